Source: an optimization exercise on an open RTL-to-GDS flow (aim: small area, a short achievable clock period and few clock cycles). Production flows keep margins and buffers that such runs may drop. Only simulation tests tie the RTL to the original design; equivalence was not proved. Order is by start time. A run may have started before the one above it ended, and the first run may already hold edits. The series may have gaps, and a smaller design here may also do less where the tests do not look. Power and IR drop assume default switching activity.

<file path="design/flow/run.sh">
#!/bin/bash
# synth_recipe.tcl (not shown) runs the flow's synth.tcl, then flattens the netlist and writes it again
# the make line also repeats each setting of config.mk as NAME=value (left out here)
make -C /OpenROAD-flow-scripts/flow DESIGN_CONFIG=/design/flow/config.mk WORK_HOME=/design/flow/orfs CLKGATE_MAP_FILE= SYNTH_SCRIPT=/design/flow/synth_recipe.tcl finish
</file>
<file path="design/flow/config.mk">
export PLATFORM = sky130hd
export DESIGN_NAME = pipelined
export DESIGN_NICKNAME = pipelined
export VERILOG_FILES = /design/flow/design.v
export SDC_FILE = /design/flow/constraint.sdc
export NUM_CORES = 4
export LEC_CHECK = 0
export CAP_MARGIN = 20
export CORE_MARGIN = 2
export CORE_UTILIZATION = 40
export SLEW_MARGIN = 20
</file>
<file path="design/flow/constraint.sdc">
create_clock -name core_clock -period 15.0 [get_ports {i_clk}]
set_input_delay 3.0000 -clock core_clock [delete_from_list [all_inputs] [get_ports {i_clk}]]
set_output_delay 3.0000 -clock core_clock [all_outputs]
set_load 0.01 [all_outputs]
</file>
<file path="design/flow/design.v">
module full_adder (
	input logic a,
	input logic b,
	input logic cin,
	output logic sum,
	output logic cout
	);
	assign sum = a^b^cin;
	assign cout = (a&b) | cin&(a^b); 
endmodule
module fulladder_32(
	input logic [31:0] a,
	input logic [31:0] b,
	output logic [31:0] sum
	);
	logic [32:0] carry; 
	assign carry[0]=0;
    genvar i;
    generate
        for (i = 0; i < 32; i = i + 1) begin: adder_loop
            full_adder fa (
                .a(a[i]),
                .b(b[i]),
                .cin(carry[i]),
                .sum(sum[i]),
                .cout(carry[i+1])
            );
        end
    endgenerate
endmodule
module sub_32 (
	input logic [31:0] a,
	input logic [31:0] b,
	output logic [31:0] s,
	output logic cout
	);
	logic [31:0] b_inv;
	logic [32:0] carry;
    assign b_inv = ~b;   
    assign carry[0] = 1;  
	genvar i;
    generate
        for (i = 0; i < 32; i = i + 1) begin: adder_loop
            full_adder fa (
                .a(a[i]),
                .b(b_inv[i]),
                .cin(carry[i]),
                .sum(s[i]),
                .cout(carry[i+1])
            );
        end
    endgenerate
    assign cout = carry[32];
endmodule
module and_32 (
	input logic [31:0] a,
	input logic [31:0] b,
	output logic [31:0] c
	);
	assign c = a&b;
endmodule
module or_32 (
	input logic [31:0] a,
	input logic [31:0] b,
	output logic [31:0] c
	);
assign c = a|b;
endmodule
module xor_32 (
	input logic [31:0] a,
	input logic [31:0] b,
	output logic [31:0] c
	);
	assign c = a^b;
endmodule
module sll_32 (
    input  logic [31:0] a,     
    input  logic [31:0] b,     
    output logic [31:0] c      
);
    logic [31:0] stage1, stage2, stage3, stage4, stage5;
    logic [4:0] shift;
    assign shift = b[4:0];
    assign stage1 = shift[4] ? {a[15:0], 16'b0} : a;
    assign stage2 = shift[3] ? {stage1[23:0], 8'b0} : stage1;
    assign stage3 = shift[2] ? {stage2[27:0], 4'b0} : stage2;
    assign stage4 = shift[1] ? {stage3[29:0], 2'b0} : stage3;
    assign stage5 = shift[0] ? {stage4[30:0], 1'b0} : stage4;
    assign c = stage5;
endmodule
module srl_32 (
    input  logic [31:0] a,     
    input  logic [31:0] b,     
    output logic [31:0] c      
);
    logic [31:0] stage1, stage2, stage3, stage4, stage5;
    logic [4:0] shift;
    assign shift = b[4:0];
    assign stage1 = shift[4] ? {16'b0, a[31:16]} : a;
    assign stage2 = shift[3] ? {8'b0, stage1[31:8]} : stage1;
    assign stage3 = shift[2] ? {4'b0, stage2[31:4]} : stage2;
    assign stage4 = shift[1] ? {2'b0, stage3[31:2]} : stage3;
    assign stage5 = shift[0] ? {1'b0, stage4[31:1]} : stage4;
    assign c = stage5;
endmodule
module sra_32 (
    input  logic [31:0] a,     
    input  logic [31:0] b,     
    output logic [31:0] c      
);
    logic [31:0] stage1, stage2, stage3, stage4, stage5;
    logic [4:0] shift;
    logic sign_extend;  
    assign shift = b[4:0];
    assign sign_extend = a[31];  
    assign stage1 = shift[4] ? {{16{sign_extend}}, a[31:16]} : a;
    assign stage2 = shift[3] ? {{8{sign_extend}}, stage1[31:8]} : stage1;
    assign stage3 = shift[2] ? {{4{sign_extend}}, stage2[31:4]} : stage2;
    assign stage4 = shift[1] ? {{2{sign_extend}}, stage3[31:2]} : stage3;
    assign stage5 = shift[0] ? {{1{sign_extend}}, stage4[31:1]} : stage4;
    assign c = stage5;
endmodule
module comparator_32bit (
    input logic [31:0] a,
    input logic [31:0] b,
    output logic A_lt_B   
);
    logic [31:0] sub_result;
    logic cout;
    logic a_sign, b_sign;
    assign a_sign = a[31];
    assign b_sign = b[31];
    sub_32 sub (
        .a(a),
        .b(b),
        .s(sub_result),
        .cout(cout)
    );
    assign A_lt_B = (a_sign & ~b_sign) |   
                    (~(a_sign ^ b_sign) & ~cout);   
endmodule
module comparator_32bit_unsigned(
    input logic [31:0] a, b,   
    output logic a_lt_b       
);
    logic [31:0] sub_result;
    logic borrow;
    sub_32 subtractor (
        .a(a),
        .b(b),
        .s(sub_result),
        .cout(borrow) 
    );
    assign a_lt_b = ~borrow; 
endmodule
module mux2_1 (
	input logic a,
	input logic b,
	input logic s,
	output logic y
	);
	assign y = s ? b : a;
endmodule
module mux2_1_32bit (
	input  logic [31:0] a,
	input  logic [31:0] b,
	input  logic        s,
	output logic [31:0] y 
);
	assign y = s ? b : a;
endmodule
module mux4_1_32bit (
	input logic [31:0] a,
	input logic [31:0] b,
	input logic [31:0] c,
	input logic [31:0] d,
	input logic [1:0] s,
	output logic [31:0] y
);
	assign y = (s == 2'b00) ? a :
              (s == 2'b01) ? b :
              (s == 2'b10) ? c :
			d;
endmodule
module mux16_1 (
    input  logic [15:0][31:0] in,  
    input  logic [3:0] sel,         
    output logic [31:0] out         
);
    assign out = (in[0]  & {32{~sel[3] & ~sel[2] & ~sel[1] & ~sel[0]}}) |
                 (in[1]  & {32{~sel[3] & ~sel[2] & ~sel[1] &  sel[0]}}) |
                 (in[2]  & {32{~sel[3] & ~sel[2] &  sel[1] & ~sel[0]}}) |
                 (in[3]  & {32{~sel[3] & ~sel[2] &  sel[1] &  sel[0]}}) |
                 (in[4]  & {32{~sel[3] &  sel[2] & ~sel[1] & ~sel[0]}}) |
                 (in[5]  & {32{~sel[3] &  sel[2] & ~sel[1] &  sel[0]}}) |
                 (in[6]  & {32{~sel[3] &  sel[2] &  sel[1] & ~sel[0]}}) |
                 (in[7]  & {32{~sel[3] &  sel[2] &  sel[1] &  sel[0]}}) |
                 (in[8]  & {32{ sel[3] & ~sel[2] & ~sel[1] & ~sel[0]}}) |
                 (in[9]  & {32{ sel[3] & ~sel[2] & ~sel[1] &  sel[0]}}) |
                 (in[10] & {32{ sel[3] & ~sel[2] &  sel[1] & ~sel[0]}}) |
                 (in[11] & {32{ sel[3] & ~sel[2] &  sel[1] &  sel[0]}}) |
                 (in[12] & {32{ sel[3] &  sel[2] & ~sel[1] & ~sel[0]}}) |
                 (in[13] & {32{ sel[3] &  sel[2] & ~sel[1] &  sel[0]}}) |
                 (in[14] & {32{ sel[3] &  sel[2] &  sel[1] & ~sel[0]}}) |
                 (in[15] & {32{ sel[3] &  sel[2] &  sel[1] &  sel[0]}});
endmodule
module alu (
	input logic [31:0] i_op_a,
	input logic [31:0] i_op_b,
	input logic [3:0] i_alu_op,
	output logic [31:0] o_alu_data
	);
	logic cout;
	logic [31:0] o_add;
	logic [31:0] o_sub;
	logic [31:0] o_slt;
	logic [31:0] o_sltu;
	logic [31:0] o_xor;
	logic [31:0] o_or;
	logic [31:0] o_and;
	logic [31:0] o_sll;
	logic [31:0] o_srl;
	logic [31:0] o_sra;
	logic [15:0][31:0] mux_inputs;
	assign mux_inputs[0]  = o_add;
	assign mux_inputs[1]  = o_sub;
	assign mux_inputs[2]  = o_slt;
	assign mux_inputs[3]  = o_sltu;
	assign mux_inputs[4]  = o_xor;
	assign mux_inputs[5]  = o_or;
	assign mux_inputs[6]  = o_and;
	assign mux_inputs[7]  = o_sll;
	assign mux_inputs[8]  = o_srl;
	assign mux_inputs[9]  = o_sra;
	assign mux_inputs[10] = 32'b0;   
	assign mux_inputs[11] = 32'b0;
	assign mux_inputs[12] = 32'b0;
	assign mux_inputs[13] = 32'b0;
	assign mux_inputs[14] = 32'b0;
	assign mux_inputs[15] = 32'b0;
	assign o_slt[31:1] = 31'b0;
	assign o_sltu[31:1] = 31'b0;
	fulladder_32 ADD (.a (i_op_a),
							.b (i_op_b),
							.sum (o_add));
	sub_32 SUB (.a (i_op_a),
					.b (i_op_b),
					.s (o_sub),
					.cout (cout));  
	comparator_32bit SLT (.a (i_op_a),
								 .b (i_op_b),
								 .A_lt_B (o_slt[0]));
	comparator_32bit_unsigned SLTU (.a (i_op_a),
											  .b (i_op_b),
											  .a_lt_b (o_sltu[0]));
	xor_32 XOR (.a (i_op_a),
					.b (i_op_b),
					.c (o_xor));
	or_32 OR (.a (i_op_a),
				 .b (i_op_b),
				 .c (o_or));
	and_32 AND (.a (i_op_a),
					.b (i_op_b),
					.c (o_and));
	sll_32 SLL (.a (i_op_a),
					.b (i_op_b),
					.c (o_sll));
	srl_32 SRL (.a (i_op_a),
					.b (i_op_b),
					.c (o_srl));
	sra_32 SRA (.a (i_op_a),
					.b (i_op_b),
					.c (o_sra));
	mux16_1 MUX (.in(mux_inputs),
						.sel(i_alu_op),
						.out(o_alu_data));
endmodule
module brc_comparator_signed(
	input logic [31:0] a,
	input logic [31:0] b,
	output logic A_eq_B,
	output logic A_lt_B 
);
	logic [31:0] sub_result;
	logic cout;
	logic a_sign, b_sign;
	assign a_sign = a[31];
	assign b_sign = b[31];
	sub_32 sub (
		.a(a),
		.b(b),
		.s(sub_result),
		.cout(cout)
	);
	assign A_eq_B = (sub_result == 0);
	assign A_lt_B = (a_sign & ~b_sign) |   
                    (~(a_sign ^ b_sign) & ~cout);   
endmodule
module brc_comparator_unsigned(
    input logic [31:0] a, b,     
    output logic A_eq_B,         
    output logic A_lt_B        
);
    logic [31:0] sub_result;
    logic borrow;
    sub_32 subtractor (
        .a(a),
        .b(b),
        .s(sub_result),
        .cout(borrow)  
    );
    assign A_eq_B = (sub_result == 32'b0);  
    assign A_lt_B = ~borrow;                
endmodule
module brc (
	input logic [31:0] i_rs1_data,  
	input logic [31:0] i_rs2_data,  
	input logic i_br_un,           
	output logic o_br_less,        
	output logic o_br_equal        
);
	logic signed_eq, signed_lt;
	logic unsigned_eq, unsigned_lt;
	brc_comparator_signed comp_signed (
		.a(i_rs1_data),
		.b(i_rs2_data),
		.A_eq_B(signed_eq),
		.A_lt_B(signed_lt)
	);
	brc_comparator_unsigned comp_unsigned (
		.a(i_rs1_data),
		.b(i_rs2_data),
		.A_eq_B(unsigned_eq),
		.A_lt_B(unsigned_lt)
	);
	mux2_1 mux_eq (
		.a(unsigned_eq),
		.b(signed_eq),
		.s(i_br_un),
		.y(o_br_equal)
	);
	mux2_1 mux_lt (
		.a(unsigned_lt),
		.b(signed_lt),
		.s(i_br_un),
		.y(o_br_less)
	);
endmodule
module branch_decision (
    input logic [2:0] fun3,            
    input logic branch,                
    input logic br_equal, br_less,     
    output logic branch_taken                 
);
    always_comb begin
		 if (branch) begin
        case (fun3)
				  3'b000: branch_taken = br_equal;         
				  3'b001: branch_taken = !br_equal;        
				  3'b100: branch_taken = br_less;          
				  3'b101: branch_taken = !br_less;         
				  3'b110: branch_taken = br_less;          
				  3'b111: branch_taken = !br_less;         
            default: branch_taken = 1'b0;
        endcase
		end
		else branch_taken = 1'b0;
	end
endmodule
module immgenn (
    input  logic [31:0] i_inst,   
    output logic [31:0] o_imm     
);
    logic [4:0] opcode;           
    assign opcode = i_inst[6:2];
    always_comb begin
        case (opcode)
            5'b00100: begin
                o_imm = {{21{i_inst[31]}}, i_inst[30:20]};  
            end
            5'b00000: begin
                o_imm = {{21{i_inst[31]}}, i_inst[30:20]};
            end
            5'b01000: begin
                o_imm = {{21{i_inst[31]}}, i_inst[30:25], i_inst[11:7]};
            end
            5'b11000: begin
                o_imm = {{20{i_inst[31]}} , i_inst[7], i_inst[30:25], i_inst[11:8], 1'b0};  
            end
            5'b11011: begin
                o_imm = {{12{i_inst[31]}}, i_inst[19:12], i_inst[20], i_inst[30:21], 1'b0};  
            end
            5'b01101: begin
                o_imm = {i_inst[31:12], 12'b0};  
            end
            5'b00101: begin
                o_imm = {i_inst[31:12], 12'b0};  
            end
            5'b11001: begin
                o_imm = {{21{i_inst[31]}}, i_inst[30:20]};
            end
            default: begin
                o_imm = 32'b0;
            end
        endcase
    end
endmodule
module controlunit (
    input logic [31:0] i_instr,
    output logic pc_sel, rd_wren, br_un, opa_sel, opb_sel, mem_wren, inst_vld,
    output logic [3:0] alu_op,
    output logic [1:0] wb_sel,
    output logic [3:0] lsu_op,
    output logic branch,   
    output logic [2:0] fun3   
);
    logic [4:0] opcode;
    logic fun7;
    logic br_unte;
    always_comb begin 
        opcode = i_instr[6:2];
        fun3   = i_instr[14:12];  
        fun7   = i_instr[30];
        br_unte = i_instr[13];
    end
    always_comb begin
        pc_sel    = 1'b0;     
        br_un     = 1'b0;     
        rd_wren   = 1'b0;     
        opa_sel   = 1'b0;     
        opb_sel   = 1'b1;     
        mem_wren  = 1'b0;     
        alu_op    = 4'b0000;  
        wb_sel    = 2'b00;    
        lsu_op    = 4'b0100;  
        inst_vld  = 1'b1;
        branch    = 1'b0;     
	inst_vld = (i_instr == 32'h00000013) ? 1'b0 : 1'b1;
        case (opcode)
				5'b01100: begin
					pc_sel  = 1'b0;
					rd_wren = 1'b1;
					opa_sel = 1'b0;
					opb_sel = 1'b0;  
					wb_sel  = 2'b00;  
					inst_vld = 1'b0;
								case  (fun3)
										3'b000: begin
															case  (fun7)
																1'b0: alu_op = 4'b0000;  
																1'b1: alu_op = 4'b0001;  
															endcase
													end
										3'b001: alu_op = 4'b0111;  
										3'b010: alu_op = 4'b0010;  
										3'b011: alu_op = 4'b0011;  
										3'b100: alu_op = 4'b0100;  
										3'b101: begin
															case (fun7)
																1'b0: alu_op = 4'b1000;  
																1'b1: alu_op = 4'b1001;  
															endcase
													end
										3'b110: alu_op = 4'b0101;  
										3'b111: alu_op = 4'b0110;  
								endcase													
						end
				5'b00100: begin
					pc_sel  = 1'b0;
					rd_wren = 1'b1;
					opa_sel = 1'b0;
					opb_sel = 1'b1;  
					wb_sel  = 2'b00;  
					inst_vld = 1'b0;
									case (fun3)
											3'b000: alu_op = 4'b0000;  
											3'b001: alu_op = 4'b0111;  
											3'b010: alu_op = 4'b0010;  
											3'b011: alu_op = 4'b0011;  
											3'b100: alu_op = 4'b0100;  
											3'b101: begin
															case (fun7)
																1'b0: alu_op = 4'b1000;  
																1'b1: alu_op = 4'b1001;  
															endcase
														end
											3'b110: alu_op = 4'b0101;  
											3'b111: alu_op = 4'b0110;  
									endcase
							end
            5'b11000: begin
                opa_sel   = 1'b1;
                opb_sel   = 1'b1;  
                rd_wren   = 1'b0;
                mem_wren  = 1'b0;
                inst_vld  = 1'b0;
                branch    = 1'b1;   
                case (br_unte)
                    1'b0: br_un = 1'b1;  
                    1'b1: br_un = 1'b0;  
                endcase
            end
				5'b01000: begin
					pc_sel   = 1'b0;
					rd_wren  = 1'b0;
					opa_sel  = 1'b0;
					opb_sel  = 1'b1;  
					mem_wren = 1'b1;
					wb_sel   = 2'b01;  
					inst_vld = 1'b0;
					case (fun3)
							3'b000: lsu_op = 4'b1000;  
							3'b001: lsu_op = 4'b1001;  
							3'b010: lsu_op = 4'b1010;  
							default: begin
										end
					endcase
							 end
				5'b00000: begin
					pc_sel   = 1'b0;
					rd_wren  = 1'b1;
					opa_sel  = 1'b0;
					opb_sel  = 1'b1;  
					mem_wren = 1'b0;
					wb_sel   = 2'b01;  
					inst_vld = 1'b0;
					case (fun3)
							3'b000: lsu_op = 4'b0000;  
							3'b001: lsu_op = 4'b0010;  
							3'b010: lsu_op = 4'b0100;  
							3'b100: lsu_op = 4'b0001;  
							3'b101: lsu_op = 4'b0011;  
							default: begin
										end
					endcase
							 end			
				5'b11011: begin    
					pc_sel   = 1'b1;
					rd_wren  = 1'b1;
					opa_sel  = 1'b1;
					opb_sel  = 1'b1;  
					mem_wren = 1'b0;
					wb_sel   = 2'b10;  
					inst_vld = 1'b0;
							 end
				5'b11001: begin 	 
					pc_sel   = 1'b1;
					rd_wren  = 1'b1;
					opa_sel  = 1'b0;
					opb_sel  = 1'b1;  
					mem_wren = 1'b0;
					wb_sel   = 2'b10;  
					inst_vld = 1'b0;
							end
				5'b01101: begin 
					pc_sel   = 1'b0;
					rd_wren  = 1'b1;
					mem_wren = 1'b0;
					opb_sel  = 1'b1;
					wb_sel   = 2'b11;   
					inst_vld = 1'b0;
						end
				5'b00101: begin
					pc_sel   = 1'b0;
					rd_wren  = 1'b1;
					opa_sel  = 1'b1;
					opb_sel  = 1'b1;  
					mem_wren = 1'b0;
					wb_sel   = 2'b00;  
					inst_vld = 1'b0;
						end
				default: begin
				end
			endcase
			if (i_instr == 32'h00000013) inst_vld = 1'b1;
		end
endmodule
module regfile (
    input  logic        i_clk,
    input  logic        i_reset,
    input  logic [4:0]  i_rs1_addr,   
    input  logic [4:0]  i_rs2_addr,   
    input  logic [4:0]  i_rd_addr,    
    input  logic [31:0] i_rd_data,    
    input  logic        i_rd_wren,    
	 output logic [31:0] o_rs1_data,   
    output logic [31:0] o_rs2_data   
);
    logic [31:0] registers [31:0];
    assign o_rs1_data = (i_rs1_addr == 5'd0) ? 32'd0 : registers[i_rs1_addr];
    assign o_rs2_data = (i_rs2_addr == 5'd0) ? 32'd0 : registers[i_rs2_addr];
    always_ff @(posedge i_clk) begin
        if (!i_reset) begin
            for (int i = 0; i < 32; i = i + 1) begin
                registers[i] <= 32'd0;
            end
        end else if (i_rd_wren && i_rd_addr != 5'd0) begin
            registers[i_rd_addr] <= i_rd_data;  
        end
    end
endmodule
module stageif (
	input logic i_clk, i_reset, 
	input logic pc_sel_ex,
	input logic i_reset_pc, i_enable_pc,
	input logic [31:0] alu_data,
	input logic [31:0] i_imem_rdata,
	output logic [8:0] o_imem_addr,
	output logic [31:0] instr,
	output logic [31:0] pc,
	output logic [31:0] pc_four
);
	logic [31:0] pc_next ;
	   assign pc_four = pc + 32'd4;
    always_comb begin
        if (pc_sel_ex) begin  
            pc_next = alu_data;
        end
        else begin
            pc_next = pc_four;
        end
    end
    always_ff @(posedge i_clk) begin
        if (!i_reset) begin 
		  pc <= 32'h0;
		  end
        else if (i_enable_pc) begin
		  pc <= pc_next;
		  end
		  else begin
		  pc <= pc;
		  end
    end
	assign o_imem_addr = pc[10:2];
	assign instr = i_imem_rdata;
endmodule
module if_ff (
		input logic i_clk, i_enable_if, i_reset_if,
		input logic [31:0] instr,
		input logic [31:0] pc,
		input logic [31:0] pc_four,
		output logic [31:0] instr_id,
		output logic [31:0] pc_id,
		output logic [31:0] pc_four_id
);
	always_ff @(posedge i_clk) begin
		if (!i_reset_if) begin
			instr_id 	<= 32'h0000_0013;
			pc_id 		<= 32'h0;
			pc_four_id	<= 32'h0;
			end
		else if (i_enable_if) begin
			instr_id 	<= instr;
			pc_id 		<= pc;
			pc_four_id	<= pc_four;
			end
		end
endmodule
module stageid(
	input logic i_clk, i_reset,
	input logic rd_wren_wb,
	input logic [31:0] instr_id, pc_id, pc_four_id, instr_wb, wb_data,
	output logic pc_sel, rd_wren, inst_vld, opa_sel, opb_sel, mem_wren,
	output logic [3:0] alu_op, lsu_op,
	output logic [1:0] wb_sel,
	output logic [31:0] rs1_data, rs2_data, immgen,
	output logic branch,
	output logic [2:0] fun3,
	output logic br_un,
			input logic [31:0] alu_data_mem, alu_data,
		input logic [1:0] forward_a, forward_b
);
	logic [31:0] rs1_data_src, rs2_data_src;
    regfile regfile (
        .i_clk          (i_clk),
        .i_reset        (i_reset),
        .i_rs1_addr     (instr_id [19:15]),
        .i_rs2_addr     (instr_id [24:20]),
        .i_rd_addr      (instr_wb [11:7]),
        .i_rd_data      (wb_data),
        .i_rd_wren      (rd_wren_wb),
        .o_rs1_data     (rs1_data_src),
        .o_rs2_data     (rs2_data_src)
);
	    immgenn immgenn (
        .i_inst (instr_id),
        .o_imm (immgen)
);
    controlunit controlunit (
        .i_instr    (instr_id),
        .pc_sel     (pc_sel),
        .rd_wren    (rd_wren),
		  .inst_vld		(inst_vld),
        .br_un      (br_un),
        .opa_sel    (opa_sel),
        .opb_sel    (opb_sel),
        .mem_wren   (mem_wren),
        .alu_op     (alu_op),
        .wb_sel     (wb_sel),
		  .lsu_op      (lsu_op),
		  .branch		(branch),  
		  .fun3			(fun3)	  
    );
	 	mux4_1_32bit rs1_sel (
		.a (rs1_data_src),
		.b (wb_data),
		.c	(alu_data_mem),
		.d	(alu_data),
		.s	(forward_a),
		.y	(rs1_data)
	);
	mux4_1_32bit rs2_sel (
		.a (rs2_data_src),
		.b (wb_data),
		.c	(alu_data_mem),
		.d	(alu_data),
		.s	(forward_b),
		.y	(rs2_data)
	);
endmodule
module id_ff (
		input logic i_clk, i_reset_id, i_enable_id,
		input logic pc_sel, rd_wren, inst_vld, opa_sel, opb_sel, mem_wren,
		input logic [3:0] alu_op,
		input logic [1:0] wb_sel,
		input logic [31:0] rs1_data,
		input logic [31:0] rs2_data,
		input logic [31:0] immgen,
		input logic [31:0] instr_id,
		input logic [31:0] pc_id,
		input logic [31:0] pc_four_id,
		input logic [3:0] lsu_op,
		input logic branch,		 
		input logic [2:0] fun3,  
		input logic	br_un,
		output logic pc_sel_ex_temp, rd_wren_ex, inst_vld_ex, opa_sel_ex, opb_sel_ex, mem_wren_ex,  
		output logic [3:0] alu_op_ex,
		output logic [1:0] wb_sel_ex,
		output logic [31:0] rs1_data_ex,
		output logic [31:0] rs2_data_ex,
		output logic [31:0] immgen_ex,
		output logic [31:0] instr_ex,
		output logic [31:0] pc_ex,
		output logic [31:0] pc_four_ex,
		output logic [3:0] lsu_op_ex,
		output logic branch_ex,
		output logic [2:0] fun3_ex,
		output logic br_un_ex
);
		always_ff @(posedge i_clk) begin
			if (!i_reset_id) begin
				pc_sel_ex_temp	<= 1'b0;
				rd_wren_ex 		<= 1'b0;
				inst_vld_ex 	<= 1'b1;
				br_un_ex			<= 1'b0;
				opa_sel_ex 		<= 1'b0;
				opb_sel_ex 		<= 1'b0;
				mem_wren_ex		<= 1'b0;
				alu_op_ex		<= 4'b0000;
				wb_sel_ex		<= 2'b00;
				rs1_data_ex		<= 32'h0;
				rs2_data_ex		<= 32'h0;
				immgen_ex		<= 32'h0;
				instr_ex			<= 32'h0000_0013;
				pc_ex				<= 32'h0;
				pc_four_ex		<= 32'h0;
				lsu_op_ex		<= 4'b0000;
				branch_ex		<= 1'b0;
				fun3_ex			<= 3'b000;
			end
		else if (i_enable_id) begin
				pc_sel_ex_temp	<= pc_sel;
				rd_wren_ex 		<= rd_wren;
				inst_vld_ex 	<= inst_vld;
				br_un_ex			<= br_un;
				opa_sel_ex 		<= opa_sel;
				opb_sel_ex 		<= opb_sel;
				mem_wren_ex		<= mem_wren;
				alu_op_ex		<= alu_op;
				wb_sel_ex		<= wb_sel;
				rs1_data_ex		<= rs1_data;
				rs2_data_ex		<= rs2_data;
				immgen_ex		<= immgen;
				instr_ex			<= instr_id;
				pc_ex				<= pc_id;
				pc_four_ex		<= pc_four_id;
				lsu_op_ex		<= lsu_op;
				branch_ex		<= branch;
				fun3_ex			<= fun3;
			end
		end
endmodule
module stageex (
		input logic br_un_ex, opa_sel_ex, opb_sel_ex,
		input logic [31:0] pc_ex, rs1_data_ex, rs2_data_ex, immgen_ex,
		input logic [3:0] alu_op_ex,
		output logic br_less, br_equal,
		output logic [31:0] alu_data,
		input logic branch_ex,		
		input logic [2:0] fun3_ex, 
		input logic pc_sel_ex_temp, 
		input logic control_hazard,
		output logic branch_taken,
		output logic pc_sel_ex
);
		logic [31:0] operand_a, operand_b;
    brc brc (
        .i_rs1_data      (rs1_data_ex),
        .i_rs2_data      (rs2_data_ex),
        .i_br_un         (br_un_ex),
        .o_br_less       (br_less),
        .o_br_equal      (br_equal)
    );
    alu alu (
        .i_op_a      (operand_a),
        .i_op_b      (operand_b),
        .i_alu_op    (alu_op_ex),
        .o_alu_data  (alu_data)
    );
    mux2_1_32bit opa (
        .a (rs1_data_ex),
        .b (pc_ex),
        .s (opa_sel_ex),
        .y (operand_a)
    );
    mux2_1_32bit opb (
        .a (rs2_data_ex),
        .b (immgen_ex),
        .s (opb_sel_ex),
        .y (operand_b)
    );
	 branch_decision branch_decision (
		.fun3 			(fun3_ex),            
		.branch			(branch_ex),                
		.br_equal		(br_equal), 
		.br_less			(br_less),     
		.branch_taken  (branch_taken)
	);
	mux2_1 pc_sel_mux (
		.a (pc_sel_ex_temp),
		.b (1'b1),
		.s (control_hazard),
		.y (pc_sel_ex)
	);
endmodule
module ex_ff (
		input logic i_clk, i_reset_ex, i_enable_ex,
		input logic pc_sel_ex, rd_wren_ex, inst_vld_ex, mem_wren_ex,
		input logic [1:0] wb_sel_ex,
		input logic [31:0] alu_data,
		input logic [31:0] rs2_data_ex,
		input logic [31:0] immgen_ex,
		input logic [31:0] instr_ex,
		input logic [31:0] pc_ex,
		input logic [31:0] pc_four_ex,
		input logic [3:0] lsu_op_ex,
		output logic pc_sel_mem, rd_wren_mem, inst_vld_mem, mem_wren_mem,
		output logic [1:0] wb_sel_mem,
		output logic [31:0] alu_data_mem,
		output logic [31:0] rs2_data_mem,
		output logic [31:0] immgen_mem,
		output logic [31:0] instr_mem,
		output logic [31:0] pc_mem,
		output logic [31:0] pc_four_mem,
		output logic [3:0] lsu_op_mem
);
		always_ff @(posedge i_clk) begin
			if (!i_reset_ex) begin
				pc_sel_mem		<= 1'b0;
				rd_wren_mem 	<= 1'b0;
				inst_vld_mem 	<= 1'b1;
				mem_wren_mem	<= 1'b0;
				wb_sel_mem		<= 2'b00;
				alu_data_mem	<= 32'h0;
				rs2_data_mem	<= 32'h0;
				immgen_mem		<= 32'h0;
				instr_mem		<= 32'h0000_0013;
				pc_mem			<= 32'h0;
				pc_four_mem		<= 32'h0;
				lsu_op_mem 		<= 4'b0000;
				end
			else if (i_enable_ex) begin
				pc_sel_mem		<= pc_sel_ex;
				rd_wren_mem 	<= rd_wren_ex;
				inst_vld_mem 	<= inst_vld_ex;
				mem_wren_mem	<= mem_wren_ex;
				wb_sel_mem		<= wb_sel_ex;
				alu_data_mem	<=	alu_data;
				rs2_data_mem	<= rs2_data_ex;
				immgen_mem		<=	immgen_ex;
				instr_mem		<=	instr_ex;
				pc_mem			<= pc_ex;
				pc_four_mem		<= pc_four_ex;
				lsu_op_mem		<= lsu_op_ex;
				end
			end
endmodule
module lsu (
    input  logic        i_clk,
    input  logic        i_reset,
    input  logic [31:0] i_addr,
    input  logic [31:0] i_wdata,
    input  logic [3:0]  i_bmask,
    input  logic        i_wren,
    output logic [31:0] o_rdata,
    input  logic [31:0] i_dmem_rdata,
    output logic [8:0]  o_dmem_addr,
    output logic [31:0] o_dmem_wdata,
    output logic [3:0]  o_dmem_wmask,
    output logic        o_dmem_we,
    output logic [31:0] o_io_ledr,     
    output logic [31:0] o_io_ledg,     
    output logic [6:0]  o_io_hex0,     
    output logic [6:0]  o_io_hex1,     
    output logic [6:0]  o_io_hex2,     
    output logic [6:0]  o_io_hex3,     
    output logic [6:0]  o_io_hex4,     
    output logic [6:0]  o_io_hex5,     
    output logic [6:0]  o_io_hex6,     
    output logic [6:0]  o_io_hex7,     
    output logic [31:0] o_io_lcd,      
    input  logic [31:0] i_io_sw        
);
    logic [31:0] lcd_reg;               
    logic [31:0] ledr_reg;              
    logic [31:0] ledg_reg;              
    logic [6:0]  hex_reg [0:7];         
    logic is_ram_access;     
    logic is_ledr_access;    
    logic is_ledg_access;    
    logic is_hex0_3_access;  
    logic is_hex4_7_access;  
    logic is_lcd_access;     
    logic is_sw_access;      
    logic [3:0]  byte_en;    
    logic [31:0] st_data;    
    logic [31:0] rd_word;    
    always_comb begin
        is_ram_access    = (i_addr[31:11] == 21'b0);           
        is_ledr_access   = (i_addr[31:12] == 20'h10000);      
        is_ledg_access   = (i_addr[31:12] == 20'h10001);      
        is_hex0_3_access = (i_addr[31:12] == 20'h10002);      
        is_hex4_7_access = (i_addr[31:12] == 20'h10003);      
        is_lcd_access    = (i_addr[31:12] == 20'h10004);      
        is_sw_access     = (i_addr[31:12] == 20'h10010);      
    end
    always_comb begin
        case (i_bmask)
            4'b1000: begin
                byte_en = 4'b0001 << i_addr[1:0];
                st_data = {4{i_wdata[7:0]}};
            end
            4'b1001: begin
                byte_en = i_addr[1] ? 4'b1100 : 4'b0011;
                st_data = {2{i_wdata[15:0]}};
            end
            4'b1010: begin
                byte_en = 4'b1111;
                st_data = i_wdata;
            end
            default: begin
                byte_en = 4'b0000;
                st_data = i_wdata;
            end
        endcase
    end
    assign o_dmem_addr  = i_addr[10:2];
    assign o_dmem_wdata = st_data;
    assign o_dmem_wmask = byte_en;
    assign o_dmem_we    = i_wren && is_ram_access && (byte_en != 4'b0000);
    always_comb begin
        case (1'b1)
            is_ram_access:    rd_word = i_dmem_rdata;
            is_ledr_access:   rd_word = ledr_reg;
            is_ledg_access:   rd_word = ledg_reg;
            is_hex0_3_access: rd_word = {1'b0, hex_reg[3], 1'b0, hex_reg[2], 1'b0, hex_reg[1], 1'b0, hex_reg[0]};
            is_hex4_7_access: rd_word = {1'b0, hex_reg[7], 1'b0, hex_reg[6], 1'b0, hex_reg[5], 1'b0, hex_reg[4]};
            is_lcd_access:    rd_word = lcd_reg;
            is_sw_access:     rd_word = i_io_sw;
            default:          rd_word = 32'h0;
        endcase
    end
    always_comb begin
        case (i_bmask)
            4'b0000: case (i_addr[1:0])
                2'b00: o_rdata = {{24{rd_word[7]}},  rd_word[7:0]};
                2'b01: o_rdata = {{24{rd_word[15]}}, rd_word[15:8]};
                2'b10: o_rdata = {{24{rd_word[23]}}, rd_word[23:16]};
                2'b11: o_rdata = {{24{rd_word[31]}}, rd_word[31:24]};
            endcase
            4'b0001: case (i_addr[1:0])
                2'b00: o_rdata = {24'h0, rd_word[7:0]};
                2'b01: o_rdata = {24'h0, rd_word[15:8]};
                2'b10: o_rdata = {24'h0, rd_word[23:16]};
                2'b11: o_rdata = {24'h0, rd_word[31:24]};
            endcase
            4'b0010: o_rdata = i_addr[1] ? {{16{rd_word[31]}}, rd_word[31:16]}
                                         : {{16{rd_word[15]}}, rd_word[15:0]};
            4'b0011: o_rdata = i_addr[1] ? {16'h0, rd_word[31:16]} : {16'h0, rd_word[15:0]};
            default: o_rdata = rd_word;
        endcase
    end
    always_ff @(posedge i_clk) begin
        if (!i_reset) begin
            lcd_reg <= 0;
            ledr_reg <= 0;
            ledg_reg <= 0;
            for (int i = 0; i < 8; i++) begin
                hex_reg[i] <= 0;
            end
        end
        else if (i_wren) begin
            for (int b = 0; b < 4; b++) begin
                if (byte_en[b]) begin
                    if (is_ledr_access) ledr_reg[8*b +: 8] <= st_data[8*b +: 8];
                    if (is_ledg_access) ledg_reg[8*b +: 8] <= st_data[8*b +: 8];
                    if (is_lcd_access)  lcd_reg[8*b +: 8]  <= st_data[8*b +: 8];
                    if (is_hex0_3_access) hex_reg[b]   <= st_data[8*b +: 7];
                    if (is_hex4_7_access) hex_reg[b+4] <= st_data[8*b +: 7];
                end
            end
        end
    end
    assign o_io_ledr = ledr_reg;
    assign o_io_ledg = ledg_reg;
    assign o_io_lcd  = lcd_reg;
    assign o_io_hex0 = hex_reg[0];
    assign o_io_hex1 = hex_reg[1];
    assign o_io_hex2 = hex_reg[2];
    assign o_io_hex3 = hex_reg[3];
    assign o_io_hex4 = hex_reg[4];
    assign o_io_hex5 = hex_reg[5];
    assign o_io_hex6 = hex_reg[6];
    assign o_io_hex7 = hex_reg[7];
endmodule
module stagemem (
		input logic i_clk, i_reset,
		input logic mem_wren_mem,
		input logic [3:0] lsu_op_mem,
		input logic [31:0] alu_data_mem, rs2_data_mem,
		input logic [31:0] i_io_sw_wb,
		input logic [31:0] i_dmem_rdata,
		output logic [8:0] o_dmem_addr,
		output logic [31:0] o_dmem_wdata,
		output logic [3:0] o_dmem_wmask,
		output logic o_dmem_we,
		output logic [31:0] ld_data, o_io_lcd_mem, o_io_ledg_mem, o_io_ledr_mem,
		output logic [6:0] o_io_hex0_mem, o_io_hex1_mem, o_io_hex2_mem, o_io_hex3_mem, o_io_hex4_mem, o_io_hex5_mem, o_io_hex6_mem, o_io_hex7_mem
);     
    lsu lsu (
		.i_clk 	(i_clk),
		.i_reset (i_reset),
		.i_addr 	(alu_data_mem),
		.i_wdata (rs2_data_mem),
		.i_bmask (lsu_op_mem),
		.i_wren	(mem_wren_mem),
		.o_rdata (ld_data),
		.i_dmem_rdata (i_dmem_rdata),
		.o_dmem_addr  (o_dmem_addr),
		.o_dmem_wdata (o_dmem_wdata),
		.o_dmem_wmask (o_dmem_wmask),
		.o_dmem_we    (o_dmem_we),
       .o_io_ledr     (o_io_ledr_mem),
        .o_io_ledg     (o_io_ledg_mem),
        .o_io_hex0     (o_io_hex0_mem),
        .o_io_hex1     (o_io_hex1_mem),
        .o_io_hex2     (o_io_hex2_mem),
        .o_io_hex3     (o_io_hex3_mem),
        .o_io_hex4     (o_io_hex4_mem),
        .o_io_hex5     (o_io_hex5_mem),
        .o_io_hex6     (o_io_hex6_mem),
        .o_io_hex7     (o_io_hex7_mem),
        .o_io_lcd      (o_io_lcd_mem),
        .i_io_sw       (i_io_sw_wb)
    );
endmodule
module mem_ff (
		input logic i_clk, i_reset_mem, i_enable_mem,
		input logic pc_sel_mem, rd_wren_mem, inst_vld_mem,
		input logic [1:0] wb_sel_mem,
		input logic [31:0] ld_data,
		input logic [31:0] alu_data_mem,
		input logic [31:0] immgen_mem,
		input logic [31:0] instr_mem,
		input logic [31:0] pc_four_mem,
		input logic [31:0] pc_mem,
		input logic [31:0] i_io_sw,
		input logic [31:0] o_io_lcd_mem,
		input logic [31:0] o_io_ledg_mem,
		input logic [31:0] o_io_ledr_mem,
		input logic [6:0] o_io_hex0_mem,
		input logic [6:0] o_io_hex1_mem,
		input logic [6:0] o_io_hex2_mem,
		input logic [6:0] o_io_hex3_mem,
		input logic [6:0] o_io_hex4_mem,
		input logic [6:0] o_io_hex5_mem,
		input logic [6:0] o_io_hex6_mem,
		input logic [6:0] o_io_hex7_mem,
		output logic pc_sel_wb, rd_wren_wb, inst_vld_wb,
		output logic [1:0] wb_sel_wb,
		output logic [31:0] ld_data_wb,
		output logic [31:0] alu_data_wb,
		output logic [31:0] immgen_wb,
		output logic [31:0] instr_wb,
		output logic [31:0] pc_four_wb,
		output logic [31:0] pc_wb,
		output logic [31:0] o_io_lcd,
		output logic [31:0] o_io_ledg,
		output logic [31:0] o_io_ledr,
		output logic [6:0] o_io_hex0,
		output logic [6:0] o_io_hex1,
		output logic [6:0] o_io_hex2,
		output logic [6:0] o_io_hex3,
		output logic [6:0] o_io_hex4,
		output logic [6:0] o_io_hex5,
		output logic [6:0] o_io_hex6,
		output logic [6:0] o_io_hex7,
		output logic [31:0] i_io_sw_wb
);
		always_ff @(posedge i_clk) begin
			if (!i_reset_mem) begin
				pc_sel_wb 		<= 1'b0;
				rd_wren_wb 		<= 1'b0;
				inst_vld_wb		<= 1'b1;
				wb_sel_wb		<= 2'b00;
				ld_data_wb		<= 32'h0;
				alu_data_wb		<= 32'h0;
				immgen_wb		<= 32'h0;
				instr_wb			<= 32'h0000_0013;
				pc_four_wb		<= 32'h0;
				pc_wb				<= 32'h0;
				o_io_lcd		<= 32'h0;
				o_io_ledg	<= 32'h0;
				o_io_ledr	<= 32'h0;
				o_io_hex0	<= 7'b0000_000;
				o_io_hex1	<= 7'b0000_000;
				o_io_hex2	<= 7'b0000_000;
				o_io_hex3	<= 7'b0000_000;
				o_io_hex4	<= 7'b0000_000;
				o_io_hex5	<= 7'b0000_000;
				o_io_hex6	<= 7'b0000_000;
				o_io_hex7	<= 7'b0000_000;
				i_io_sw_wb		<= 32'h0;
				end
			else if (i_enable_mem) begin
				pc_sel_wb 		<= pc_sel_mem;
				rd_wren_wb 		<= rd_wren_mem;
				inst_vld_wb		<= inst_vld_mem;
				wb_sel_wb		<= wb_sel_mem;
				ld_data_wb		<= ld_data;
				alu_data_wb		<= alu_data_mem;
				immgen_wb		<= immgen_mem;
				instr_wb			<= instr_mem;
				pc_four_wb		<= pc_four_mem;
				pc_wb				<= pc_mem;
				o_io_lcd		<= o_io_lcd_mem;
				o_io_ledg	<= o_io_ledg_mem;
				o_io_ledr	<= o_io_ledr_mem;
				o_io_hex0	<= o_io_hex0_mem;
				o_io_hex1	<= o_io_hex1_mem;
				o_io_hex2	<= o_io_hex2_mem;
				o_io_hex3	<= o_io_hex3_mem;
				o_io_hex4	<= o_io_hex4_mem;
				o_io_hex5	<= o_io_hex5_mem;
				o_io_hex6	<= o_io_hex6_mem;
				o_io_hex7	<= o_io_hex7_mem;
				i_io_sw_wb		<= i_io_sw;
				end
			end
endmodule
module stagewb (
		input logic [31:0] pc_four_wb, alu_data_wb, ld_data_wb, immgen_wb,
		input logic [1:0] wb_sel_wb,
		output logic [31:0] wb_data
);
    mux4_1_32bit wb (
	    .a (alu_data_wb),
	    .b (ld_data_wb),
	    .c (pc_four_wb),
        .d (immgen_wb),
        .s (wb_sel_wb),
        .y (wb_data)
    );
endmodule
module hdu (
	input logic 		 i_clk,
	input logic 		 i_reset,
	input logic [31:0] instr_id,
	input logic [31:0] instr_ex,
	input logic [31:0] instr_mem,
	input logic [31:0] instr_wb,
	input logic rd_wren_ex, rd_wren_mem, rd_wren_wb,
	input logic pc_sel_ex_temp,
	input logic branch_taken,
	input logic [3:0] lsu_op_ex,
	input logic mem_wren_ex,
	input logic mem_wren_mem,
	output logic i_reset_pc, i_enable_pc,
	output logic i_reset_if, i_enable_if,	
	output logic i_reset_id, i_enable_id,
	output logic i_reset_ex, i_enable_ex,
	output logic i_reset_mem, i_enable_mem,
	output logic control_hazard,
	output logic [1:0] forward_a, forward_b
);
	logic [4:0] rs1_addr_id, rs2_addr_id, rd_addr_ex, rd_addr_mem, rd_addr_wb, rs1_addr_ex, rs2_addr_ex;
	logic is_rs2_addr_id;
	logic data_hazard_ex;
	logic [4:0] opcode_ex, opcode_mem;
	logic load_use_hazard;
	assign opcode_ex = instr_ex[6:2];
	assign opcode_mem = instr_mem[6:2];
	assign is_rs2_addr_id = ((instr_id[6:0] == 7'b0110011) ||    
							 (instr_id[6:0] == 7'b0100011) ||    
							 (instr_id[6:0] == 7'b1100011));     
	assign rs1_addr_id = instr_id[19:15];
	assign rs2_addr_id = instr_id[24:20];
	assign rs1_addr_ex = instr_ex[19:15];
	assign rs2_addr_ex = instr_ex[24:20];
	assign rd_addr_ex	 = instr_ex[11:7];
	assign rd_addr_mem = instr_mem[11:7];
	assign rd_addr_wb	 = instr_wb[11:7];
	assign data_hazard_ex = (rd_wren_ex && (rd_addr_ex != 5'd0) &&((rd_addr_ex == rs1_addr_id) || (rd_addr_ex == rs2_addr_id && is_rs2_addr_id)));
	assign control_hazard = branch_taken || pc_sel_ex_temp;
	assign load_use_hazard = (rd_wren_ex && (rd_addr_ex != 5'd0) && 
                             !mem_wren_ex && (opcode_ex ==5'b0000) && ((rd_addr_ex == rs1_addr_id) || (rd_addr_ex == rs2_addr_id && is_rs2_addr_id))) ||
									  (rd_wren_mem && (rd_addr_mem != 5'd0) && 
                             !mem_wren_mem && (opcode_mem ==5'b0000) && ((rd_addr_mem == rs1_addr_id) || (rd_addr_mem == rs2_addr_id && is_rs2_addr_id)))
									  || (opcode_ex == 5'b01101) || (opcode_mem == 5'b01101);
	always_comb begin
		 if ((rd_wren_ex) && (rd_addr_ex != 5'h0) && (rd_addr_ex == rs1_addr_id)) begin
			  forward_a = 2'b11;  
		 end else if ((rd_wren_mem) && (rd_addr_mem != 5'h0) && (rd_addr_mem == rs1_addr_id)) begin
			  forward_a = 2'b10;  
		 end else if ((rd_wren_wb) && (rd_addr_wb != 5'h0) && (rd_addr_wb == rs1_addr_id)) begin
        forward_a = 2'b01;  
		 end else begin
			  forward_a = 2'b00;  
		 end
		 if ((rd_wren_ex) && (rd_addr_ex != 5'h0) && (rd_addr_ex == rs2_addr_id) && is_rs2_addr_id) begin
			  forward_b = 2'b11;  
		 end else if ((rd_wren_mem) && (rd_addr_mem != 5'h0) && (rd_addr_mem == rs2_addr_id) && is_rs2_addr_id) begin
			  forward_b = 2'b10;  
		 end else if ((rd_wren_wb) && (rd_addr_wb != 5'h0) && (rd_addr_wb == rs2_addr_id) && is_rs2_addr_id) begin
			  forward_b = 2'b01;  
		 end else begin
			  forward_b = 2'b00;  
		 end
	end
	always_comb begin
		i_reset_pc   = i_reset;
		i_reset_if   = i_reset;
		i_reset_id   = i_reset;
		i_reset_ex   = i_reset;
		i_reset_mem  = i_reset;
		i_enable_pc  = 1'b1;
		i_enable_if  = 1'b1;
		i_enable_id  = 1'b1;
		i_enable_ex  = 1'b1;
		i_enable_mem = 1'b1;
		if (load_use_hazard) begin
            i_enable_pc = 1'b0;   
            i_enable_if = 1'b0;   
            i_enable_id = 1'b0;   
            i_reset_id  = 1'b0;   
		end
		if (control_hazard) begin
			i_reset_if  = 1'b0;
			i_reset_id  = 1'b0;
			i_enable_pc = 1'b1;
		end
	end
endmodule
module pipelined (
    input logic i_clk,
    input logic i_reset,
    input logic [31:0] i_io_sw,
    output logic [8:0]  o_imem_addr,
    input  logic [31:0] i_imem_rdata,
    output logic [8:0]  o_dmem_addr,
    output logic [31:0] o_dmem_wdata,
    output logic [3:0]  o_dmem_wmask,
    output logic        o_dmem_we,
    input  logic [31:0] i_dmem_rdata,
    output logic [31:0] o_io_lcd,
    output logic [31:0] o_io_ledg,
    output logic [31:0] o_io_ledr,
    output logic [6:0] o_io_hex0,
    output logic [6:0] o_io_hex1,
    output logic [6:0] o_io_hex2,
    output logic [6:0] o_io_hex3,
    output logic [6:0] o_io_hex4,
    output logic [6:0] o_io_hex5,
    output logic [6:0] o_io_hex6,
    output logic [6:0] o_io_hex7,
    output logic [31:0] o_pc_debug,
    output logic	o_insn_vld
);
	logic i_reset_pc,i_reset_if, i_reset_id, i_reset_ex, i_reset_mem;
	logic i_enable_pc, i_enable_if, i_enable_id, i_enable_ex, i_enable_mem;
   logic pc_sel_wb;
	logic [31:0] alu_data_mem, pc_four, pc, instr;
   logic pc_sel, rd_wren, inst_vld, br_un, opa_sel, opb_sel, mem_wren;
	logic [31:0] instr_id, pc_id, pc_four_id, rs1_data, rs2_data, immgen;
	logic [3:0] alu_op, lsu_op; 
	logic [1:0] wb_sel;
	logic branch;
	logic [2:0] fun3;
	logic pc_sel_ex, rd_wren_ex, inst_vld_ex, mem_wren_ex, br_un_ex,br_equal, br_less, opa_sel_ex, opb_sel_ex;
	logic [31:0] alu_data, rs1_data_ex, rs2_data_ex, immgen_ex, pc_ex, pc_four_ex, instr_ex;
	logic [3:0] alu_op_ex, lsu_op_ex;
	logic [1:0] wb_sel_ex;
	logic branch_ex;
	logic [2:0] fun3_ex;
	logic pc_sel_ex_temp;
	logic control_hazard;
	logic branch_taken;
	logic pc_sel_mem, rd_wren_mem, inst_vld_mem, mem_wren_mem;
	logic [31:0] rs2_data_mem, immgen_mem , pc_mem, pc_four_mem, instr_mem, ld_data;
	logic [3:0] lsu_op_mem;
	logic [1:0] wb_sel_mem;
	logic rd_wren_wb, inst_vld_wb;
	logic [31:0] pc_four_wb, alu_data_wb, ld_data_wb, immgen_wb, wb_data, pc_wb, instr_wb;
	logic [1:0] wb_sel_wb;
	logic [31:0] o_io_lcd_mem, o_io_ledg_mem, o_io_ledr_mem, i_io_sw_wb;
	logic [6:0] o_io_hex0_mem, o_io_hex1_mem, o_io_hex2_mem, o_io_hex3_mem, o_io_hex4_mem, o_io_hex5_mem, o_io_hex6_mem, o_io_hex7_mem; 
	logic [1:0] forward_a, forward_b;
		stageif stageif(
		.i_clk		(i_clk),
		.i_reset		(i_reset),
		.i_reset_pc	(i_reset_pc),
		.i_enable_pc (i_enable_pc),
		.pc_sel_ex	(pc_sel_ex),
		.alu_data	(alu_data),
		.i_imem_rdata	(i_imem_rdata),
		.o_imem_addr	(o_imem_addr),
		.instr 			(instr),
		.pc				(pc),
		.pc_four			(pc_four)
		);
	if_ff if_ff(
		.i_clk 				(i_clk),
		.i_reset_if 		(i_reset_if),
		.i_enable_if		(i_enable_if),
		.instr 				(instr),
		.pc					(pc),
		.pc_four				(pc_four),
		.instr_id 			(instr_id),
		.pc_id 				(pc_id),
		.pc_four_id 		(pc_four_id)
	);
		stageid stageid(
		.i_clk          (i_clk),
		.i_reset        (i_reset),
		.rd_wren_wb  	  (rd_wren_wb),
		.instr_id 			(instr_id),
		.pc_id 				(pc_id),
		.pc_four_id 		(pc_four_id),
		.instr_wb			(instr_wb),
		.wb_data				(wb_data),
		.alu_data_mem	(alu_data_mem),
		.alu_data		(alu_data),
		.forward_a		(forward_a),
		.forward_b		(forward_b),
        .pc_sel     (pc_sel),
        .rd_wren    (rd_wren),
		  .inst_vld		(inst_vld),
        .br_un      (br_un),
        .opa_sel    (opa_sel),
        .opb_sel    (opb_sel),
        .mem_wren   (mem_wren),
        .alu_op     (alu_op),
        .wb_sel     (wb_sel),
		  .lsu_op      (lsu_op),
        .rs1_data     (rs1_data),
        .rs2_data     (rs2_data),
		  .immgen		 (immgen),
		  .branch		(branch),
		  .fun3			(fun3)
		);
		id_ff id_ff(
		  .i_clk			(i_clk),
		  .i_reset_id 	(i_reset_id),
		  .i_enable_id	(i_enable_id),
        .pc_sel     (pc_sel),
        .rd_wren    (rd_wren),
		  .inst_vld		(inst_vld),
        .br_un      (br_un),
        .opa_sel    (opa_sel),
        .opb_sel    (opb_sel),
        .mem_wren   (mem_wren),
        .alu_op     (alu_op),
        .wb_sel     (wb_sel),
		  .lsu_op     (lsu_op),
		  .rs1_data	  (rs1_data),
		  .rs2_data		(rs2_data),
		  .immgen		(immgen),
		  .instr_id		(instr_id),
		  .pc_id			(pc_id),
		  .pc_four_id	(pc_four_id),
		  .branch		(branch),
		  .fun3			(fun3),
		  .pc_sel_ex_temp     (pc_sel_ex_temp),
        .rd_wren_ex    (rd_wren_ex),
		  .inst_vld_ex		(inst_vld_ex),
        .br_un_ex      (br_un_ex),
        .opa_sel_ex    (opa_sel_ex),
        .opb_sel_ex    (opb_sel_ex),
        .mem_wren_ex   (mem_wren_ex),
        .alu_op_ex     (alu_op_ex),
        .wb_sel_ex     (wb_sel_ex),
		  .lsu_op_ex     (lsu_op_ex),
		  .rs1_data_ex	  (rs1_data_ex),
		  .rs2_data_ex		(rs2_data_ex),
		  .immgen_ex		(immgen_ex),
		  .instr_ex		(instr_ex),
		  .pc_ex			(pc_ex),
		  .pc_four_ex	(pc_four_ex),
		  .branch_ex	(branch_ex),
		  .fun3_ex		(fun3_ex)
		);
		stageex stageex (
		.br_un_ex      (br_un_ex),
		.opa_sel_ex    (opa_sel_ex),
		.opb_sel_ex    (opb_sel_ex),
		.pc_ex			(pc_ex),
		.rs1_data_ex	(rs1_data_ex),
		.rs2_data_ex	(rs2_data_ex),
		.immgen_ex		(immgen_ex),
		.alu_op_ex     (alu_op_ex),
		.branch_ex		(branch_ex),		
		.fun3_ex			(fun3_ex), 
		.pc_sel_ex_temp (pc_sel_ex_temp), 
		.control_hazard (control_hazard),
		.br_less  	 	 (br_less),
		.br_equal   	(br_equal),
		.alu_data		(alu_data),
		.branch_taken	(branch_taken),
		.pc_sel_ex		(pc_sel_ex)
		);
	 ex_ff ex_ff (
				.i_clk 				(i_clk),
				.i_reset_ex			(i_reset_ex),
				.i_enable_ex		(i_enable_ex),
				.pc_sel_ex			(pc_sel_ex),
				.rd_wren_ex 		(rd_wren_ex),
				.inst_vld_ex		(inst_vld_ex),
				.mem_wren_ex		(mem_wren_ex),
				.wb_sel_ex			(wb_sel_ex),
				.alu_data			(alu_data),
				.rs2_data_ex		(rs2_data_ex),
				.immgen_ex			(immgen_ex),
				.instr_ex			(instr_ex),
				.pc_ex				(pc_ex),
				.pc_four_ex			(pc_four_ex),
				.lsu_op_ex 			(lsu_op_ex),
				.pc_sel_mem			(pc_sel_mem),
				.rd_wren_mem 		(rd_wren_mem),
				.inst_vld_mem		(inst_vld_mem),
				.mem_wren_mem		(mem_wren_mem),
				.wb_sel_mem			(wb_sel_mem),
				.alu_data_mem		(alu_data_mem),
				.rs2_data_mem		(rs2_data_mem),
				.immgen_mem			(immgen_mem),
				.instr_mem			(instr_mem),
				.pc_mem				(pc_mem),
				.pc_four_mem		(pc_four_mem),
				.lsu_op_mem 		(lsu_op_mem)
				);
		stagemem stagemem (
		.i_clk			(i_clk),
		.i_reset 		(i_reset),
		.mem_wren_mem	(mem_wren_mem),
		.lsu_op_mem		(lsu_op_mem),
		.alu_data_mem	(alu_data_mem),
		.rs2_data_mem	(rs2_data_mem),
		.i_io_sw_wb		(i_io_sw_wb),
		.i_dmem_rdata	(i_dmem_rdata),
		.o_dmem_addr	(o_dmem_addr),
		.o_dmem_wdata	(o_dmem_wdata),
		.o_dmem_wmask	(o_dmem_wmask),
		.o_dmem_we		(o_dmem_we),
		.ld_data 		(ld_data),
		.o_io_lcd_mem	(o_io_lcd_mem),
		.o_io_ledg_mem	(o_io_ledg_mem),
		.o_io_ledr_mem	(o_io_ledr_mem),
		.o_io_hex0_mem	(o_io_hex0_mem),
		.o_io_hex1_mem	(o_io_hex1_mem),
		.o_io_hex2_mem	(o_io_hex2_mem),
		.o_io_hex3_mem	(o_io_hex3_mem),
		.o_io_hex4_mem	(o_io_hex4_mem),
		.o_io_hex5_mem	(o_io_hex5_mem),
		.o_io_hex6_mem	(o_io_hex6_mem),
		.o_io_hex7_mem	(o_io_hex7_mem)
    );
			mem_ff mem_ff (
				.i_clk			(i_clk),
				.i_reset_mem	(i_reset_mem),
				.i_enable_mem	(i_enable_mem),
				.pc_sel_mem		(pc_sel_mem),
				.rd_wren_mem	(rd_wren_mem),
				.inst_vld_mem  (inst_vld_mem),
				.wb_sel_mem		(wb_sel_mem),		
				.ld_data			(ld_data),
				.alu_data_mem	(alu_data_mem),
				.immgen_mem		(immgen_mem),
				.instr_mem		(instr_mem),
				.pc_four_mem	(pc_four_mem),
				.pc_mem			(pc_mem),
        .o_io_ledr_mem     (o_io_ledr_mem),
        .o_io_ledg_mem     (o_io_ledg_mem),
        .o_io_hex0_mem     (o_io_hex0_mem),
        .o_io_hex1_mem     (o_io_hex1_mem),
        .o_io_hex2_mem     (o_io_hex2_mem),
        .o_io_hex3_mem     (o_io_hex3_mem),
        .o_io_hex4_mem     (o_io_hex4_mem),
        .o_io_hex5_mem     (o_io_hex5_mem),
        .o_io_hex6_mem     (o_io_hex6_mem),
        .o_io_hex7_mem     (o_io_hex7_mem),
        .o_io_lcd_mem      (o_io_lcd_mem),
        .i_io_sw       (i_io_sw),
				.pc_sel_wb		(pc_sel_wb),
				.rd_wren_wb		(rd_wren_wb),
				.inst_vld_wb  (inst_vld_wb),
				.wb_sel_wb		(wb_sel_wb),		
				.ld_data_wb		(ld_data_wb),
				.alu_data_wb	(alu_data_wb),
				.immgen_wb		(immgen_wb),
				.instr_wb		(instr_wb),
				.pc_four_wb		(pc_four_wb),
				.pc_wb			(pc_wb),
        .o_io_ledr     (o_io_ledr),
        .o_io_ledg    (o_io_ledg),
        .o_io_hex0     (o_io_hex0),
        .o_io_hex1    (o_io_hex1),
        .o_io_hex2     (o_io_hex2),
        .o_io_hex3    (o_io_hex3),
        .o_io_hex4     (o_io_hex4),
        .o_io_hex5     (o_io_hex5),
        .o_io_hex6     (o_io_hex6),
        .o_io_hex7    (o_io_hex7),
        .o_io_lcd     (o_io_lcd),
        .i_io_sw_wb       (i_io_sw_wb)
			);
		stagewb stagewb(
	    .alu_data_wb	 (alu_data_wb),
	    .ld_data_wb	 (ld_data_wb),
	    .pc_four_wb	 (pc_four_wb),
       .immgen_wb		 (immgen_wb),
       .wb_sel_wb		 (wb_sel_wb),
       .wb_data (wb_data)
		);
	assign o_pc_debug = pc_wb;
	assign o_insn_vld = !inst_vld_wb;
	hdu hdu (
		.i_clk			(i_clk),
		.i_reset			(i_reset),
		.instr_id 		(instr_id),
		.instr_ex 		(instr_ex),
		.instr_mem		(instr_mem),
		.instr_wb		(instr_wb),
		.rd_wren_ex		(rd_wren_ex),
		.rd_wren_mem	(rd_wren_mem),
		.rd_wren_wb		(rd_wren_wb),
		.i_reset_pc 	(i_reset_pc),
		.i_reset_if		(i_reset_if),
		.i_reset_id		(i_reset_id),
		.i_reset_ex		(i_reset_ex),
		.i_reset_mem	(i_reset_mem),
		.i_enable_pc	(i_enable_pc),
		.i_enable_if	(i_enable_if),
		.i_enable_id	(i_enable_id),		
		.i_enable_ex	(i_enable_ex),		
		.i_enable_mem	(i_enable_mem),
		.control_hazard (control_hazard),
		.branch_taken	(branch_taken),
		.pc_sel_ex_temp (pc_sel_ex_temp),
		.forward_a 		(forward_a),
		.forward_b		(forward_b),
		.lsu_op_ex		(lsu_op_ex),
		.mem_wren_ex	(mem_wren_ex),
		.mem_wren_mem	(mem_wren_mem)
	);
endmodule
</file>
==> results_dict.tcl, run 1 <==
set metrics [dict create \
    clk_pin_slew_worst_paths_ps 70 \
    slowest_stage "fa_1" \
    yosys_warnings 12 \
    period_minus_slack_ps 14690 \
    row_count 181 \
    ys_seq_area_share_pct 52.2 \
    rsz0062_at_grt "true" \
    slew_violations 0 \
    synthTopCellsByArea "edfxtp_1 (32%), dfxtp_1 (21%), mux4_2 (15%)" \
    ios 338 \
    ant_nets 0 \
    syn_area_sq_um 97500 \
    drt_iter0_drc 10700 \
    fin_cells 11800 \
    status "timing/DRC/antenna clean" \
    synth_area_per_cell_sq_um 11.7 \
    viasPerCell 6.17 \
    die_area_sq_um 248000 \
    first_pass_iters 9 \
    synth-compound-area-share_pct 7.32 \
    clock_latency_ps 900 \
    largest_reg_flops 1024 \
    final_util_pct 46.2 \
    fmaxAchievable_ghz 0.0681 \
    clockBufferDepth 3 \
    synth_cells 8305 \
    grt_pass1_vias 71400 \
    power.total_mw 13.8 \
    grt_pass1_wl_microns 560000 \
    numPortBuffers 337 \
    die_h_microns 498 \
    synth_top_family_by_area "multiplexers" \
    drv_cap 0 \
    required_ps 15790 \
    track_usage_pct 32.0 \
    cts.htree.levels 4 \
    synth_seq_cells 2029 \
    grt_max_degree 124 \
    relSlewSlack_pct 19.8 \
    max-vdd-ir-drop_mv 0.102 \
    cp_max_fo 6 \
    synth_top_area_share_pct 31.5 \
    synthFlopType "edfxtp_1" \
    synthMuxAreaShare_pct 19.1 \
    yosys.area_share.simple_pct 13.9 \
    worstPathArrival_ps 15480 \
    whs_path_depth 1 \
    route.vias.total 73100 \
    synth_edf_count 1024 \
    place.detailed.hpwl_microns 272000 \
    grt_antenna_before_repair 22 \
    reg2reg_depth 45 \
    grt_overflow 0 \
    cpMostUsedCell "fa_2" \
    start_util_pct 40.1 \
    power_density_nw_per_um2 123 \
    cp_slowest_stage_delay_ps 500 \
    async_flop_share_pct 0 \
    drc 0 \
    wl_microns 407000 \
    place.gp.congestion 1.01 \
    finalHoldWorstSlack_ps 404 \
    drive_above_1_share_pct 18.8 \
    core_sq_um 243000 \
    tightest_slew_ps 1190 \
    critical_path_class "flip-flop to flip-flop" \
    worstHoldPathType "flip-flop to flip-flop" \
    yosys.cell_types.count 104 \
    synthXorXnorAreaFrac_pct 0.791 \
    power_leakage_nw 38.6 \
    area_delta_synth_final_pct 15.1 \
    finalSetupViolCount 0 \
    synth_fa_ha_area_share_pct 2.80 \
    hold_violations 0 \
    fin_crit_sh_pct 97.9 \
    cts_tree "done" \
    yosys.area.top_type "edfxtp_1" \
    clock_skew_ps 52.8 \
    cts_sinks 2029 \
    cts-buffers-inserted 209 \
    nFillCells 22000 \
    cp-start-kind "flip-flop" \
    cts_root_buffer "clkbuf_16" \
    die_w_microns 498 \
    wl_per_cell_microns 34.4 \
    cp-end-kind "flip-flop" \
    dp_cells 11400 \
    layout.nets 8708 \
]
-- final timing paths --
| path | slack, ps | endpoint | start |
|---|---|---|---|
| min reg2reg | 400 | mem_ff.immgen_wb[1] | ex_ff.immgen_mem[1] |
| max | 310 | id_ff.rs2_data_ex[14] | id_ff.rs1_data_ex[0] |
| max reg2reg | 310 | id_ff.rs2_data_ex[14] | id_ff.rs1_data_ex[0] |
| min | 400 | mem_ff.immgen_wb[1] | ex_ff.immgen_mem[1] |
-- report_power, final --
part	total, mW	leakage, nW	internal, mW	switching, mW
sequential	6.21	18.7	6.00	0.215
combinational	2.27	16.6	0.786	1.49
clock	5.28	3.34	2.94	2.34
-- Yosys cell counts (94+ instances only) --
| library cell | number |
|---|---|
| inv_1 | 136 |
| clkbuf_1 | 527 |
| mux4_2 | 651 |
| mux2i_1 | 265 |
| edfxtp_1 | 1024 |
| nor2_1 | 1456 |
| nand2_1 | 672 |
| dfxtp_1 | 1005 |
| buf_2 | 108 |
| a21oi_1 | 382 |
| o21ai_0 | 124 |
| fa_1 | 94 |
| and2_1 | 472 |
-- kinds of logic after synthesis --
group	count (synthesis)
XOR/XNOR	88
multiplexers	1013
AND/OR/NAND/NOR	3016
flip-flops	2029
other	1
AO/OA/AOI/OAI	1087
buffers and inverters	909
adder cells (fa/ha/maj)	162
-- cell usage in the layout (no fill, tap or decap), types with 132 or more instances in the layout --
cell             synthesis  final
nor2_1                1456   1447
clkdlybuf4s50_1          0    336
inv_1                  136    132
a21oi_1                382    378
buf_4                   44    299
and2_1                 472    472
clkbuf_16                0    213
mux4_2                 651    651
nand2_1                672    638
mux2i_1                265    261
dfxtp_1               1005    988
edfxtp_1              1024   1024
-- final cells by class --
| cell class | instances | area (sq um) | area share [%] |
|---|---|---|---|
| sequential | 2029 | 50900 | 45.4 |
| clock inverter | 95 | 1010 | 0.905 |
| timing repair buffer | 660 | 6050 | 5.40 |
| inverter | 150 | 574 | 0.512 |
| antenna | 8 | 20.0 | 0.0179 |
| tap | 3202 | 4010 | 3.57 |
| multi-input combinational | 5398 | 43700 | 39.0 |
| clock buffer | 297 | 5870 | 5.23 |
-- metrics by stage --
step | worst slack (ps) | area (sq um) | TNS [ps]
global route | -133 | 112000 | -1400
floorplan | 42.4 | 97700 | 0
global placement | -504 | 105000 | -80010
finish | 311 | 112000 | 0
CTS | 0.233 | 112000 | 0
detailed placement | -529 | 105000 | -89230
-- critical path, delay by kind of cell (launching register included) --
family	cells	cell delay, ps
and+or+nand+nor	5	1300
AOI/OAI and AO/OA	3	380
adders and majority gates	32	12190
buffers and inverters	5	400
DFF	1	340
-- repair_timing --
action                     in CTS  in global routing
pin swaps                      18                 40
setup endpoints to repair     308                315
hold buffers                    0                  0
resized for setup               9                 51
setup buffers                   2                  7
cloned                          0                  2
-- metal layers --
layer	GRT usage (%)	vias up	share of wire (%)
met4	17.7	14	6.5
met3	8.59	1012	11
li1	-	30300	-
met1	41.2	37100	37
met2	49.1	4580	45
met5	0	-	0.023
Testbench counts, summed over its fixed seeds: cycles 102,311.
==> run 2: changes to the inputs <==
==> design/flow/design.v (replaced) <==
module pipelined (
    input  logic        i_clk,
    input  logic        i_reset,
    input  logic [31:0] i_io_sw,
    output logic [8:0]  o_imem_addr,
    input  logic [31:0] i_imem_rdata,
    output logic [8:0]  o_dmem_addr,
    output logic [31:0] o_dmem_wdata,
    output logic [3:0]  o_dmem_wmask,
    output logic        o_dmem_we,
    input  logic [31:0] i_dmem_rdata,
    output logic [31:0] o_io_lcd,
    output logic [31:0] o_io_ledg,
    output logic [31:0] o_io_ledr,
    output logic [6:0]  o_io_hex0,
    output logic [6:0]  o_io_hex1,
    output logic [6:0]  o_io_hex2,
    output logic [6:0]  o_io_hex3,
    output logic [6:0]  o_io_hex4,
    output logic [6:0]  o_io_hex5,
    output logic [6:0]  o_io_hex6,
    output logic [6:0]  o_io_hex7,
    output logic [31:0] o_pc_debug,
    output logic        o_insn_vld
);
  logic [31:0] pc_f;
  logic        v_e;
  logic [31:0] ir_e, pc_e;
  logic        v_m;        
  logic        wr_m;       
  logic        ld_m;       
  logic        st_m;       
  logic        we_m;       
  logic [4:0]  rd_m;
  logic [2:0]  f3_m;
  logic [31:0] pc_m, res_m, sd_m;
  logic [3:0]  mask_m;
  logic [31:0] rf [1:31];
  logic [31:0] rv;         
  logic [31:0] ledr_q, ledg_q, lcd_q;
  logic [6:0]  hex_q [0:7];
  wire [4:0] opc = ir_e[6:2];
  wire [4:0] rs1 = ir_e[19:15];
  wire [4:0] rs2 = ir_e[24:20];
  wire [4:0] rd  = ir_e[11:7];
  wire [2:0] f3  = ir_e[14:12];
  wire d_lui   = opc == 5'b01101;
  wire d_auipc = opc == 5'b00101;
  wire d_jal   = opc == 5'b11011;
  wire d_jalr  = opc == 5'b11001;
  wire d_br    = opc == 5'b11000;
  wire d_ld    = opc == 5'b00000;
  wire d_st    = opc == 5'b01000;
  wire d_opi   = opc == 5'b00100;
  wire d_op    = opc == 5'b01100;
  wire known   = d_lui | d_auipc | d_jal | d_jalr | d_br | d_ld | d_st | d_opi | d_op;
  wire d_wr    = d_lui | d_auipc | d_jal | d_jalr | d_ld | d_opi | d_op;
  wire use1    = d_jalr | d_br | d_ld | d_st | d_opi | d_op;
  wire use2    = d_br | d_st | d_op;
  wire [31:0] imm_i = {{20{ir_e[31]}}, ir_e[31:20]};
  wire [31:0] imm_s = {{20{ir_e[31]}}, ir_e[31:25], ir_e[11:7]};
  wire [31:0] imm_b = {{20{ir_e[31]}}, ir_e[7], ir_e[30:25], ir_e[11:8], 1'b0};
  wire [31:0] imm_u = {ir_e[31:12], 12'b0};
  wire [31:0] imm_j = {{12{ir_e[31]}}, ir_e[19:12], ir_e[20], ir_e[30:21], 1'b0};
  wire [31:0] r1 = rv[rs1] ? rf[rs1] : 32'd0;
  wire [31:0] r2 = rv[rs2] ? rf[rs2] : 32'd0;
  wire fw1 = wr_m & ~ld_m & (rd_m == rs1);
  wire fw2 = wr_m & ~ld_m & (rd_m == rs2);
  wire [31:0] a  = fw1 ? res_m : r1;
  wire [31:0] rb = fw2 ? res_m : r2;
  wire stall = v_e & ld_m & wr_m & (((rd_m == rs1) & use1) | ((rd_m == rs2) & use2));
  wire go    = v_e & ~stall;
  wire [31:0] b = (d_op | d_br) ? rb : (d_st ? imm_s : imm_i);
  wire [31:0] sum = a + b;
  wire [32:0] dif = {1'b0, a} - {1'b0, b};
  wire ltu = dif[32];
  wire lt  = (a[31] ^ b[31]) ? a[31] : ltu;
  wire eq  = a == b;
  wire [4:0]  sh  = b[4:0];
  wire [31:0] sll = a << sh;
  wire        fill = ir_e[30] & a[31];
  wire [31:0] sr1 = sh[4] ? {{16{fill}}, a[31:16]}  : a;
  wire [31:0] sr2 = sh[3] ? {{8{fill}},  sr1[31:8]} : sr1;
  wire [31:0] sr3 = sh[2] ? {{4{fill}},  sr2[31:4]} : sr2;
  wire [31:0] sr4 = sh[1] ? {{2{fill}},  sr3[31:2]} : sr3;
  wire [31:0] srx = sh[0] ? {fill,       sr4[31:1]} : sr4;
  logic [31:0] alu;
  always_comb begin
    case (f3)
      3'b000:  alu = (d_op & ir_e[30]) ? dif[31:0] : sum;
      3'b001:  alu = sll;
      3'b010:  alu = {31'd0, lt};
      3'b011:  alu = {31'd0, ltu};
      3'b100:  alu = a ^ b;
      3'b101:  alu = srx;
      3'b110:  alu = a | b;
      default: alu = a & b;
    endcase
  end
  wire [31:0] pc_imm = d_jal ? imm_j : (d_auipc ? imm_u : imm_b);
  wire [31:0] pc_tgt = pc_e + pc_imm;
  wire [31:0] pc_lnk = pc_e + 32'd4;
  logic [31:0] res_e;
  always_comb begin
    if (d_lui)                res_e = imm_u;
    else if (d_auipc)         res_e = pc_tgt;
    else if (d_jal | d_jalr)  res_e = pc_lnk;
    else if (d_op | d_opi)    res_e = alu;
    else                      res_e = sum;       
  end
  logic br_t;
  always_comb begin
    case (f3)
      3'b000:  br_t = eq;
      3'b001:  br_t = ~eq;
      3'b100:  br_t = lt;
      3'b101:  br_t = ~lt;
      3'b110:  br_t = ltu;
      3'b111:  br_t = ~ltu;
      default: br_t = 1'b0;
    endcase
  end
  wire redirect = go & (d_jal | d_jalr | (d_br & br_t));
  wire [31:0] target = d_jalr ? {sum[31:1], 1'b0} : pc_tgt;
  logic [3:0]  mask_e;
  logic [31:0] sd_e;
  always_comb begin
    case (f3)
      3'b000:  begin mask_e = 4'b0001 << sum[1:0];            sd_e = {4{rb[7:0]}};  end
      3'b001:  begin mask_e = sum[1] ? 4'b1100 : 4'b0011;     sd_e = {2{rb[15:0]}}; end
      3'b010:  begin mask_e = 4'b1111;                        sd_e = rb;            end
      default: begin mask_e = 4'b0000;                        sd_e = rb;            end
    endcase
  end
  wire ram_e = sum[31:11] == 21'd0;
  assign o_imem_addr = pc_f[10:2];
  always_ff @(posedge i_clk) begin
    if (!i_reset)      pc_f <= 32'd0;
    else if (redirect) pc_f <= target;
    else if (!stall)   pc_f <= pc_f + 32'd4;
  end
  always_ff @(posedge i_clk) begin
    if (!i_reset)      v_e <= 1'b0;
    else if (redirect) v_e <= 1'b0;
    else if (!stall)   v_e <= 1'b1;
  end
  always_ff @(posedge i_clk) begin
    if (!stall) begin
      ir_e <= i_imem_rdata;
      pc_e <= pc_f;
    end
  end
  always_ff @(posedge i_clk) begin
    if (!i_reset) begin
      v_m  <= 1'b0;
      wr_m <= 1'b0;
      ld_m <= 1'b0;
      st_m <= 1'b0;
      we_m <= 1'b0;
    end else begin
      v_m  <= go & known & (ir_e != 32'h00000013);
      wr_m <= go & d_wr & (rd != 5'd0);
      ld_m <= go & d_ld;
      st_m <= go & d_st;
      we_m <= go & d_st & ram_e & (mask_e != 4'b0000);
    end
  end
  always_ff @(posedge i_clk) begin
    rd_m   <= rd;
    f3_m   <= f3;
    pc_m   <= pc_e;
    res_m  <= res_e;
    sd_m   <= sd_e;
    mask_m <= mask_e;
  end
  assign o_dmem_addr  = res_m[10:2];
  assign o_dmem_wdata = sd_m;
  assign o_dmem_wmask = mask_m;
  assign o_dmem_we    = we_m;
  wire [19:0] pg = res_m[31:12];
  wire m_ram  = res_m[31:11] == 21'd0;
  wire m_ledr = pg == 20'h10000;
  wire m_ledg = pg == 20'h10001;
  wire m_hexl = pg == 20'h10002;
  wire m_hexh = pg == 20'h10003;
  wire m_lcd  = pg == 20'h10004;
  wire m_sw   = pg == 20'h10010;
  logic [31:0] io_word;
  always_comb begin
    io_word = 32'd0;
    if (m_ledr) io_word = ledr_q;
    if (m_ledg) io_word = ledg_q;
    if (m_hexl) io_word = {1'b0, hex_q[3], 1'b0, hex_q[2], 1'b0, hex_q[1], 1'b0, hex_q[0]};
    if (m_hexh) io_word = {1'b0, hex_q[7], 1'b0, hex_q[6], 1'b0, hex_q[5], 1'b0, hex_q[4]};
    if (m_lcd)  io_word = lcd_q;
    if (m_sw)   io_word = i_io_sw;
  end
  wire [31:0] word = m_ram ? i_dmem_rdata : io_word;
  logic [7:0]  ld_b;
  logic [15:0] ld_h;
  logic [31:0] ld_v;
  always_comb begin
    case (res_m[1:0])
      2'b00:   ld_b = word[7:0];
      2'b01:   ld_b = word[15:8];
      2'b10:   ld_b = word[23:16];
      default: ld_b = word[31:24];
    endcase
    ld_h = res_m[1] ? word[31:16] : word[15:0];
    case (f3_m)
      3'b000:  ld_v = {{24{ld_b[7]}}, ld_b};
      3'b100:  ld_v = {24'd0, ld_b};
      3'b001:  ld_v = {{16{ld_h[15]}}, ld_h};
      3'b101:  ld_v = {16'd0, ld_h};
      default: ld_v = word;
    endcase
  end
  wire [31:0] wb = ld_m ? ld_v : res_m;
  always_ff @(posedge i_clk) begin
    if (wr_m) rf[rd_m] <= wb;
  end
  always_ff @(posedge i_clk) begin
    if (!i_reset)  rv <= 32'd0;
    else if (wr_m) rv[rd_m] <= 1'b1;
  end
  always_ff @(posedge i_clk) begin
    if (!i_reset) begin
      ledr_q <= 32'd0;
      ledg_q <= 32'd0;
      lcd_q  <= 32'd0;
      for (int i = 0; i < 8; i++) hex_q[i] <= 7'd0;
    end else if (st_m) begin
      for (int k = 0; k < 4; k++) begin
        if (mask_m[k]) begin
          if (m_ledr) ledr_q[8*k +: 8] <= sd_m[8*k +: 8];
          if (m_ledg) ledg_q[8*k +: 8] <= sd_m[8*k +: 8];
          if (m_lcd)  lcd_q[8*k +: 8]  <= sd_m[8*k +: 8];
          if (m_hexl) hex_q[k]         <= sd_m[8*k +: 7];
          if (m_hexh) hex_q[k+4]       <= sd_m[8*k +: 7];
        end
      end
    end
  end
  assign o_io_ledr = ledr_q;
  assign o_io_ledg = ledg_q;
  assign o_io_lcd  = lcd_q;
  assign o_io_hex0 = hex_q[0];
  assign o_io_hex1 = hex_q[1];
  assign o_io_hex2 = hex_q[2];
  assign o_io_hex3 = hex_q[3];
  assign o_io_hex4 = hex_q[4];
  assign o_io_hex5 = hex_q[5];
  assign o_io_hex6 = hex_q[6];
  assign o_io_hex7 = hex_q[7];
  assign o_pc_debug = pc_m;
  assign o_insn_vld = v_m;
endmodule
==> results_dict.tcl, run 2 <==
set metrics [dict create \
    status "timing/DRC/antenna clean" \
    cts-buffers-inserted 154 \
    final_common_cell "edfxtp_1" \
    ys_seq_area_share_pct 50.8 \
    grt_antenna_before_repair 17 \
    syn_area_sq_um 75800 \
    switchingPower_mw 2.46 \
    largest_reg_flops 992 \
    clock_skew_ps 29.2 \
    period_minus_slack_ps 9210 \
    place.gp.congestion 1.06 \
    tns_ps 0 \
    synth_area_per_cell_sq_um 12.3 \
    multi_input_area_sq_um 35200 \
    grt_overflow 0 \
    cts_sinks 1396 \
    async_flop_share_pct 0 \
    synth_seq_cells 1396 \
    post-cts-setup-buffer-count 0 \
    core_sq_um 188000 \
    dp_cells 8740 \
    synth_top_area_share_pct 41.8 \
    cp-start-kind "flip-flop" \
    intPower_mw 6.85 \
    p_clk_share_pct 41.1 \
    required_ps 15730 \
    drt_iter0_drc 8606 \
    max-vdd-ir-drop_mv 0.135 \
    start_util_pct 40.3 \
    wl_per_cell_microns 34.2 \
    yosys.area.top_type "edfxtp_1" \
    drv_cap 0 \
    p_seq_share_pct 46.9 \
    reg2reg_depth 22 \
    power_frac_comb_pct 11.9 \
    viasPerCell 6.53 \
    fin_crit_sh_pct 61.4 \
    nFillCells 16800 \
    cts_resized 0 \
    finalHoldWorstSlack_ps 432 \
    layout.nets 6637 \
    yosys_warnings 2 \
    regMostFlops "rf" \
    ios 338 \
    place.detailed.hpwl_microns 210000 \
    synthTopCellsByArea "edfxtp_1 (42%), mux4_2 (16%), dfxtp_1 (9.0%)" \
    fin_cells 9034 \
    cp-end-kind "flip-flop" \
    cts_tree "done" \
    rsz0062_at_grt "false" \
    synthFlopType "edfxtp_1" \
    clock_latency_ps 840 \
    wl_microns 309000 \
    drc 0 \
    swShare_pct 26.4 \
    worstHoldPathType "flip-flop to flip-flop" \
    rrSetupSlack_ps 5790 \
    synthTopCellsByCount "edfxtp_1 (1056), nand2_1 (674), mux4_2 (537)" \
    reg2reg_to "pc_f[20]" \
    fmaxAchievable_ghz 0.109 \
    hold_path.startpoint "pc_f[0]" \
    grt_max_degree 117 \
    power_density_nw_per_um2 107 \
    synth_cells 6163 \
    die_h_microns 439 \
    row_count 159 \
    yosys.cell_types.count 96 \
    finalSetupViolCount 0 \
    route.vias.total 59000 \
    synth.most_common_cell "edfxtp_1" \
    slew_violations 0 \
    area_delta_synth_final_pct 15.3 \
    die_area_sq_um 193000 \
    regArea_sq_um 38600 \
    clk_pin_slew_worst_paths_ps 60 \
    relSlewSlack_pct 7.46 \
    drive_above_1_share_pct 18.2 \
    hold_violations 0 \
    final_util_pct 46.5 \
    dpl_cell_area_sq_um 82300 \
    postCtsHoldBufs 0 \
    cts.htree.levels 4 \
    crit_end "pc_f[20]" \
    numPortBuffers 337 \
    ant_nets 0 \
    layout_common_cells "edfxtp_1 (1056), nand2_1 (673), mux4_2 (537)" \
    worstPathArrival_ps 9940 \
    cts_root_buffer "clkbuf_16" \
    grt_pass1_wl_microns 431000 \
    grt_pass1_vias 56300 \
    synth_edf_count 1056 \
    track_usage_pct 31.3 \
    clockBufferDepth 3 \
    die_w_microns 439 \
    power_leakage_nw 29.7 \
    cp_max_fo 116 \
    final_area_sq_um 87500 \
    critical_path_class "flip-flop to flip-flop" \
    first_pass_iters 8 \
    tightest_slew_ps 1390 \
]
[run 2: cell count changes after synthesis, sizes merged, moves of 91 or more]
cell	before	now
nor2	1459	473
dfxtp	1005	340
and2	472	33
a21oi	383	516
mux4	651	543
clkbuf	527	271
fa	94	3
[run 2: cell type report]
class	instances	share of cell area, %
multi-input cells	4187	40.3
clock buffers	201	4.94
repair buffers	537	5.68
flip-flops and latches	1396	44.1
inverters	127	0.554
diodes	9	0.0258
clock inverters	82	0.883
well taps	2495	3.57
[run 2: layer usage]
metal	routed length (microns)	track usage (%)
met1	118000	41.1
met2	138000	47.8
met4	21200	18.6
met5	22	0
met3	31600	6.63
[run 2: worst min-delay path by stage]
stage                         end  cells past startpoint
after global placement    pc_e[0]                      0
after floorplan           f3_m[0]                      0
after CTS                 pc_e[0]                      0
after detailed placement  pc_e[0]                      0
final                     pc_e[0]                      0
after global routing      pc_e[1]                      0
[run 2: logic make-up after synthesis]
family | after synthesis | synth area share, %
AOI/OAI and AO/OA | 1453 | 12.3
xor gates and xnor gates | 122 | 1.41
adders and majority gates | 136 | 2.27
buffers and inverters | 580 | 3.42
DFF | 1396 | 50.8
muxes | 855 | 20.4
and+or+nand+nor | 1621 | 9.40
[run 2: worst max-delay path, cell delays in order (launching register included)]
cell and delay (ps):
dfxtp_4 840, buf_12 760, mux4_2 600, a2111oi_0 810, or4_1 390, o21ai_1 90
buf_4 220, nand2_1 80, buf_4 420, ha_1 290, inv_1 110, o21bai_1 250
a2111oi_0 150, o21bai_1 460, a221oi_1 200, a311oi_1 490, o21ai_0 220, a31oi_1 440
mux2i_2 480, and2_1 720, buf_4 410, mux2_2 370, o32ai_1 190
[run 2: power by group through the flow]
stage / clock network, mW / registers (mW) / logic [mW]
2_1_floorplan: 0 / 4.38 / 0.667
3_3_place_gp: 0 / 4.45 / 1.06
3_5_place_dp: 0 / 4.45 / 1.07
4_1_cts: 3.88 / 4.37 / 1.08
5_1_grt: 4.03 / 4.37 / 1.15
6_report: 3.83 / 4.37 / 1.11
[run 2: stage by stage]
step	setup slack [ps]	total power [mW]
final	5790	9.31
after global routing	5150	9.55
after floorplan	8440	5.05
after CTS	5550	9.32
after global placement	5600	5.52
after detailed placement	5640	5.52
Testbench counts for the RTL of run 2, summed over its fixed seeds: cycles 84,444.
==> run 3: changes to the inputs <==
--- a/design/flow/config.mk
+++ b/design/flow/config.mk
@@ -5,7 +5,9 @@
 export SDC_FILE = /design/flow/constraint.sdc
 export NUM_CORES = 4
 export LEC_CHECK = 0
+export ABC_CLOCK_PERIOD_IN_PS = 4000
 export CAP_MARGIN = 20
 export CORE_MARGIN = 2
-export CORE_UTILIZATION = 40
+export CORE_UTILIZATION = 55
+export SETUP_SLACK_MARGIN = 5
 export SLEW_MARGIN = 20
==> results_dict.tcl, run 3 <==
set metrics [dict create \
    status "timing/DRC/antenna clean" \
    swShare_pct 26.5 \
    ios 338 \
    synth.most_common_cell "edfxtp_1" \
    crit_family "compound AO/OA/AOI/OAI gates" \
    grt_pass1_vias 57300 \
    die_area_sq_um 141000 \
    yosys.cell_types.count 96 \
    intPower_mw 6.80 \
    grt_overflow 0 \
    final_area_sq_um 86300 \
    ant_nets 0 \
    post-cts-setup-buffer-count 0 \
    tightest_slew_ps 1300 \
    required_ps 15730 \
    cp-start-kind "flip-flop" \
    fmaxAchievable_ghz 0.107 \
    grt_antenna_before_repair 24 \
    numPortBuffers 337 \
    rsz0062_at_grt "false" \
    wl_microns 306000 \
    synth_seq_cells 1396 \
    synth_cells 6163 \
    finalSetupViolCount 0 \
    period_minus_slack_ps 9340 \
    row_count 136 \
    track_usage_pct 43.0 \
    first_pass_iters 6 \
    cp_max_fo 86 \
    area_delta_synth_final_pct 13.8 \
    regMostFlops "rf" \
    grt_pass1_wl_microns 430000 \
    syn_area_sq_um 75800 \
    die_h_microns 375 \
    synthTopCellsByCount "edfxtp_1 (1056), nand2_1 (674), mux4_2 (537)" \
    fin_crit_sh_pct 62.2 \
    cts-buffers-inserted 148 \
    relSlewSlack_pct 13.5 \
    yosys.area.top_type "edfxtp_1" \
    synthTopCellsByArea "edfxtp_1 (42%), mux4_2 (16%), dfxtp_1 (9.0%)" \
    drc 0 \
    tns_ps 0 \
    start_util_pct 55.3 \
    synth_area_per_cell_sq_um 12.3 \
    place.detailed.hpwl_microns 202000 \
    crit_path_cell_trace "buf_12 -> buf_6 -> mux4_2 -> mux4_2 -> mux2i_1 -> o21ai_0 -> nand2_1 -> o21ai_0 -> ha_1 -> a21oi_1 -> o21ai_0 -> a211oi_1 -> o21ai_0 -> a311oi_1 -> o21ai_0 -> a31oi_1 -> mux2i_2 -> nand2_1 -> mux2_2 -> a221oi_1" \
    yosys_warnings 2 \
    wl_per_cell_microns 36.8 \
    place.gp.congestion 1.06 \
    layout_common_cells "edfxtp_1 (1056), nand2_1 (674), mux4_2 (537)" \
    worstHoldPathType "flip-flop to flip-flop" \
    max-vdd-ir-drop_mv 0.161 \
    dpl_cell_area_sq_um 81200 \
    power_leakage_nw 29.5 \
    slew_violations 0 \
    critical_path_class "flip-flop to flip-flop" \
    largest_reg_flops 992 \
    final_common_cell "edfxtp_1" \
    viasPerCell 7.23 \
    cts_tree "done" \
    clock_skew_ps 60.8 \
    grt_max_degree 144 \
    cp_slowest_stage_delay_ps 700 \
    cts_sinks 1396 \
    p_seq_share_pct 47.3 \
    synthFlopType "edfxtp_1" \
    worst-path-buf-inv 2 \
    drv_cap 0 \
    cts.htree.levels 4 \
    core_sq_um 137000 \
    drive_above_1_share_pct 17.8 \
    ys_seq_area_share_pct 50.8 \
    power_frac_comb_pct 12.0 \
    layout.nets 6612 \
    drt_iter0_drc 9309 \
    switchingPower_mw 2.45 \
    cpMostUsedCell "o21ai_0" \
    power_density_nw_per_um2 107 \
    die_w_microns 375 \
    route.vias.total 60000 \
    slowest_stage "nand2_1" \
    cts_root_buffer "clkbuf_16" \
    worstPathArrival_ps 10060 \
    p_clk_share_pct 40.8 \
    synth_edf_count 1056 \
    hold_violations 0 \
    cp-end-kind "flip-flop" \
    synth_top_area_share_pct 41.8 \
    async_flop_share_pct 0 \
    power.total_mw 9.25 \
    clock_latency_ps 820 \
    clockBufferDepth 3 \
    clk_pin_slew_worst_paths_ps 70 \
]
==> run 3: power by group through the flow <==
stage	sequential (mW)	combinational, mW	clock, mW
2_1_floorplan	4.38	0.667	0
3_3_place_gp	4.45	1.05	0
3_5_place_dp	4.45	1.06	0
4_1_cts	4.37	1.07	3.79
5_1_grt	4.37	1.14	3.93
6_report	4.37	1.11	3.77
==> run 3: metrics by stage <==
step | util [%] | hold WS (ps) | worst slack, ps | cells
detailed placement | 59.2 | 424 | 5610 | 8020
CTS | 62.8 | 411 | 5470 | 8286
finish | 62.9 | 404 | 5660 | 8300
global placement | 59.2 | 413 | 5710 | 8020
global route | 62.9 | 417 | 5110 | 8290
floorplan | - | 346 | 8440 | 6163
==> run 3: worst paths after layout <==
check / startpoint / end / slack [ps] / cells past startpoint
hold reg to reg: pc_f[0] / pc_e[0] / 400 / 0
hold / removal: pc_f[0] / pc_e[0] / 400 / 0
setup reg to reg: flip-flop / pc_f[14] / 5660 / 20
setup / recovery: flip-flop / pc_f[14] / 5660 / 20
==> run 3: worst register-to-register path, stage by stage (launching register included) <==
cell	delay, ps
dfxtp_4	570
buf_12	490
buf_6	770
mux4_2	620
mux4_2	490
mux2i_1	630
o21ai_0	550
nand2_1	280
o21ai_0	150
ha_1	500
a21oi_1	220
o21ai_0	110
a211oi_1	440
o21ai_0	240
a311oi_1	550
o21ai_0	290
a31oi_1	350
mux2i_2	500
nand2_1	700
mux2_2	520
a221oi_1	270
==> run 3: timing repair <==
| item | in CTS | in global routing |
|---|---|---|
| gates resized for setup | 0 | 2 |
| setup endpoints to repair | 0 | 6 |
| hold buffers | 0 | 0 |
==> run 3: cell families after synthesis <==
group | after synthesis | synth area share [%]
and+or+nand+nor | 1621 | 9.40
muxes | 855 | 20.4
xor gates and xnor gates | 122 | 1.41
buffers and inverters | 580 | 3.42
adders and majority gates | 136 | 2.27
DFF | 1396 | 50.8
AOI/OAI and AO/OA | 1453 | 12.3
==> run 3: area by class of cell <==
class                           count  area [sq um]
Timing Repair Buffer              518          4820
Antenna cell                       12          30.0
Inverter                          127           483
Clock inverter                     81          1040
Fill cell                       10400         50900
Tap cell                         1794          2240
Sequential cell                  1396         38600
Clock buffer                      185          3910
Multi-Input combinational cell   4187         35200
==> run 3: metal layers <==
metal  vias up  global-route usage (%)  share of wire [%]
met4         6                    25.5                7.0
met3       965                    10.1                 12
li1      24400                       -                  -
met5         -                       0             0.0082
met2      4606                    64.6                 45
met1     30000                    57.2                 37
==> run 4: changes to the inputs <==
==> design/flow/flow/run.sh (new file) <==
#!/bin/bash
# The standard layout (standard.sh, standard synthesis unchanged), with the
# timing repair steps asked to leave extra setup slack so that they work the
# critical paths down further than the 15 ns clock alone requires.
set -euo pipefail
MARGIN=$(cat flow/margin.txt)
bash standard.sh synth > synth.log 2>&1
bash standard.sh SETUP_SLACK_MARGIN=$MARGIN finish > layout.log 2>&1
==> design/flow/flow/margin.txt (new file) <==
10
==> design/flow/standard.sh (new file) <==
#!/bin/bash
# synth_recipe.tcl (not shown) runs the flow's synth.tcl, then flattens the netlist and writes it again
# the make line also repeats each setting of config.mk as NAME=value (left out here)
make -C /OpenROAD-flow-scripts/flow DESIGN_CONFIG=/design/flow/config.mk WORK_HOME=/design/flow/orfs CLKGATE_MAP_FILE= SYNTH_SCRIPT=/design/flow/synth_recipe.tcl "${@:-finish}"
--- a/design/flow/config.mk
+++ b/design/flow/config.mk
@@ -9,5 +9,4 @@
 export CAP_MARGIN = 20
 export CORE_MARGIN = 2
 export CORE_UTILIZATION = 55
-export SETUP_SLACK_MARGIN = 5
 export SLEW_MARGIN = 20
removed: design/flow/run.sh
==> results_dict.tcl, run 4 <==
set metrics [dict create \
    synth.most_common_cell "edfxtp_1" \
    period_minus_slack_ps 6150 \
    die_area_sq_um 141000 \
    clock_skew_ps 39.5 \
    status "timing/DRC/antenna clean" \
    drv_cap 0 \
    drive_above_1_share_pct 28.5 \
    area_delta_synth_final_pct 25.3 \
    largest_reg_flops 992 \
    layout.nets 6998 \
    core_sq_um 137000 \
    synth_area_per_cell_sq_um 12.3 \
    required_ps 15680 \
    fin_crit_sh_pct 41.0 \
    worstPathArrival_ps 6830 \
    synthTopCellsByArea "edfxtp_1 (42%), mux4_2 (16%), dfxtp_1 (9.0%)" \
    place.gp.congestion 1.06 \
    track_usage_pct 47.3 \
    drt_iter0_drc 11200 \
    yosys.cell_types.count 96 \
    cp-end-kind "flip-flop" \
    synthTopCellsByCount "edfxtp_1 (1056), nand2_1 (674), mux4_2 (537)" \
    fmaxAchievable_ghz 0.162 \
    critical_path_class "flip-flop to flip-flop" \
    postCtsHoldBufs 0 \
    ant_nets 0 \
    yosys.area.top_type "edfxtp_1" \
    viasPerCell 7.43 \
    ys_seq_area_share_pct 50.8 \
    final_util_pct 69.3 \
    cts_sinks 1396 \
    die_h_microns 375 \
    grt_overflow 0 \
    hold_violations 0 \
    synthFlopType "edfxtp_1" \
    grt_pass1_wl_microns 468000 \
    setup_slack_ps 8850 \
    ios 338 \
    wl_per_cell_microns 39.0 \
    cp-start-kind "flip-flop" \
    cts_tree "done" \
    grt_pass1_vias 61000 \
    cts_root_buffer "clkbuf_16" \
    tns_ps 0 \
    rsz0062_at_grt "true" \
    synth_edf_count 1056 \
    grt_max_degree 83 \
    power_density_nw_per_um2 101 \
    final_common_cell "edfxtp_1" \
    relSlewSlack_pct 18.8 \
    clockBufferDepth 3 \
    synth_seq_cells 1396 \
    dp_slack_ps 5870 \
    row_count 136 \
    cts-buffers-inserted 149 \
    power.total_mw 9.56 \
    clock_latency_ps 830 \
    cts.htree.levels 4 \
    clk_pin_slew_worst_paths_ps 60 \
    wl_microns 339000 \
    first_pass_iters 13 \
    yosys_warnings 2 \
    layout_common_cells "edfxtp_1 (1056), nand2_1 (655), mux4_2 (538)" \
    finalSetupViolCount 0 \
    die_w_microns 375 \
    power_leakage_nw 33.0 \
    max-vdd-ir-drop_mv 0.121 \
    tightest_slew_ps 1210 \
    nFillCells 9549 \
    drc 0 \
    final_area_sq_um 95000 \
    async_flop_share_pct 0 \
    worstHoldPathType "flip-flop to flip-flop" \
    start_util_pct 55.3 \
    route.vias.total 64500 \
    cp_max_fo 4 \
    rrSetupSlack_ps 8850 \
    place.detailed.hpwl_microns 200000 \
    syn_area_sq_um 75800 \
    regMostFlops "rf" \
    slew_violations 0 \
    numPortBuffers 337 \
    synth_cells 6163 \
    synth_top_area_share_pct 41.8 \
    grt_antenna_before_repair 14 \
    dpl_cell_area_sq_um 81300 \
]
## run 4: per-layer routing
| layer | wire [microns] | GRT usage [%] | part of all wire, % | up-vias |
|---|---|---|---|---|
| li1 | - | - | - | 25300 |
| met4 | 28100 | 32.2 | 8.3 | 14 |
| met2 | 147000 | 69.0 | 43 | 5928 |
| met1 | 115000 | 60.0 | 34 | 31800 |
| met5 | 230 | 0.206 | 0.068 | - |
| met3 | 49000 | 15.8 | 14 | 1464 |
## run 4: report_power, final
| part | internal (mW) | total (mW) | switching [mW] |
|---|---|---|---|
| clock network | 2.11 | 3.75 | 1.63 |
| registers | 4.26 | 4.37 | 0.109 |
| logic | 0.570 | 1.44 | 0.870 |
| total | 6.95 | 9.56 | 2.61 |
## run 4: cells by family (layout without fill, tap and decap cells)
group	count (synthesis)	in the layout	share of synthesized area, %
fa+ha+maj	136	136	2.27
buf+inv	580	1270	3.42
other cells	0	13	0
flops	1396	1396	50.8
xor+xnor	122	122	1.41
mux	855	855	20.4
simple gates	1621	1641	9.40
compound gates	1453	1454	12.3
## run 4: cell type report
type / instances / area (sq um) / share of cell area (%)
antenna: 13 / 32.5 / 0.0342
clock buffer: 186 / 4050 / 4.26
clock inverter: 75 / 823 / 0.866
inverter: 127 / 529 / 0.557
multi-input combinational: 4208 / 38500 / 40.5
sequential: 1396 / 38600 / 40.6
tap: 1794 / 2240 / 2.36
timing repair buffer: 880 / 10300 / 10.8
timing repair inverter: 2 / 17.5 / 0.0184
## run 4: per-stage QoR
| step | hold WS [ps] | std cells |
|---|---|---|
| floorplan | 346 | 6163 |
| global placement | 425 | 8001 |
| detailed placement | 431 | 8004 |
| CTS | 443 | 8580 |
| global route | 454 | 8672 |
| finish | 446 | 8681 |
## run 4: path summary, 6_finish.rpt
check	startpoint	endpoint	cells after the start
worst max-delay path	flip-flop	res_m[31]	23
worst max register to register	flip-flop	res_m[31]	23
worst min-delay path	pc_f[1]	pc_e[1]	0
worst min register to register	pc_f[1]	pc_e[1]	0
## run 4: repair_timing
item / 4_1_cts / 5_1_grt
gates resized for setup: 634 / 153
gates cloned: 74 / 3
endpoints found under the setup margin: 1124 / 756
setup buffers: 241 / 85
pin swaps: 211 / 115
## run 4: critical path: stages (launching register included)
cell	delay [ps]
dfxtp_4	420
buf_12	140
buf_12	140
buf_16	130
mux4_2	520
mux4_2	480
nand2_2	90
o211ai_1	420
a22oi_2	480
inv_2	130
ha_4	210
a2111oi_4	310
nor2b_4	230
a221oi_4	90
buf_6	160
buf_6	110
a21o_4	250
a211o_4	360
a2111oi_4	490
o31ai_4	120
xnor2_2	200
a21oi_2	100
a211oi_2	330
a21oi_1	70
==> run 5: changes to the inputs <==
--- a/design/flow/design.v
+++ b/design/flow/design.v
@@ -35,8 +35,14 @@
   logic [2:0]  f3_m;
   logic [31:0] pc_m, res_m, sd_m;
   logic [3:0]  mask_m;
+  logic        wr_w;       
+  logic [4:0]  rd_w;
+  logic [31:0] wd_w;
   logic [31:0] rf [1:31];
   logic [31:0] rv;         
+  logic [31:1] oh1_e, oh2_e;   
+  logic        fm1_e, fm2_e;   
+  logic        fw1_e, fw2_e;   
   logic [31:0] ledr_q, ledg_q, lcd_q;
   logic [6:0]  hex_q [0:7];
   wire [4:0] opc = ir_e[6:2];
@@ -62,12 +68,15 @@
   wire [31:0] imm_b = {{20{ir_e[31]}}, ir_e[7], ir_e[30:25], ir_e[11:8], 1'b0};
   wire [31:0] imm_u = {ir_e[31:12], 12'b0};
   wire [31:0] imm_j = {{12{ir_e[31]}}, ir_e[19:12], ir_e[20], ir_e[30:21], 1'b0};
-  wire [31:0] r1 = rv[rs1] ? rf[rs1] : 32'd0;
-  wire [31:0] r2 = rv[rs2] ? rf[rs2] : 32'd0;
-  wire fw1 = wr_m & ~ld_m & (rd_m == rs1);
-  wire fw2 = wr_m & ~ld_m & (rd_m == rs2);
-  wire [31:0] a  = fw1 ? res_m : r1;
-  wire [31:0] rb = fw2 ? res_m : r2;
+  logic [31:0] a, rb;
+  always_comb begin
+    a  = ({32{fm1_e}} & res_m) | ({32{fw1_e}} & wd_w);
+    rb = ({32{fm2_e}} & res_m) | ({32{fw2_e}} & wd_w);
+    for (int i = 1; i < 32; i++) begin
+      a  = a  | ({32{oh1_e[i]}} & rf[i]);
+      rb = rb | ({32{oh2_e[i]}} & rf[i]);
+    end
+  end
   wire stall = v_e & ld_m & wr_m & (((rd_m == rs1) & use1) | ((rd_m == rs2) & use2));
   wire go    = v_e & ~stall;
   wire [31:0] b = (d_op | d_br) ? rb : (d_st ? imm_s : imm_i);
@@ -132,7 +141,11 @@
       default: begin mask_e = 4'b0000;                        sd_e = rb;            end
     endcase
   end
-  wire ram_e = sum[31:11] == 21'd0;
+  wire [11:0] lo11 = {1'b0, a[10:0]} + {1'b0, b[10:0]};
+  wire hi_zero = a[31:11] == 21'd0;
+  wire hi_one  = a[31:11] == 21'd1;
+  wire hi_ones = &a[31:11];
+  wire ram_e = b[11] ? (lo11[11] ? hi_zero : hi_one) : (lo11[11] ? hi_ones : hi_zero);
   assign o_imem_addr = pc_f[10:2];
   always_ff @(posedge i_clk) begin
     if (!i_reset)      pc_f <= 32'd0;
@@ -143,6 +156,29 @@
     if (!i_reset)      v_e <= 1'b0;
     else if (redirect) v_e <= 1'b0;
     else if (!stall)   v_e <= 1'b1;
+  end
+  wire [31:0] ir_n = stall ? ir_e : i_imem_rdata;
+  logic [31:0] rv_n;
+  always_comb begin
+    rv_n = rv;
+    if (wr_w) rv_n[rd_w] = 1'b1;
+  end
+  wire       wr_mn = go & d_wr & (rd != 5'd0);
+  wire [4:0] rs1_n = ir_n[19:15];
+  wire [4:0] rs2_n = ir_n[24:20];
+  wire fm1_n = wr_mn & (rd == rs1_n);
+  wire fm2_n = wr_mn & (rd == rs2_n);
+  wire fw1_n = wr_m & (rd_m == rs1_n) & ~fm1_n;
+  wire fw2_n = wr_m & (rd_m == rs2_n) & ~fm2_n;
+  always_ff @(posedge i_clk) begin
+    fm1_e <= fm1_n;
+    fm2_e <= fm2_n;
+    fw1_e <= fw1_n;
+    fw2_e <= fw2_n;
+    for (int i = 1; i < 32; i++) begin
+      oh1_e[i] <= (rs1_n == i[4:0]) & rv_n[i] & ~fm1_n & ~fw1_n;
+      oh2_e[i] <= (rs2_n == i[4:0]) & rv_n[i] & ~fm2_n & ~fw2_n;
+    end
   end
   always_ff @(posedge i_clk) begin
     if (!stall) begin
@@ -217,11 +253,18 @@
   end
   wire [31:0] wb = ld_m ? ld_v : res_m;
   always_ff @(posedge i_clk) begin
-    if (wr_m) rf[rd_m] <= wb;
+    if (!i_reset) wr_w <= 1'b0;
+    else          wr_w <= wr_m;
+    rd_w <= rd_m;
+    wd_w <= wb;
+  end
+  always_ff @(posedge i_clk) begin
+    for (int i = 1; i < 32; i++)
+      if (wr_w && rd_w == i[4:0]) rf[i] <= wd_w;
   end
   always_ff @(posedge i_clk) begin
     if (!i_reset)  rv <= 32'd0;
-    else if (wr_m) rv[rd_m] <= 1'b1;
+    else if (wr_w) rv[rd_w] <= 1'b1;
   end
   always_ff @(posedge i_clk) begin
     if (!i_reset) begin
==> design/flow/config.mk (replaced) <==
export PLATFORM = sky130hd
export DESIGN_NAME = pipelined
export DESIGN_NICKNAME = pipelined
export VERILOG_FILES = /design/flow/design.v
export SDC_FILE = /design/flow/constraint.sdc
export NUM_CORES = 4
export LEC_CHECK = 0
export CAP_MARGIN = 20
export CORE_MARGIN = 2
export CORE_UTILIZATION = 45
export SLEW_MARGIN = 20
==> results_dict.tcl, run 5 <==
set metrics [dict create \
    regMostFlops "rf" \
    synth_area_per_cell_sq_um 10.9 \
    ant_nets 0 \
    yosys.cell_types.count 94 \
    cpMostUsedCell "buf_4" \
    worstPathArrival_ps 6020 \
    grt_max_degree 93 \
    largest_reg_flops 992 \
    finalHoldWorstSlack_ps 447 \
    drv_cap 0 \
    period_minus_slack_ps 5340 \
    syn_area_sq_um 72200 \
    synthTopCellsByCount "edfxtp_1 (1046), a22oi_1 (627), nand2_1 (550)" \
    drt_iter0_drc 16900 \
    numPortBuffers 337 \
    cts_sinks 1489 \
    hold_violations 0 \
    power_leakage_nw 31.5 \
    wl_per_cell_microns 44.9 \
    synth_seq_cells 1489 \
    cts_tree "done" \
    relSlewSlack_pct 14.6 \
    yosys_warnings 3 \
    dp_cells 8814 \
    ios 338 \
    required_ps 15670 \
    nFillCells 13400 \
    synth_cells 6615 \
    final_common_cell "edfxtp_1" \
    postCtsHoldBufs 0 \
    slowest_stage "nor4_2" \
    yosys.area.top_type "edfxtp_1" \
    layout_common_cells "edfxtp_1 (1046), a22oi_1 (623), nand2_1 (511)" \
    layout.nets 7434 \
    place.detailed.hpwl_microns 256000 \
    clk_pin_slew_worst_paths_ps 60 \
    grt_pass1_wl_microns 559000 \
    rsz0062_at_grt "true" \
    fin_cells 9464 \
    crit_path_cell_trace "buf_4 -> a22oi_1 -> nand3_1 -> nor4_2 -> nand3_2 -> ha_4 -> buf_4 -> nor3_2 -> o31a_1 -> o2111ai_2 -> a311oi_2 -> o31ai_4 -> a31oi_4 -> mux2i_4 -> buf_6 -> buf_4 -> o21a_4 -> o21ai_0 -> a22oi_1 -> nor2_1" \
    ys_seq_area_share_pct 55.8 \
    critical_path_class "flip-flop to flip-flop" \
    drc 0 \
    fmaxAchievable_ghz 0.187 \
    cp_max_fo 32 \
    grt_antenna_before_repair 43 \
    grt_overflow 0 \
    cp-start-kind "flip-flop" \
    finalSetupViolCount 0 \
    async_flop_share_pct 0 \
    synthFlopType "edfxtp_1" \
    worstHoldPathType "flip-flop to flip-flop" \
    track_usage_pct 49.6 \
    tightest_slew_ps 1280 \
    setup_slack_ps 9660 \
    die_area_sq_um 164000 \
    drive_above_1_share_pct 18.9 \
    row_count 147 \
    dp_slack_ps 7720 \
    max-vdd-ir-drop_mv 0.131 \
    synthTopCellsByArea "edfxtp_1 (43%), dfxtp_1 (12%), a22oi_1 (6.5%)" \
    synth_edf_count 1046 \
    synth.most_common_cell "edfxtp_1" \
    tns_ps 0 \
    slew_violations 0 \
    power_density_nw_per_um2 106 \
    die_w_microns 405 \
    first_pass_iters 14 \
    route.vias.total 72900 \
    die_h_microns 405 \
    cts_root_buffer "clkbuf_16" \
    place.gp.congestion 1.02 \
    crit_family "compound AO/OA/AOI/OAI gates" \
    cp-end-kind "flip-flop" \
    fin_crit_sh_pct 35.6 \
    grt_pass1_vias 66100 \
    wl_microns 425000 \
    area_delta_synth_final_pct 26.5 \
    status "timing/DRC/antenna clean" \
    clock_skew_ps 58.2 \
    cts.htree.levels 4 \
    cts-buffers-inserted 159 \
    viasPerCell 7.70 \
    clock_latency_ps 870 \
    clockBufferDepth 3 \
    synth_top_area_share_pct 43.5 \
    core_sq_um 160000 \
    cp_slowest_stage_delay_ps 470 \
    worst-path-buf-inv 4 \
    start_util_pct 45.1 \
]
run 5: cell count changes after synthesis, moves of 56 or more:
cell,previous run,this run
nor3_1,79,180
nand3_1,127,183
nand4_1,18,163
a222oi_1,26,90
nand2_1,674,550
a221oi_1,30,216
a21oi_1,516,440
a22oi_1,90,627
clkbuf_1,271,343
mux2i_1,265,183
dfxtp_1,340,443
a22o_1,10,185
mux4_2,537,0
run 5: what timing repair did:
action | 4_1_cts | 5_1_grt
pin swaps | 118 | 153
cloned | 22 | 16
buffers inserted | 162 | 108
gates resized for setup | 570 | 276
setup endpoints to repair | 206 | 119
run 5: final timing paths:
check | from | end | slack [ps] | depth (start not counted)
setup reg to reg | oh1_e[16] | pc_f[11] | 9660 | 20
hold reg to reg | pc_f[1] | pc_e[1] | 450 | 0
setup / recovery | oh1_e[16] | pc_f[11] | 9660 | 20
hold / removal | pc_f[1] | pc_e[1] | 450 | 0
run 5: where the power goes:
group          internal, mW  total, mW  switching, mW
sequential             4.51       4.67          0.153
clock                  2.43       4.21           1.78
combinational         0.287      0.845          0.558
total                  7.23       9.72           2.49
run 5: cell type report:
| type | instances | area, sq um | area share (%) |
|---|---|---|---|
| timing repair buffer | 897 | 9670 | 10.6 |
| multi-input combinational | 4510 | 32400 | 35.5 |
| tap | 2086 | 2610 | 2.86 |
| clock buffer | 203 | 4340 | 4.75 |
| antenna | 49 | 123 | 0.134 |
| sequential | 1489 | 40500 | 44.3 |
| inverter | 141 | 568 | 0.622 |
| clock inverter | 89 | 1180 | 1.29 |
run 5: per-stage QoR:
step / power (mW) / instance area (sq um) / utilization [%]
2_1_floorplan: 5.06 / 72300 / -
3_5_place_dp: 5.42 / 78700 / 49.2
5_1_grt: 9.89 / 91300 / 57.1
4_1_cts: 9.60 / 88800 / 55.5
6_report: 9.72 / 91400 / 57.1
3_3_place_gp: 5.42 / 78600 / 49.1
run 5: kinds of logic after synthesis:
kind of cell | synth area share, %
AND/OR/NAND/NOR | 11.3
buffers and inverters | 3.46
adder cells (fa/ha/maj) | 2.42
XOR/XNOR | 1.69
multiplexers | 2.91
flip-flops | 55.8
AO/OA/AOI/OAI | 22.5
run 5: metal layers:
layer,up-vias,wire length [microns],track usage [%]
met5,-,704,2.94
met4,31,46300,38.3
met3,2645,68500,22.1
met2,7985,169000,69.5
met1,34900,141000,59.0
li1,27300,-,-
run 5: worst reg2reg max path, delay by kind of cell, from the launching register on:
family                     cells  cell delay (ps)
AOI/OAI and AO/OA              9             2140
and+or+nand+nor                5             1180
buffers and inverters          4              870
adders and majority gates      1              340
muxes                          1              320
DFF                            1              310
Testbench counts for the RTL of run 5, summed over its fixed seeds: cycles 84,444.
==> run 6: changes to the inputs <==
--- a/design/flow/design.v
+++ b/design/flow/design.v
@@ -108,7 +108,7 @@
   end
   wire [31:0] pc_imm = d_jal ? imm_j : (d_auipc ? imm_u : imm_b);
   wire [31:0] pc_tgt = pc_e + pc_imm;
-  wire [31:0] pc_lnk = pc_e + 32'd4;
+  wire [31:0] pc_lnk = pc_f;
   logic [31:0] res_e;
   always_comb begin
     if (d_lui)                res_e = imm_u;
--- a/design/flow/config.mk
+++ b/design/flow/config.mk
@@ -9,3 +9,4 @@
 export CORE_MARGIN = 2
 export CORE_UTILIZATION = 45
 export SLEW_MARGIN = 20
+export TNS_END_PERCENT = 0
==> results_dict.tcl, run 6 <==
set metrics [dict create \
    synth.most_common_cell "edfxtp_1" \
    synthTopCellsByCount "edfxtp_1 (1046), nand2_1 (679), a22oi_1 (655)" \
    final_common_cell "edfxtp_1" \
    slowest_stage "nor2_1" \
    synth-compound-area-share_pct 23.2 \
    drt_iter0_drc 17400 \
    synth_area_per_cell_sq_um 10.8 \
    required_ps 15680 \
    fmaxAchievable_ghz 0.177 \
    crit_family "compound AO/OA/AOI/OAI gates" \
    rsz0062_at_grt "true" \
    final_util_pct 55.6 \
    layout_common_cells "edfxtp_1 (1046), a22oi_1 (655), nand2_1 (651)" \
    cts-buffers-inserted 159 \
    cp_max_fo 9 \
    ys_seq_area_share_pct 55.2 \
    largest_reg_flops 992 \
    tightest_slew_ps 1370 \
    ios 338 \
    drive_above_1_share_pct 15.4 \
    synthXorXnorAreaFrac_pct 1.44 \
    core_sq_um 161000 \
    area_delta_synth_final_pct 22.6 \
    grt_antenna_before_repair 45 \
    viasPerCell 7.72 \
    synth_fa_ha_area_share_pct 2.36 \
    layout.nets 7467 \
    cts_root_buffer "clkbuf_16" \
    rr_startpoint "oh2_e[7]" \
    final_area_sq_um 89500 \
    place.detailed.hpwl_microns 258000 \
    numPortBuffers 337 \
    synthFlopType "edfxtp_1" \
    cp-end-kind "flip-flop" \
    worstHoldPathType "flip-flop to flip-flop" \
    grt_pass1_vias 67300 \
    async_flop_share_pct 0 \
    status "timing/DRC/antenna clean" \
    postCtsHoldBufs 0 \
    row_count 147 \
    grt_max_degree 92 \
    worstPathArrival_ps 6330 \
    crit_path_cell_trace "clkdlybuf4s50_1 -> nor2_1 -> a41oi_1 -> mux2i_1 -> nor3b_1 -> o41ai_4 -> buf_4 -> a21oi_1 -> nor2_1" \
    power_density_nw_per_um2 107 \
    power.total_mw 9.56 \
    track_usage_pct 49.9 \
    tns_ps 0 \
    power_leakage_nw 30.5 \
    relSlewSlack_pct 8.09 \
    cp_slowest_stage_delay_ps 690 \
    clock_skew_ps 53.9 \
    finalSetupViolCount 0 \
    syn_area_sq_um 73000 \
    route.vias.total 73900 \
    cts_sinks 1489 \
    fin_crit_sh_pct 37.7 \
    wl_per_cell_microns 44.3 \
    die_area_sq_um 166000 \
    dpl_cell_area_sq_um 79400 \
    synth_cells 6769 \
    start_util_pct 45.4 \
    wl_microns 424000 \
    regMostFlops "rf" \
    clk_pin_slew_worst_paths_ps 60 \
    synth_top_area_share_pct 43.0 \
    hold_path.startpoint "pc_e[17]" \
    synth_edf_count 1046 \
    clock_latency_ps 870 \
    drc 0 \
    cts_tree "done" \
    drv_cap 0 \
    cpMostUsedCell "nor2_1" \
    synthMuxAreaShare_pct 2.10 \
    critical_path_class "input port to flip-flop" \
    yosys_warnings 3 \
    slew_violations 0 \
    crit_start "i_dmem_rdata[23]" \
    worst-path-buf-inv 2 \
    grt_pass1_wl_microns 567000 \
    cts.htree.levels 4 \
    clockBufferDepth 3 \
    first_pass_iters 17 \
    synth_seq_cells 1489 \
    period_minus_slack_ps 5650 \
    synth_top_family_by_area "compound AO/OA/AOI/OAI gates" \
    yosys.cell_types.count 97 \
    cp-start-kind "input port" \
    synthTopCellsByArea "edfxtp_1 (43%), dfxtp_1 (12%), a22oi_1 (6.7%)" \
    yosys.area.top_type "edfxtp_1" \
    die_h_microns 407 \
    die_w_microns 407 \
    grt_overflow 0 \
    place.gp.congestion 1.06 \
    yosys.area_share.simple_pct 12.3 \
    max-vdd-ir-drop_mv 0.145 \
    hold_violations 0 \
    ant_nets 0 \
]
-- run 6: cell types whose count changed in the layout (fill, tap and decap cells not counted), sizes merged, moves of 18 or more --
cell / delta
a211oi: +27
nand2: +129
a31oi: +18
buf: -87
nor3: +18
nor2: -59
o21ai: -62
mux2: +27
mux2i: -101
nand3: -18
a21oi: +24
a22oi: +27
-- run 6: final timing paths --
kind              end  slack (ps)  cells after the start
max reg2reg  pc_f[22]        9370                     20
min reg2reg  pc_m[17]         380                      0
min          pc_m[17]         380                      0
max          wd_w[20]        9350                      9
-- run 6: what timing repair did --
item	4_1_cts	5_1_grt
setup endpoints to repair	175	184
cloned	24	0
pin swaps	86	21
gates resized for setup	483	27
setup buffers	190	10
-- run 6: cell families after synthesis --
| group | Yosys count |
|---|---|
| AO/OA/AOI/OAI | 2345 |
| AND/OR/NAND/NOR | 1903 |
| flip-flops | 1489 |
| buffers and inverters | 637 |
| multiplexers | 139 |
| adder cells (fa/ha/maj) | 136 |
| XOR/XNOR | 120 |
-- run 6: layer usage --
layer / GRT usage (%) / vias up / part of all wire [%]
met5: 2.91 / - / 0.27
met4: 39.5 / 48 / 11
met3: 25.6 / 2704 / 17
met2: 68.6 / 8148 / 39
met1: 58.0 / 35200 / 33
li1: - / 27800 / -
-- run 6: final cells by class --
class	count	area (sq um)
timing repair buffer	799	8560
timing repair inverter	1	6.26
clock inverter	83	1010
antenna	50	125
multi-input combinational	4646	31900
tap	2160	2700
sequential	1489	40500
inverter	137	534
fill	13700	71400
clock buffer	212	4290
-- run 6: power breakdown --
group	internal [mW]	total, mW	switching, mW
logic	0.254	0.785	0.530
clock network	2.26	4.08	1.82
registers	4.51	4.69	0.184
-- run 6: per-stage QoR --
stage               worst slack [ps]  cells  hold slack [ps]
floorplan                       9980   6769              346
global placement                7840   9002              376
detailed placement              7870   9003              373
CTS                             9680   9512              385
global route                    9430   9534              396
finish                          9350   9577              379
Testbench counts for the RTL of run 6, summed over its fixed seeds: cycles 84,444.
==> run 7: changes to the inputs <==
--- a/design/flow/design.v
+++ b/design/flow/design.v
@@ -25,6 +25,7 @@
 );
   logic [31:0] pc_f;
   logic        v_e;
+  logic        pt_e;       
   logic [31:0] ir_e, pc_e;
   logic        v_m;        
   logic        wr_m;       
@@ -108,7 +109,7 @@
   end
   wire [31:0] pc_imm = d_jal ? imm_j : (d_auipc ? imm_u : imm_b);
   wire [31:0] pc_tgt = pc_e + pc_imm;
-  wire [31:0] pc_lnk = pc_f;
+  wire [31:0] pc_lnk = pc_e + 32'd4;
   logic [31:0] res_e;
   always_comb begin
     if (d_lui)                res_e = imm_u;
@@ -129,7 +130,7 @@
       default: br_t = 1'b0;
     endcase
   end
-  wire redirect = go & (d_jal | d_jalr | (d_br & br_t));
+  wire redirect = go & ((d_jal & ~pt_e) | d_jalr | (d_br & br_t));
   wire [31:0] target = d_jalr ? {sum[31:1], 1'b0} : pc_tgt;
   logic [3:0]  mask_e;
   logic [31:0] sd_e;
@@ -147,10 +148,16 @@
   wire hi_ones = &a[31:11];
   wire ram_e = b[11] ? (lo11[11] ? hi_zero : hi_one) : (lo11[11] ? hi_ones : hi_zero);
   assign o_imem_addr = pc_f[10:2];
+  wire [31:0] ir_f  = i_imem_rdata;
+  wire f_jal  = ir_f[6:2] == 5'b11011;
+  wire fit_j  = (ir_f[20] == ir_f[31]) & (ir_f[19:12] == {8{ir_f[31]}});
+  wire [11:0] f_lo = {1'b0, pc_f[10:0]} + {1'b0, ir_f[30:21], 1'b0};
+  wire f_pt   = f_jal & fit_j & (f_lo[11] == ir_f[31]);
+  wire [31:0] f_tgt = {pc_f[31:11], f_lo[10:0]};
   always_ff @(posedge i_clk) begin
     if (!i_reset)      pc_f <= 32'd0;
     else if (redirect) pc_f <= target;
-    else if (!stall)   pc_f <= pc_f + 32'd4;
+    else if (!stall)   pc_f <= f_pt ? f_tgt : pc_f + 32'd4;
   end
   always_ff @(posedge i_clk) begin
     if (!i_reset)      v_e <= 1'b0;
@@ -184,6 +191,7 @@
     if (!stall) begin
       ir_e <= i_imem_rdata;
       pc_e <= pc_f;
+      pt_e <= f_pt;
     end
   end
   always_ff @(posedge i_clk) begin
--- a/design/flow/config.mk
+++ b/design/flow/config.mk
@@ -9,4 +9,3 @@
 export CORE_MARGIN = 2
 export CORE_UTILIZATION = 45
 export SLEW_MARGIN = 20
-export TNS_END_PERCENT = 0
==> results_dict.tcl, run 7 <==
set metrics [dict create \
    area_delta_synth_final_pct 28.1 \
    grt_pass1_vias 67200 \
    wl_per_cell_microns 43.9 \
    synthTopCellsByArea "edfxtp_1 (43%), dfxtp_1 (12%), a22oi_1 (7.2%)" \
    regMostFlops "rf" \
    highest_layer "met5" \
    power_density_nw_per_um2 104 \
    place.detailed.hpwl_microns 257000 \
    clk_pin_slew_worst_paths_ps 60 \
    synth_area_per_cell_sq_um 10.8 \
    core_sq_um 161000 \
    wl_microns 427000 \
    yosys.area.top_type "edfxtp_1" \
    layout.nets 7634 \
    ys_seq_area_share_pct 55.4 \
    grt_pass1_wl_microns 564000 \
    layout_common_cells "edfxtp_1 (1047), a22oi_1 (680), nand2_1 (639)" \
    power_frac_comb_pct 9.0 \
    largest_reg_flops 992 \
    rsz0062_at_grt "true" \
    cts.htree.levels 4 \
    power_leakage_nw 32.4 \
    cp_max_fo 14 \
    worstHoldPathType "flip-flop to flip-flop" \
    row_count 147 \
    p_seq_share_pct 48.1 \
    status "timing/DRC/antenna clean" \
    cp-end-kind "flip-flop" \
    drv_cap 0 \
    final_common_cell "edfxtp_1" \
    grt_overflow 0 \
    slew_violations 0 \
    clock_latency_ps 840 \
    numPortBuffers 337 \
    synth_cells 6717 \
    switchingPower_mw 2.51 \
    place.gp.congestion 1.05 \
    die_w_microns 406 \
    finalSetupViolCount 0 \
    synth_seq_cells 1490 \
    critical_path_class "flip-flop to flip-flop" \
    cts_sinks 1490 \
    tns_ps 0 \
    grt_max_degree 101 \
    cts_root_buffer "clkbuf_16" \
    worstPathArrival_ps 6070 \
    swShare_pct 25.9 \
    fin_crit_sh_pct 36.0 \
    synth_top_area_share_pct 43.2 \
    wl_met1_microns 142000 \
    max-vdd-ir-drop_mv 0.121 \
    start_util_pct 45.3 \
    synth_edf_count 1047 \
    p_clk_share_pct 42.9 \
    required_ps 15670 \
    ant_nets 0 \
    synthFlopType "edfxtp_1" \
    die_area_sq_um 165000 \
    cts_tree "done" \
    cp-start-kind "flip-flop" \
    ios 338 \
    postCtsHoldBufs 0 \
    clock_skew_ps 74.8 \
    dr_wl_met3_microns 68400 \
    async_flop_share_pct 0 \
    drt_iter0_drc 17300 \
    wl_met2_microns 172000 \
    clockBufferDepth 3 \
    intPower_mw 7.15 \
    period_minus_slack_ps 5400 \
    hold_violations 0 \
    route.vias.total 73900 \
    grt_antenna_before_repair 39 \
    drive_above_1_share_pct 20.7 \
    first_pass_iters 15 \
    synthTopCellsByCount "edfxtp_1 (1047), a22oi_1 (701), nand2_1 (687)" \
    final_util_pct 58.1 \
    cts-buffers-inserted 159 \
    yosys.cell_types.count 94 \
    viasPerCell 7.60 \
    die_h_microns 406 \
    track_usage_pct 49.8 \
    synth.most_common_cell "edfxtp_1" \
    syn_area_sq_um 72800 \
    tightest_slew_ps 1200 \
    fmaxAchievable_ghz 0.185 \
    relSlewSlack_pct 20.0 \
    yosys_warnings 3 \
    drc 0 \
]
-- run 7: changes by cell type in the layout (fill, tap and decap cells not counted), moves of 25 or more --
cell	delta
buf_4	+125
mux2i_1	+55
a221oi_1	-53
nor3_1	-44
nor2_1	+42
mux2_2	-29
o21ai_0	-29
a22o_1	-28
or3_1	-27
a221oi_2	+25
a22oi_1	+25
-- run 7: power by group through the flow --
stage,clock (mW),combinational (mW),sequential [mW]
final,4.15,0.865,4.65
after global routing,4.30,0.880,4.65
after CTS,4.13,0.778,4.64
after detailed placement,0,0.694,4.73
after global placement,0,0.695,4.73
after floorplan,0,0.360,4.69
-- run 7: critical path, cell delays in order, from the launching register on --
cell and delay, ps:
dfxtp_4 350, buf_12 160, buf_8 140, a22o_1 200
a221oi_1 360, nand4_1 270, nor3_4 180, buf_4 210
nand2_2 130, o21a_1 220, ha_2 430, a221oi_2 340
o211ai_1 130, buf_4 160, o2111ai_4 260, nand3_4 180
and3_4 220, or3_4 390, a21bo_4 260, a21o_4 260
buf_6 140, a21oi_4 130, o22ai_2 70
-- run 7: kinds of logic after synthesis --
| logic type | Yosys count | synth area share (%) |
|---|---|---|
| DFF | 1490 | 55.4 |
| adders and majority gates | 148 | 2.58 |
| muxes | 185 | 2.95 |
| and+or+nand+nor | 1857 | 11.7 |
| buffers and inverters | 620 | 3.41 |
| xor gates and xnor gates | 158 | 1.90 |
| AOI/OAI and AO/OA | 2259 | 22.1 |
-- run 7: final timing paths --
| kind | slack [ps] | depth (start not counted) | start | to |
|---|---|---|---|---|
| worst min-delay path | 440 | 0 | pc_f[0] | pc_e[0] |
| worst max register to register | 9600 | 22 | oh2_e[24] | pc_f[25] |
| worst min register to register | 440 | 0 | pc_f[0] | pc_e[0] |
| worst max-delay path | 9600 | 22 | oh2_e[24] | pc_f[25] |
-- run 7: through the flow --
stage	hold WS (ps)	total power, mW	setup slack (ps)	cells	area [sq um]
final	443	9.66	9600	9718	93300
after global routing	451	9.82	9590	9689	93200
after CTS	440	9.55	9770	9553	90800
after detailed placement	423	5.42	7590	8988	79300
after global placement	414	5.42	7610	8987	79300
after floorplan	329	5.05	9550	6717	73000
-- run 7: final cells by class --
| cell class | instances | area [sq um] |
|---|---|---|
| diodes | 35 | 87.6 |
| clock buffers | 198 | 4260 |
| clock inverters | 98 | 1230 |
| fillers | 13300 | 67300 |
| inverters | 146 | 573 |
| multi-input cells | 4608 | 33300 |
| flip-flops and latches | 1490 | 40500 |
| well taps | 2160 | 2700 |
| repair buffers | 983 | 10600 |
-- run 7: timing repair --
item	in CTS	in global routing
setup endpoints to repair	170	113
setup buffers	235	127
resized for setup	674	279
pin swaps	156	153
hold endpoints to repair	0	0
cloned	34	2
-- run 7: per-layer routing --
layer  vias up  track usage [%]
met5         -             1.01
met4        42             37.1
met3      2621             23.6
met2      7847             70.4
met1     35600             58.6
li1      27800                -
Testbench counts for the RTL of run 7, summed over its fixed seeds: cycles 83,240.

-- separate check: timing with driven ports --
No port has a modelled driver above. Below, the same layouts with a new extraction and two added sets of constraints.
Step 1 sets driving cells, clkbuf_16 on the clock port and buf_2 on the other inputs (assumed; they add their load-dependent delay and slew).
Step 2, shift: input delay + t, output delay - t, t = (earliest + latest rising clock arrival at the registers) / 2. This alone moves slack from input paths to output paths.
a / b / c = ideal / step 1 / step 2; a / b = the first two.
run | t, ns | setup WS [ns] | worst setup path at the end | clock arrival spread, ns | slew at the worst register clock pin (ns)
run 1 | 0.978 | 0.311 / 0.311 / 0.311 | register to register | 0.058 / 0.057 | 0.07 / 0.07
run 2 | 0.907 | 5.787 / 5.787 / 5.787 | register to register | 0.030 / 0.030 | 0.07 / 0.07
run 3 | 0.875 | 5.663 / 5.663 / 5.663 | register to register | 0.061 / 0.061 | 0.08 / 0.08
run 4 | 0.897 | 8.846 / 8.846 / 8.553 | input to register | 0.041 / 0.041 | 0.08 / 0.08
run 5 | 0.926 | 9.659 / 9.659 / 9.049 | input to register | 0.059 / 0.058 | 0.08 / 0.08
run 6 | 0.933 | 9.349 / 9.370 / 8.481 | input to register | 0.054 / 0.054 | 0.08 / 0.08
run 7 | 0.893 | 9.595 / 9.595 / 8.962 | input to register | 0.076 / 0.075 | 0.07 / 0.07
After both steps every run listed still meets setup and hold. For run 6, which loses most, drivers alone change the setup slack by +0.021 ns; drivers and shift together by -0.868 ns.
